This design comes from an exercise in tuning for small area on the open sky130 flow, not from production work.
Function was checked by simulation only, so behaviour that the tests miss may differ from the original.
The runs stand in the order in which they began. Some may have run side by side, so a run need not build on the results above it, and the first need not be the original design.
Some runs may be left out. An edit can pass the tests and still lose a function that they never use.
The clock port is modelled as an ideal driver; clocking choices that lean on that would not hold on a real chip.

`design/flow/constraint.sdc`:
```
create_clock -name core_clock -period 10.0 [get_ports {clk}]
set_input_delay 2.0000 -clock core_clock [delete_from_list [all_inputs] [get_ports {clk}]]
set_output_delay 2.0000 -clock core_clock [all_outputs]
set_load 0.01 [all_outputs]
```
`design/flow/run.sh`:
```
#!/bin/bash
# synth_recipe.tcl (not shown) runs the flow's synth.tcl, then flattens the netlist and writes it again
# the make line also repeats each setting of config.mk as NAME=value (left out here)
make -C /OpenROAD-flow-scripts/flow DESIGN_CONFIG=/design/flow/config.mk WORK_HOME=/design/flow/orfs CLKGATE_MAP_FILE= SYNTH_SCRIPT=/design/flow/synth_recipe.tcl finish
```
`design/flow/design.v`:
```
module divide(clk,rst,sw,clkout_1khz,tick_1khz,tick_1hz,tick_out);
input clk,rst; 
input [1:0] sw; 
output reg clkout_1khz; 
output tick_1khz; 
output tick_1hz; 
output tick_out; 
reg clkout_half_hz,clkout_1hz,clkout_2hz,clkout_4hz,clkout_d;
reg clkout;
reg [6:0] cnt1;
reg [8:0] cnt;
always @(sw or clkout_half_hz or clkout_1hz or clkout_2hz or clkout_4hz) 
begin
	case(sw)
	 2'b00:clkout = clkout_half_hz;
	 2'b01:clkout = clkout_1hz;
	 2'b10:clkout = clkout_2hz;
	 default:clkout = clkout_4hz;
	endcase
end
assign tick_1khz = (cnt == 500) & ~clkout_1khz;
wire   tick_4hz  = tick_1khz & (cnt1 == 125) & ~clkout_4hz;
wire   tick_2hz  = tick_4hz & ~clkout_2hz;
assign tick_1hz  = tick_2hz & ~clkout_1hz;
assign tick_out  = clkout & ~clkout_d;
always @(posedge clk or posedge rst) 
begin
	if(rst) begin cnt <= 0; clkout_1khz <= 0; end
	else begin
	if(cnt == 500) begin clkout_1khz <= ~clkout_1khz;cnt <= 0;end
	else cnt <= cnt + 1;
	end
end
always @(posedge clk or posedge rst) 
begin
	if(rst) begin cnt1 <= 0; clkout_4hz <= 0; end
	else if (tick_1khz) begin
	if(cnt1 == 125) begin clkout_4hz <= ~clkout_4hz;cnt1 <= 0;end
	else cnt1 <= cnt1 + 1;
	end
end
always @(posedge clk or posedge rst) 
begin
	if(rst) clkout_2hz <= 0;
	else if (tick_4hz) clkout_2hz <= ~clkout_2hz;
end
always @(posedge clk or posedge rst) 
begin
	if(rst) clkout_1hz <= 0;
	else if (tick_2hz) clkout_1hz <= ~clkout_1hz;
end
always @(posedge clk or posedge rst) 
begin
	if(rst) clkout_half_hz <= 0;
	else if (tick_1hz) clkout_half_hz <= ~clkout_half_hz;
end
always @(posedge clk or posedge rst) 
begin
	if(rst) clkout_d <= 0;
	else clkout_d <= clkout;
end
endmodule
module counter (clk,en,cnt,rst,stop);
input clk,en,rst,stop; 
parameter N = 5; 
output reg [N:0] cnt;
always @ (posedge clk or posedge rst)
	if (rst) begin
		cnt <= 0;
	end
	else if (en) begin
	if (stop ==0) begin  
			if (cnt == 60) cnt <= 0;
			else cnt <= cnt + 1;
		end
		else
			cnt <= cnt;
	end
endmodule
module seg_led (num,seg_led,seg_leds,clk,rst);
input [5:0] num; 
input clk,rst;
output reg [8:0] seg_led; 
output reg [1:0] seg_leds; 
function [7:0] seg; 
input [3:0] n;
begin
	case (n)
	4'd0: seg = 8'b11111100;
	4'd1: seg = 8'b01100000;
	4'd2: seg = 8'b11011010;
	4'd3: seg = 8'b11110010;
	4'd4: seg = 8'b01100110;
	4'd5: seg = 8'b10110110;
	4'd6: seg = 8'b10111110;
	4'd7: seg = 8'b11100100;
	4'd8: seg = 8'b11111110;
	4'd9: seg = 8'b11110110;
	default: seg = 8'b00000000;
	endcase
end
endfunction
wire [5:0] tens = num / 10;
wire [5:0] ones = num - 10*(num/10);
always @ (posedge clk or posedge rst) 
begin
if (rst) begin
	seg_leds <= 2'b01;
	seg_led <= 9'b0_1111_1100;
end
else begin
seg_leds <= ~seg_leds;
if (~seg_leds == 2'b10) seg_led <= {1'b0, seg(tens[3:0])};
else if (~seg_leds == 2'b01) seg_led <= {1'b0, seg(ones[3:0])};
end
end
endmodule
module debounce (clk,rst,key,key_pulse);
parameter   N = 1;  
input             clk;
input             rst;
input   [N-1:0]   key;          
output  [N-1:0]   key_pulse;    
reg     [N-1:0]   key_rst_pre;   
reg     [N-1:0]   key_rst;       
wire    [N-1:0]   key_edge;    
always @(posedge clk  or  posedge rst)
begin
  if (rst) begin
	   key_rst <= {N{1'b1}};
	   key_rst_pre <= {N{1'b1}};
  end
  else begin
	   key_rst <= key;
	   key_rst_pre <= key_rst;
  end    
end
assign  key_edge = key_rst_pre & (~key_rst);
reg	[16:0]	  cnt;
always @(posedge clk or posedge rst)
begin
	if(rst)
	 cnt <= 0;
	else if(key_edge)
	 cnt <= 0;
	else
	 cnt <= cnt + 1'h1;
end  
  reg     [N-1:0]   key_sec_pre;
  reg     [N-1:0]   key_sec;                    
always @(posedge clk  or  posedge rst)
begin
	if (rst) 
	  key_sec <= {N{1'b1}};                
	else begin
	if (cnt==16'h4e20)
	  key_sec <= key;
	else if (key_edge)
	  key_sec <= {N{1'b1}};
	end
end
always @(posedge clk  or  posedge rst)
begin
 if (rst)
	  key_sec_pre <= {N{1'b1}};
 else                   
	  key_sec_pre <= key_sec;             
end 
assign  key_pulse = key_sec_pre & (~key_sec);     
endmodule	
module led_matrix (tick,clk,cnt,r_col,g_col,row,rst,sw1,stop);
input clk,tick,rst,sw1,stop;
output reg[7:0]r_col,g_col,row;
input [4:0]cnt;
reg [2:0] row_cnt;
reg [9:0] row_l;
reg [9:0] row_r;
always @(posedge clk or posedge rst)
 if (rst) begin
   row_l <= 10'b11_1111_1111;
	row_r <= 10'b11_1111_1111;
	end
 else if (tick) begin
 if(stop==0)begin   
	 if (!cnt[0]) begin
	  if(sw1==1) row_l <= row_l<<1'b1;   
	  else row_l <= {1'b1,row_l[9:1]};   
	 end
	 else begin
	  if(sw1==1) row_r <= row_r>>1'b1;   
	  else row_r <= {row_r[8:0],1'b1};   
	 end
	end
 end
wire [2:0] rc = row_cnt + 3'd1;
always @(posedge clk or posedge rst)  
begin
 if (rst) begin
  row_cnt <= 3'b000;
  row <= 8'b1111_1111;
  r_col <= 8'b0;
  g_col <= 8'b0;
 end
 else begin
 row_cnt <= rc;
  case(rc)
	3'b000: begin
			row<=8'b1111_1110;
			r_col <= {row_l[3:0],row_r[9:6]};
			g_col <= {~row_l[3:0],~row_r[9:6]};
			  end
	3'b001: begin
			row<=8'b1111_1101;
			r_col <= {1'b0,row_l[6:4],row_r[5:3],1'b0};
			g_col <= {1'b0,~row_l[6:4],~row_r[5:3],1'b0};
			  end
  	3'b010: begin
			row<=8'b1111_1011;
			r_col <= {2'b00,row_l[8:7],row_r[2:1],2'b00};
			g_col <= {2'b00,~row_l[8:7],~row_r[2:1],2'b00};
			  end
	3'b011: begin
			row<=8'b1111_0111;
			r_col <= {3'b000,row_l[9],row_r[0],3'b000};
			g_col <= {3'b000,~row_l[9],~row_r[0],3'b000};
			  end
	3'b100: begin
			row<=8'b1110_1111;
			r_col <= {3'b000,~row_l[9],~row_r[0],3'b000};
			g_col <= {3'b000,row_l[9],row_r[0],3'b000};
			  end
	3'b101: begin
			row<=8'b1101_1111;
			r_col <= {2'b00,~row_l[8:7],~row_r[2:1],2'b00};
			g_col <= {2'b00,row_l[8:7],row_r[2:1],2'b00};
			  end
	3'b110: begin
			row<=8'b1011_1111;
			r_col <= {1'b0,~row_l[6:4],~row_r[5:3],1'b0};
			g_col <= {1'b0,row_l[6:4],row_r[5:3],1'b0};
			  end
	default: begin
			row<=8'b0111_1111;
			r_col <= {~row_l[3:0],~row_r[9:6]};
			g_col <= {row_l[3:0],row_r[9:6]};
			  end
	endcase
 end
end
endmodule
module lcd(clk,tick,clk_LCD,rst,en,RS,RW,data,stop,speed);
input      clk;       
input      tick;      
input      clk_LCD;   
input       rst,stop;
input [1:0] speed;    
output    en,RS,RW;   
output   reg [7:0]  data;
reg               RS,en_sel;
reg     [2:0]   disp_count; 
reg     [2:0]   state; 
parameter   clear_lcd  = 3'b000,  
		  set_disp_mode  = 3'b001,  
	  disp_on           = 3'b010, 
			shift_down    = 3'b011,  
	  write_data_first  = 3'b101, 
				  idle     = 3'b111; 
assign  RW = 1'b0;                     
assign  en = en_sel ? clk_LCD : 1'b0;
reg [7:0]    data_first_line     [13:0];   
reg [1:0] speed_pre,speed_now; 
always @(posedge clk)
begin
	if (tick) begin
	speed_now <= speed;
	speed_pre <= speed_now;
	end
end
wire pulse = (speed_now==speed_pre)? 1'b0:1'b1;
always @(posedge clk)
begin
if (tick) begin
if(stop)begin	  
   data_first_line[0] <= 8'h57;
   data_first_line[1] <= 8'h65;
   data_first_line[2] <= 8'h7c;
   data_first_line[3] <= 8'h63;
   data_first_line[4] <= 8'h6f;
   data_first_line[5] <= 8'h6d;
   data_first_line[6] <= 8'h65;
   end
else begin	 
   data_first_line[0] <= 8'h53;
   data_first_line[1] <= 8'h50;
   data_first_line[2] <= 8'h45;
   data_first_line[3] <= 8'h45;
   data_first_line[4] <= 8'h44;
   data_first_line[5] <= 8'h3a;
	case(speed)				 
	0:data_first_line[6] <= 8'h31;
	1:data_first_line[6] <= 8'h32;
	2:data_first_line[6] <= 8'h33;
	default:data_first_line[6] <= 8'h34;
	endcase
   end
end
end
always @(posedge clk or posedge rst)
begin
   if(rst)
     begin
         state         <= clear_lcd;    
         RS            <= 1'b0;         
         data        <= 8'b0;
         en_sel       <= 1'b1;        
         disp_count <= 3'b0;
     end
   else if (tick)
     case(state)
     clear_lcd:
            begin
               state  <= set_disp_mode;
               data  <= 8'h01;
            end
     set_disp_mode:
            begin
               state  <= disp_on;
               data  <= 8'h38;
            end
     disp_on:
            begin
               state  <= shift_down;
               data  <= 8'h0c;
            end
     shift_down:
           begin
               state  <= write_data_first;
               data  <= 8'h06;
           end
     write_data_first:
           begin
               if(disp_count == 7)
                   begin
                       data    <= 8'hc2;
                       RS     <= 1'b0;
                       disp_count   <= 3'b0;
                       state    <= idle;
                   end
               else
                   begin
                       data    <= data_first_line[disp_count];
                       RS     <= 1'b1;
                       disp_count   <= disp_count + 1'b1;
                       state    <= write_data_first;
                   end
           end
     idle:
           begin
               if(pulse)state <= clear_lcd;  
					else state <= idle;
           end
     default:  state <= clear_lcd;
     endcase
end
endmodule
module music(beep,clk,rst,tick);
input clk,tick,rst;
output reg beep;
reg [10:0]count_end,count;
reg [3:0] seconds;
always @(posedge clk or posedge rst)
if (rst) begin count <= 0;beep <= 0;end
else begin
	if (seconds < 12) begin
		if (count == count_end) begin
		count <= 0;
		beep <= ~beep;
		end
		else count <= count + 1;
	end
	else beep <= 0;
end
always @(posedge clk or posedge rst)
if (rst) begin seconds <= 0; count_end <= 1517; end
else if (tick) begin
	case(seconds)
	0,1:count_end <= 1517;
	2:count_end <= 1275;
	3,4,5:count_end <= 851;
	6,7:count_end <= 956;
	8:count_end <= 1275;
	9,10,11:count_end <= 1432;
	default:;
	endcase
	if (seconds < 12) seconds <= seconds + 1;
	else seconds <= 15;
	end
endmodule
module ehourglass(sw1,btn0,rst,clk,speed,beep,r_col,g_col,row,seg_led,seg_led_d,
				lcd_rs,lcd_rw,lcd_e,d);
input sw1,btn0,rst,clk; 
input [1:0]speed; 
output  lcd_rs,lcd_rw,lcd_e; 
output  [7:0] d;
output beep;
output [7:0]r_col,g_col,row; 
output [8:0]seg_led; 
output [7:0]seg_led_d;
wire [1:0]seg_leds;
assign seg_led_d={6'b111111,seg_leds};
wire clk_1khz; 
wire tick_1khz,tick_1hz,tick_out; 
wire [5:0] cnt_clock;
wire [0:0] cnt_matrix;
wire btn0_pulse;
reg stop;
always @(posedge clk or posedge rst) 
begin
if (rst) stop <= 0;
else if (btn0_pulse) stop <= ~stop;
end
divide  d1(
			.clk(clk),
			.rst(rst),
			.sw(speed),
			.clkout_1khz(clk_1khz),
			.tick_1khz(tick_1khz),
			.tick_1hz(tick_1hz),
			.tick_out(tick_out)
			); 
counter ct(
			.clk(clk),
			.en(tick_1hz),
			.cnt(cnt_clock),
			.rst(rst),
			.stop(stop)
			); 
counter #(.N(0))cm(
			.clk(clk),
			.en(tick_out),
			.cnt(cnt_matrix),
			.rst(rst),
			.stop(stop)
			); 
seg_led s1(
			.num(cnt_clock),
			.seg_led(seg_led),
			.seg_leds(seg_leds),
			.clk(clk),
			.rst(rst)
			); 
debounce de1(
			  .clk(clk),
			  .rst(rst),
			  .key(btn0),
			  .key_pulse(btn0_pulse)
				); 
led_matrix l1(
			  .clk(clk),
			  .cnt({4'b0000,cnt_matrix}),
			  .r_col(r_col),
			  .g_col(g_col),
			  .row(row),
			  .tick(tick_out),
			  .sw1(sw1),
			  .stop(stop),
			  .rst(rst)
			    ); 
lcd 	lcd1(
			  .clk(clk),
			  .tick(tick_1khz),
			  .clk_LCD(clk_1khz),
			  .speed(speed),
			  .rst(rst),
			  .stop(stop),
			  .data(d),
			  .RS(lcd_rs),
			  .RW(lcd_rw),
			  .en(lcd_e)
				);	 
music m1(
			.clk(clk),
			.tick(tick_out),
			.rst(rst),
			.beep(beep)
			); 
endmodule
```
`design/flow/config.mk`:
```
export PLATFORM = sky130hd
export DESIGN_NAME = ehourglass
export DESIGN_NICKNAME = ehourglass
export VERILOG_FILES = /design/flow/design.v
export SDC_FILE = /design/flow/constraint.sdc
export NUM_CORES = 4
export LEC_CHECK = 0
export CAP_MARGIN = 20
export CORE_MARGIN = 2
export CORE_UTILIZATION = 40
export SLEW_MARGIN = 20
```
==> summary.txt, run 1 <==
status finished clean; slew margin rel. 0.377; sequential area share after synthesis 0.478; Hold Path Class reg -> reg; RePlAce Congestion 0.789; CTS sink count 158; Hold Fails Final Rpt 0; Starting Density 0.406; largest net degree at the start of global routing 100; crit path kind reg -> reg; initial drt markers 339; critical path's slowest cell dfrtp_1; Core Area 0.0210 sq mm; die area 0.0225 sq mm; CTS tree yes; vias in the first global route 5,904; crit-path max FO 14; CTS Buffer Depth 2; max frequency 0.207 GHz; Total Nets Final 965; most common cell after layout, fill and taps aside dfrtp_1; clk latency of the worst-skew pair 420 ps; TritonRoute pass-1 iters 6; H-tree levels 4; total track usage 0.156; critical path endpoint category register; Final Slew Violations 0; Wirelength per Cell 14.1 microns; first-pass GRT wire length 28,500 microns; critical-path cell list or2_1 > ha_1 > nor2b_1 > a21oi_1 > a21oi_1 > ha_1 > nand2b_1 > o32ai_1 > a21oi_1 > a21oi_4 > inv_1 > ha_1 > fa_1 > xor2_1 > xor2_2 > or3b_1 > a31oi_1; Seq cells post-synth 158; HPWL after DPL 11,400 microns; Synth warnings 18; skew final 15.0 ps; Die H 150 microns; Least-Margin Pin Slew 926 ps; FFs w/ async S/R, synth 0.930; Yosys top cell area share 0.300; min cycle time layout 4820 ps; RSZ-0062 raised after global routing no; layout cells sized above 1 0.102; Crit path largest cell delay 510 ps; setup TNS 0 ps; post-route ant nets 0; number of distinct library cells after synthesis 76; CP arrival 5170 ps; Final Cycle Share 0.482; commonest cells after routing, fill and taps aside 102 x dfrtp_1, 98 x nor2_1, 66 x nand2_1, 64 x a21oi_1, 62 x o21ai_0; Yosys top cell by area dfrtp_1; Final setup viols 0; buffers added on ports 49; Mapped Cells 884; Ant. Diodes 0; EDFF count, synth 11; ys flop type dfrtp_1; # resized after CTS 0; DRC Markers 0; CP startpoint kind register; largest cells by area after synthesis dfrtp_1 30%, dfstp_2 14%, ha_1 6.8%; clock-pin slew on the worst setup and hold paths 60 ps; Root Buffer clkbuf_16; initial antenna violation count 0; via count 6,281; IO Count 59; Worst Path Required 10,340 ps; Layout area overhead 14.8%; postcts setup bufs 0; Post-CTS Hold Buffers 0; drt total wl 16,900 microns; # rows 53; # Max-Cap Violations 0; Synth Cell Area 0.00851 sq mm; Die X 150 microns; post-synthesis area per instance 9.62 sq um; aggregate global routing overflow 0; Vias/cell 5.23; CTS buffer count 17
-- area by class of cell --
class	count	area [sq um]
repair buffers	53	515
fillers	2025	11200
inverters	46	179
multi-input cells	636	4070
flip-flops and latches	158	4070
clock buffers	20	468
well taps	275	344
clock inverters	12	121
-- per-stage QoR --
step	worst slack, ps	cell area (sq um)	hold slack, ps	instances	util
after global routing	4750	9760	372	1200	0.466
final	5180	9760	368	1200	0.466
after global placement	5220	9170	357	1168	0.438
after detailed placement	5110	9170	360	1168	0.438
after CTS	5200	9760	370	1200	0.466
after floorplan	4120	8530	354	891	-
-- layer usage --
layer / global-route usage / vias to the layer above / share of wire
met5: 0 / - / 0
met4: 0.0439 / 0 / 0.0060
met3: 0.0317 / 8 / 0.027
met2: 0.245 / 94 / 0.47
met1: 0.218 / 3038 / 0.50
li1: - / 3141 / -
-- worst max-delay path, delay by kind of cell (launching register included) --
kind / cells / cell delay (ps)
DFF: 1 / 510
xor gates and xnor gates: 2 / 850
buffers and inverters: 1 / 140
adders and majority gates: 4 / 1060
and+or+nand+nor: 4 / 980
AOI/OAI and AO/OA: 6 / 1220
-- cells in the mapped netlist, types with 4 or more instances --
master	n
dfrtp_1	102
nor2_1	98
nand2_1	66
a21oi_1	64
o21ai_0	62
ha_1	46
dfstp_2	45
inv_1	45
clkbuf_1	37
nand3_1	24
xor2_1	24
mux2i_1	21
nor3_1	20
xnor2_1	17
a31oi_1	14
nor2b_1	13
nand4_1	12
edfxtp_1	11
and3_1	10
nand2b_1	10
o22ai_1	10
buf_4	9
o31ai_1	9
a221oi_1	7
a22oi_1	7
o21ai_1	7
or3_1	7
a21o_1	6
nand3b_1	5
o211ai_1	5
nor4_1	4
nor4b_1	4
o32a_1	4
-- state kept, by name, indices dropped and copies added, names as in the netlist, 9 cells and up --
name	cells
m1.count	11
d1.cnt	9
l1.row_l	10
m1.count_end	9
l1.row_r	10
de1.cnt	17
-- cell families (layout without fill, tap and decap cells) --
group,count (synthesis),after routing,share of synthesized area
other cells,2,9,0.000883
compound gates,220,220,0.159
buf+inv,97,131,0.0481
fa+ha+maj,48,48,0.0712
mux,25,25,0.0300
simple gates,291,291,0.166
xor+xnor,43,43,0.0468
flops,158,158,0.478
-- worst paths after layout --
check                                 startpoint  cells past startpoint  slack, ps                         to
max in group asynchronous                    rst                      3       6680  d1.clkout_2hz$_DFFE_PP0P_
max                        ct.cnt[3]$_DFFE_PP0P_                     17       5180  s1.seg_led[7]$_DFFE_PP1P_
min in group asynchronous                    rst                      2       2150      l1.r_col[3]$_DFF_PP0_
min                        de1.key_rst$_DFF_PP1_                      0        370  de1.key_rst_pre$_DFF_PP1_
max reg2reg                ct.cnt[3]$_DFFE_PP0P_                     17       5180  s1.seg_led[7]$_DFFE_PP1P_
min reg2reg                de1.key_rst$_DFF_PP1_                      0        370  de1.key_rst_pre$_DFF_PP1_
Power of run 1 is not shown: the default activity estimate is doubtful for this run.
==> run 2, diff against run 1 <==
==> design/flow/design.v (replaced) <==
module divide(clk,rst,sw,clkout_1khz,tick_1khz,tick_1hz,tick_out);
input clk,rst; 
input [1:0] sw; 
output reg clkout_1khz; 
output tick_1khz; 
output tick_1hz; 
output tick_out; 
reg clkout_half_hz,clkout_1hz,clkout_2hz,clkout_4hz,clkout_d;
reg clkout;
reg [6:0] cnt1;
reg [8:0] cnt;
always @(sw or clkout_half_hz or clkout_1hz or clkout_2hz or clkout_4hz) 
begin
	case(sw)
	 2'b00:clkout = clkout_half_hz;
	 2'b01:clkout = clkout_1hz;
	 2'b10:clkout = clkout_2hz;
	 default:clkout = clkout_4hz;
	endcase
end
assign tick_1khz = (cnt == 500) & ~clkout_1khz;
wire   tick_4hz  = tick_1khz & (cnt1 == 125) & ~clkout_4hz;
wire   tick_2hz  = tick_4hz & ~clkout_2hz;
assign tick_1hz  = tick_2hz & ~clkout_1hz;
assign tick_out  = clkout & ~clkout_d;
always @(posedge clk or posedge rst) 
begin
	if(rst) begin cnt <= 0; clkout_1khz <= 0; end
	else begin
	if(cnt == 500) begin clkout_1khz <= ~clkout_1khz;cnt <= 0;end
	else cnt <= cnt + 1;
	end
end
always @(posedge clk or posedge rst) 
begin
	if(rst) begin cnt1 <= 0; clkout_4hz <= 0; end
	else if (tick_1khz) begin
	if(cnt1 == 125) begin clkout_4hz <= ~clkout_4hz;cnt1 <= 0;end
	else cnt1 <= cnt1 + 1;
	end
end
always @(posedge clk or posedge rst) 
begin
	if(rst) clkout_2hz <= 0;
	else if (tick_4hz) clkout_2hz <= ~clkout_2hz;
end
always @(posedge clk or posedge rst) 
begin
	if(rst) clkout_1hz <= 0;
	else if (tick_2hz) clkout_1hz <= ~clkout_1hz;
end
always @(posedge clk or posedge rst) 
begin
	if(rst) clkout_half_hz <= 0;
	else if (tick_1hz) clkout_half_hz <= ~clkout_half_hz;
end
always @(posedge clk or posedge rst) 
begin
	if(rst) clkout_d <= 0;
	else clkout_d <= clkout;
end
endmodule
module counter (clk,rst,inc,tens,ones);
input clk,rst,inc;
output reg [2:0] tens;
output reg [3:0] ones;
always @(posedge clk or posedge rst)
	if (rst) begin
		tens <= 0;
		ones <= 0;
	end
	else if (inc) begin
		if (tens == 6) begin tens <= 0; ones <= 0; end
		else if (ones == 9) begin tens <= tens + 1'b1; ones <= 0; end
		else ones <= ones + 1'b1;
	end
endmodule
module seg_led (tens,ones,sel,seg_led);
input [2:0] tens;
input [3:0] ones;
input sel;
output [8:0] seg_led;
function [7:0] seg; 
input [3:0] n;
begin
	case (n)
	4'd0: seg = 8'b11111100;
	4'd1: seg = 8'b01100000;
	4'd2: seg = 8'b11011010;
	4'd3: seg = 8'b11110010;
	4'd4: seg = 8'b01100110;
	4'd5: seg = 8'b10110110;
	4'd6: seg = 8'b10111110;
	4'd7: seg = 8'b11100100;
	4'd8: seg = 8'b11111110;
	4'd9: seg = 8'b11110110;
	default: seg = 8'b00000000;
	endcase
end
endfunction
assign seg_led = {1'b0, seg(sel ? {1'b0,tens} : ones)};
endmodule
module debounce (clk,rst,key,key_pulse);
parameter   N = 1;  
input             clk;
input             rst;
input   [N-1:0]   key;          
output  [N-1:0]   key_pulse;    
reg     [N-1:0]   key_rst_pre;   
reg     [N-1:0]   key_rst;       
wire    [N-1:0]   key_edge;    
always @(posedge clk  or  posedge rst)
begin
  if (rst) begin
	   key_rst <= {N{1'b1}};
	   key_rst_pre <= {N{1'b1}};
  end
  else begin
	   key_rst <= key;
	   key_rst_pre <= key_rst;
  end    
end
assign  key_edge = key_rst_pre & (~key_rst);
reg	[16:0]	  cnt;
always @(posedge clk or posedge rst)
begin
	if(rst)
	 cnt <= 0;
	else if(key_edge)
	 cnt <= 0;
	else
	 cnt <= cnt + 1'h1;
end  
  reg     [N-1:0]   key_sec_pre;
  reg     [N-1:0]   key_sec;                    
always @(posedge clk  or  posedge rst)
begin
	if (rst) 
	  key_sec <= {N{1'b1}};                
	else begin
	if (cnt==16'h4e20)
	  key_sec <= key;
	else if (key_edge)
	  key_sec <= {N{1'b1}};
	end
end
always @(posedge clk  or  posedge rst)
begin
 if (rst)
	  key_sec_pre <= {N{1'b1}};
 else                   
	  key_sec_pre <= key_sec;             
end 
assign  key_pulse = key_sec_pre & (~key_sec);     
endmodule	
module led_matrix (clk,rst,shift,side,sw1,r_col,g_col,row);
input clk,rst;
input shift;    
input side;     
input sw1;
output reg [7:0] r_col,g_col,row;
reg [2:0] row_cnt;
reg valid;
reg pend, dir;
reg [3:0] nl, nr;    
always @(posedge clk or posedge rst)
	if (rst) begin
		row_cnt <= 0;
		valid <= 0;
		pend <= 0;
	end
	else begin
		row_cnt <= row_cnt + 1'b1;
		valid <= 1'b1;
		pend <= shift;
	end
always @(posedge clk)
	dir <= sw1;
always @(posedge clk or posedge rst)
	if (rst) begin
		nl <= 0;
		nr <= 0;
	end
	else if (pend) begin
		if (side) begin
			if (dir) begin if (nl != 10) nl <= nl + 1'b1; end
			else begin if (nl != 0) nl <= nl - 1'b1; end
		end
		else begin
			if (dir) begin if (nr != 10) nr <= nr + 1'b1; end
			else begin if (nr != 0) nr <= nr - 1'b1; end
		end
	end
wire [9:0] row_l, row_r;
genvar i;
generate for (i = 0; i < 10; i = i + 1) begin : th
	assign row_l[i] = (nl <= i);
	assign row_r[i] = (nr <= 9 - i);
end endgenerate
always @(*) begin
	if (!valid) begin
		row = 8'b1111_1111; r_col = 8'b0; g_col = 8'b0;
	end
	else case (row_cnt)
	3'b000: begin
			row=8'b1111_1110;
			r_col = {row_l[3:0],row_r[9:6]};
			g_col = {~row_l[3:0],~row_r[9:6]};
			  end
	3'b001: begin
			row=8'b1111_1101;
			r_col = {1'b0,row_l[6:4],row_r[5:3],1'b0};
			g_col = {1'b0,~row_l[6:4],~row_r[5:3],1'b0};
			  end
	3'b010: begin
			row=8'b1111_1011;
			r_col = {2'b00,row_l[8:7],row_r[2:1],2'b00};
			g_col = {2'b00,~row_l[8:7],~row_r[2:1],2'b00};
			  end
	3'b011: begin
			row=8'b1111_0111;
			r_col = {3'b000,row_l[9],row_r[0],3'b000};
			g_col = {3'b000,~row_l[9],~row_r[0],3'b000};
			  end
	3'b100: begin
			row=8'b1110_1111;
			r_col = {3'b000,~row_l[9],~row_r[0],3'b000};
			g_col = {3'b000,row_l[9],row_r[0],3'b000};
			  end
	3'b101: begin
			row=8'b1101_1111;
			r_col = {2'b00,~row_l[8:7],~row_r[2:1],2'b00};
			g_col = {2'b00,row_l[8:7],row_r[2:1],2'b00};
			  end
	3'b110: begin
			row=8'b1011_1111;
			r_col = {1'b0,~row_l[6:4],~row_r[5:3],1'b0};
			g_col = {1'b0,row_l[6:4],row_r[5:3],1'b0};
			  end
	default: begin
			row=8'b0111_1111;
			r_col = {~row_l[3:0],~row_r[9:6]};
			g_col = {row_l[3:0],row_r[9:6]};
			  end
	endcase
end
endmodule
module lcd(clk,tick,clk_LCD,rst,en,RS,RW,data,stop,speed);
input      clk;       
input      tick;      
input      clk_LCD;   
input       rst,stop;
input [1:0] speed;    
output    en,RS,RW;
output   reg [7:0]  data;
assign  RW = 1'b0;
assign  en = clk_LCD;
reg [1:0] speed_pre,speed_now; 
reg stop_now,stop_pre;
always @(posedge clk)
begin
	if (tick) begin
	speed_now <= speed;
	speed_pre <= speed_now;
	stop_now <= stop;
	stop_pre <= stop_now;
	end
end
wire pulse = (speed_now==speed_pre)? 1'b0:1'b1;
reg [3:0] st;
always @(posedge clk or posedge rst)
	if (rst) st <= 4'd0;
	else if (tick) begin
		if (st == 4'd13) begin if (pulse) st <= 4'd1; end
		else if (st == 4'd0) st <= 4'd2;
		else st <= st + 1'b1;
	end
assign RS = (st >= 4'd6) && (st <= 4'd12);
always @(*)
	case (st)
	4'd0: data = 8'h00;
	4'd2: data = 8'h01;
	4'd3: data = 8'h38;
	4'd4: data = 8'h0c;
	4'd5: data = 8'h06;
	4'd6: data = stop_pre ? 8'h57 : 8'h53;
	4'd7: data = stop_pre ? 8'h65 : 8'h50;
	4'd8: data = stop_pre ? 8'h7c : 8'h45;
	4'd9: data = stop_pre ? 8'h63 : 8'h45;
	4'd10: data = stop_pre ? 8'h6f : 8'h44;
	4'd11: data = stop_pre ? 8'h6d : 8'h3a;
	4'd12: data = stop_pre ? 8'h65 : {6'b001100, speed_pre} + 8'h01;
	default: data = 8'hc2;
	endcase
endmodule
module music(beep,clk,rst,tick);
input clk,tick,rst;
output reg beep;
reg [10:0] count;
reg [3:0] seconds;
reg [10:0] count_end;
always @(*)
	case (seconds)
	4'd0,4'd1,4'd2: count_end = 11'd1517;
	4'd3,4'd9: count_end = 11'd1275;
	4'd4,4'd5,4'd6: count_end = 11'd851;
	4'd7,4'd8: count_end = 11'd956;
	default: count_end = 11'd1432;
	endcase
wire playing = (seconds != 4'd12);
always @(posedge clk or posedge rst)
if (rst) begin count <= 0;beep <= 0;end
else begin
	if (playing) begin
		if (count == count_end) begin
		count <= 0;
		beep <= ~beep;
		end
		else count <= count + 1'b1;
	end
	else beep <= 0;
end
always @(posedge clk or posedge rst)
if (rst) seconds <= 0;
else if (tick && playing) seconds <= seconds + 1'b1;
endmodule
module ehourglass(sw1,btn0,rst,clk,speed,beep,r_col,g_col,row,seg_led,seg_led_d,
				lcd_rs,lcd_rw,lcd_e,d);
input sw1,btn0,rst,clk; 
input [1:0]speed; 
output  lcd_rs,lcd_rw,lcd_e; 
output  [7:0] d;
output beep;
output [7:0]r_col,g_col,row; 
output [8:0]seg_led; 
output [7:0]seg_led_d;
wire clk_1khz; 
wire tick_1khz,tick_1hz,tick_out; 
wire btn0_pulse;
reg stop;
reg cnt_matrix; 
reg sec_inc; 
reg sel; 
wire [2:0] tens;
wire [3:0] ones;
assign seg_led_d={6'b111111,sel,~sel};
always @(posedge clk or posedge rst)
begin
if (rst) begin
	stop <= 0;
	cnt_matrix <= 0;
	sec_inc <= 0;
	sel <= 0;
end
else begin
	if (btn0_pulse) stop <= ~stop;
	if (tick_out & ~stop) cnt_matrix <= ~cnt_matrix;
	sec_inc <= tick_1hz & ~stop;
	sel <= ~sel;
end
end
divide  d1(
			.clk(clk),
			.rst(rst),
			.sw(speed),
			.clkout_1khz(clk_1khz),
			.tick_1khz(tick_1khz),
			.tick_1hz(tick_1hz),
			.tick_out(tick_out)
			);
counter ct(
			.clk(clk),
			.rst(rst),
			.inc(sec_inc),
			.tens(tens),
			.ones(ones)
			);
seg_led s1(
			.tens(tens),
			.ones(ones),
			.sel(sel),
			.seg_led(seg_led)
			);
debounce de1(
			  .clk(clk),
			  .rst(rst),
			  .key(btn0),
			  .key_pulse(btn0_pulse)
				);
led_matrix l1(
			  .clk(clk),
			  .rst(rst),
			  .shift(tick_out & ~stop),
			  .side(cnt_matrix),
			  .sw1(sw1),
			  .r_col(r_col),
			  .g_col(g_col),
			  .row(row)
			    );
lcd 	lcd1(
			  .clk(clk),
			  .tick(tick_1khz),
			  .clk_LCD(clk_1khz),
			  .speed(speed),
			  .rst(rst),
			  .stop(stop),
			  .data(d),
			  .RS(lcd_rs),
			  .RW(lcd_rw),
			  .en(lcd_e)
				);
music m1(
			.clk(clk),
			.tick(tick_out),
			.rst(rst),
			.beep(beep)
			);
endmodule
==> run 2 against run 1 <==
Effect of this change: worst hold slack better by 1.7 ps; maximum frequency is 9.5% lower; via count shrank 18%; global-route usage grew 0.15 points; wire length fell by 25%.
==> summary.txt, run 2 <==
sequential area share after synthesis 0.384 (-0.0937); layout cells sized above 1 0.0471 (-0.0546); Starting Density 0.408 (+0.00196); initial drt markers 347 (+2.4%); largest cells by area after synthesis dfrtp_1 33%, ha_1 7.9%, nor2_1 5.0%; Crit path depth 8 (-9); skew final 7.76 ps (-7.26 ps); most frequent cell after synthesis dfrtp_1; critical-path cell list inv_1 > ha_1 > or3_1 > nor2_1 > nor2_1 > o221ai_1 > and3_1 > clkdlybuf4s50_1; Ant. Diodes 0 (unchanged); Hold Path Class reg -> reg; min cycle time layout 5330 ps (+508 ps); Wirelength per Cell 13.4 microns (-5.0%); Hold Fails Final Rpt 0 (unchanged); # rows 45 (-15%); Final Cycle Share 0.533 (+0.0508); met2 global-route usage 0.260 (+0.0145); Synth warnings 8 (-10); Hold Path Stages 0 (unchanged); Mapped Cells 733 (-17%); fin util 0.465 (-0.00119); Final setup viols 0 (unchanged); Crit path largest cell delay 590 ps (+80 ps); # resized after CTS 0 (unchanged); Final Slew Violations 0 (unchanged); DRC Markers 0 (unchanged); Synth Cell Area 0.00620 sq mm (-27%); CTS Buffer Depth 2 (unchanged); EDFF count, synth 6 (-5); Most Crowded Layer GR met2; # Max-Cap Violations 0 (unchanged); most common library cells after synthesis 83 x dfrtp_1, 82 x nor2_1, 81 x nand2_1; via count 5,164 (-18%); reg2reg path depth 9 (-8); HPWL after DPL 9210 microns (-19%); clock-pin slew on the worst setup and hold paths 70 ps (about the same); Total Nets Final 805 (-17%); Core Area 0.0152 sq mm (-27%); critical path endpoint category output pin; Least-Margin Pin Slew 854 ps (-71.7 ps); CP arrival 3330 ps (-1840 ps); Layout area overhead 13.9%; clk latency of the worst-skew pair 340 ps (-80 ps); status finished clean; TritonRoute pass-1 iters 5 (-1); CTS buffer count 9 (-8); Die X 129 microns (-14%); slew margin rel. 0.431 (+0.0535); drt total wl 12,700 microns (-25%); Vias/cell 5.42 (+3.5%); number of distinct library cells after synthesis 66 (-13%); met1 track demand over resource 0.215 (-0.00390); postcts setup bufs 0 (unchanged); first-pass GRT wire length 21,500 microns (-24%); ys flop type dfrtp_1; most used cell, CP nor2_1; RSZ-0062 raised after global routing no; Root Buffer clkbuf_16; IO Count 59 (unchanged); Post-CTS Hold Buffers 0 (unchanged); most common cell after layout, fill and taps aside dfrtp_1; post-route ant nets 0 (unchanged); Worst Path Required 8000 ps (-2340 ps); Die H 129 microns (-14%); Cells after DPL 937 (-20%); RePlAce Congestion 0.859 (+8.9%); final non-filler cell total 953 (-21%); CP startpoint kind register; die area 0.0165 sq mm (-26%); aggregate global routing overflow 0 (unchanged); H-tree levels 3 (-1); max frequency 0.188 GHz (-9.5%); met3 Track Usage GR 0.0216 (-0.0101); vias in the first global route 4,680 (-21%); post-synthesis area per instance 8.46 sq um (-12%); initial antenna violation count 0 (unchanged); CTS sink count 94 (-41%); WP buf/inv 2 (+1); CTS tree yes; critical path's slowest cell nor2_1; max reg flops 17 (unchanged); Seq cells post-synth 94 (-41%); top cell family by delay on the critical path simple AND/OR/NAND/NOR gates; crit path kind reg -> out; commonest cells after routing, fill and taps aside 83 x dfrtp_1, 82 x nor2_1, 81 x nand2_1, 61 x o21ai_0, 49 x clkdlybuf4s50_1; crit-path max FO 12 (-2); setup TNS 0 ps (unchanged); R2R Setup Slk 7400 ps (+2220 ps); buffers added on ports 49 (unchanged); Largest regs de1.cnt x17, m1.count x11, d1.cnt x9; Yosys top cell area share 0.335 (+0.0349); Yosys top cell by area dfrtp_1; total track usage 0.157 (+0.00148); largest net degree at the start of global routing 68 (-32%); Top reg by flops de1.cnt; FFs w/ async S/R, synth 0.926 (-0.00485)
[run 2: changes by cell type in the layout (fill, tap and decap cells not counted), moves of 9 or more]
| cell | previous run | this run |
|---|---|---|
| nor2_1 | 98 | 82 |
| dfrtp_1 | 102 | 83 |
| inv_1 | 44 | 35 |
| a21oi_1 | 64 | 45 |
| dfstp_2 | 45 | 4 |
| clkbuf_16 | 18 | 9 |
| mux2i_1 | 21 | 11 |
| nand2_1 | 66 | 81 |
[run 2: cells by family after synthesis]
group,count (synthesis),synth area share
other,2,0.00121
adder cells (fa/ha/maj),39,0.0787
AND/OR/NAND/NOR,293,0.233
AO/OA/AOI/OAI,168,0.160
XOR/XNOR,44,0.0621
flip-flops,94,0.384
buffers and inverters,79,0.0555
multiplexers,14,0.0250
[run 2: worst paths after layout]
check | end | start
worst max-delay path | r_col[6] | l1.row_cnt[0]$_DFF_PP0_
worst min-delay path | de1.key_rst_pre$_DFF_PP1_ | de1.key_rst$_DFF_PP1_
worst max register to register | m1.count[7]$_DFFE_PP0N_ | m1.seconds[0]$_DFFE_PP0P_
worst min register to register | de1.key_rst_pre$_DFF_PP1_ | de1.key_rst$_DFF_PP1_
max in group asynchronous | l1.nr[3]$_DFFE_PP0P_ | rst
min in group asynchronous | d1.cnt[3]$_DFF_PP0_ | rst
[run 2: layer usage]
metal / up-vias / wire length (microns)
li1: 2593 / -
met3: 14 / 420
met1: 2448 / 6220
met2: 109 / 5930
met5: - / 0
met4: 0 / 148
[run 2: worst register-to-register path, stage by stage, from the launching register on]
cell and delay, ps:
dfrtp_1 440, ha_1 230, inv_1 70, ha_1 230
nor4bb_1 310, a22oi_1 110, o21ai_0 220, nand3_1 160
nor3_2 560, nor2_1 110
[run 2: through the flow]
stage	hold WS, ps	worst slack [ps]	instance area, sq um
floorplan	354	5760	6230
global placement	356	5180	6760
detailed placement	367	5080	6770
CTS	377	4700	7070
global route	381	4450	7070
finish	369	4670	7070
[run 2: final cells by class]
cell class | count | area (sq um)
well taps | 188 | 235
clock inverters | 4 | 53.8
repair buffers | 50 | 498
flip-flops and latches | 94 | 2380
multi-input cells | 568 | 3510
fillers | 1477 | 8140
inverters | 37 | 141
clock buffers | 12 | 246
Power of run 2 is not shown: the default activity estimate is doubtful for this run.
==> run 3, diff against run 2 <==
--- a/design/flow/design.v
+++ b/design/flow/design.v
@@ -7,8 +7,10 @@
 output tick_out; 
 reg clkout_half_hz,clkout_1hz,clkout_2hz,clkout_4hz,clkout_d;
 reg clkout;
-reg [6:0] cnt1;
 reg [8:0] cnt;
+reg [6:0] cnt1;
+wire cnt_last  = (cnt[7:0] == 8'h21);
+wire cnt1_last = (cnt1[5:0] == 6'h00);
 always @(sw or clkout_half_hz or clkout_1hz or clkout_2hz or clkout_4hz) 
 begin
 	case(sw)
@@ -18,25 +20,25 @@
 	 default:clkout = clkout_4hz;
 	endcase
 end
-assign tick_1khz = (cnt == 500) & ~clkout_1khz;
-wire   tick_4hz  = tick_1khz & (cnt1 == 125) & ~clkout_4hz;
+assign tick_1khz = cnt_last & ~clkout_1khz;
+wire   tick_4hz  = tick_1khz & cnt1_last & ~clkout_4hz;
 wire   tick_2hz  = tick_4hz & ~clkout_2hz;
 assign tick_1hz  = tick_2hz & ~clkout_1hz;
 assign tick_out  = clkout & ~clkout_d;
 always @(posedge clk or posedge rst) 
 begin
-	if(rst) begin cnt <= 0; clkout_1khz <= 0; end
+	if(rst) begin cnt <= 9'h042; clkout_1khz <= 0; end
 	else begin
-	if(cnt == 500) begin clkout_1khz <= ~clkout_1khz;cnt <= 0;end
-	else cnt <= cnt + 1;
+	cnt <= {cnt[7:0], cnt[8] ^ cnt[3] ^ cnt_last};
+	if(cnt_last) clkout_1khz <= ~clkout_1khz;
 	end
 end
 always @(posedge clk or posedge rst) 
 begin
-	if(rst) begin cnt1 <= 0; clkout_4hz <= 0; end
+	if(rst) begin cnt1 <= 7'h01; clkout_4hz <= 0; end
 	else if (tick_1khz) begin
-	if(cnt1 == 125) begin clkout_4hz <= ~clkout_4hz;cnt1 <= 0;end
-	else cnt1 <= cnt1 + 1;
+	cnt1 <= {cnt1[5:0], ~(cnt1[6] ^ cnt1[5]) ^ cnt1_last};
+	if(cnt1_last) clkout_4hz <= ~clkout_4hz;
 	end
 end
 always @(posedge clk or posedge rst) 
@@ -129,7 +131,7 @@
 	else if(key_edge)
 	 cnt <= 0;
 	else
-	 cnt <= cnt + 1'h1;
+	 cnt <= {cnt[15:0], cnt[16] ^ cnt[13] ^ (cnt[15:0] == 16'h0)};
 end  
   reg     [N-1:0]   key_sec_pre;
   reg     [N-1:0]   key_sec;                    
@@ -138,7 +140,7 @@
 	if (rst) 
 	  key_sec <= {N{1'b1}};                
 	else begin
-	if (cnt==16'h4e20)
+	if (cnt==17'h19921)
 	  key_sec <= key;
 	else if (key_edge)
 	  key_sec <= {N{1'b1}};
@@ -176,73 +178,36 @@
 	end
 always @(posedge clk)
 	dir <= sw1;
+wire [3:0] cur = side ? nl : nr;
+wire [3:0] nxt = dir ? ((cur == 4'd10) ? cur : cur + 1'b1) : ((cur == 4'd0) ? cur : cur - 1'b1);
 always @(posedge clk or posedge rst)
 	if (rst) begin
 		nl <= 0;
 		nr <= 0;
 	end
 	else if (pend) begin
-		if (side) begin
-			if (dir) begin if (nl != 10) nl <= nl + 1'b1; end
-			else begin if (nl != 0) nl <= nl - 1'b1; end
-		end
-		else begin
-			if (dir) begin if (nr != 10) nr <= nr + 1'b1; end
-			else begin if (nr != 0) nr <= nr - 1'b1; end
-		end
+		if (side) nl <= nxt;
+		else nr <= nxt;
 	end
-wire [9:0] row_l, row_r;
+wire [9:0] L, R;
 genvar i;
 generate for (i = 0; i < 10; i = i + 1) begin : th
-	assign row_l[i] = (nl <= i);
-	assign row_r[i] = (nr <= 9 - i);
+	assign L[i] = (nl <= i);
+	assign R[i] = (nr <= 9 - i);
 end endgenerate
+wire p = row_cnt[2];
+wire [1:0] j = row_cnt[1:0] ^ {2{p}};
+reg [7:0] raw, mask;
+always @(*) case (j)
+  2'd0: begin raw = {L[3:0],R[9:6]}; mask = 8'b11111111; end
+  2'd1: begin raw = {1'b0,L[6:4],R[5:3],1'b0}; mask = 8'b01111110; end
+  2'd2: begin raw = {2'b0,L[8:7],R[2:1],2'b0}; mask = 8'b00111100; end
+  default: begin raw = {3'b0,L[9],R[0],3'b0}; mask = 8'b00011000; end
+endcase
 always @(*) begin
-	if (!valid) begin
-		row = 8'b1111_1111; r_col = 8'b0; g_col = 8'b0;
-	end
-	else case (row_cnt)
-	3'b000: begin
-			row=8'b1111_1110;
-			r_col = {row_l[3:0],row_r[9:6]};
-			g_col = {~row_l[3:0],~row_r[9:6]};
-			  end
-	3'b001: begin
-			row=8'b1111_1101;
-			r_col = {1'b0,row_l[6:4],row_r[5:3],1'b0};
-			g_col = {1'b0,~row_l[6:4],~row_r[5:3],1'b0};
-			  end
-	3'b010: begin
-			row=8'b1111_1011;
-			r_col = {2'b00,row_l[8:7],row_r[2:1],2'b00};
-			g_col = {2'b00,~row_l[8:7],~row_r[2:1],2'b00};
-			  end
-	3'b011: begin
-			row=8'b1111_0111;
-			r_col = {3'b000,row_l[9],row_r[0],3'b000};
-			g_col = {3'b000,~row_l[9],~row_r[0],3'b000};
-			  end
-	3'b100: begin
-			row=8'b1110_1111;
-			r_col = {3'b000,~row_l[9],~row_r[0],3'b000};
-			g_col = {3'b000,row_l[9],row_r[0],3'b000};
-			  end
-	3'b101: begin
-			row=8'b1101_1111;
-			r_col = {2'b00,~row_l[8:7],~row_r[2:1],2'b00};
-			g_col = {2'b00,row_l[8:7],row_r[2:1],2'b00};
-			  end
-	3'b110: begin
-			row=8'b1011_1111;
-			r_col = {1'b0,~row_l[6:4],~row_r[5:3],1'b0};
-			g_col = {1'b0,row_l[6:4],row_r[5:3],1'b0};
-			  end
-	default: begin
-			row=8'b0111_1111;
-			r_col = {~row_l[3:0],~row_r[9:6]};
-			g_col = {row_l[3:0],row_r[9:6]};
-			  end
-	endcase
+  r_col = {8{valid}} & mask & (raw ^ {8{p}});
+  g_col = {8{valid}} & mask & ~(raw ^ {8{p}});
+  row = valid ? ~(8'd1 << row_cnt) : 8'hff;
 end
 endmodule
 module lcd(clk,tick,clk_LCD,rst,en,RS,RW,data,stop,speed);
@@ -301,11 +266,11 @@
 reg [10:0] count_end;
 always @(*)
 	case (seconds)
-	4'd0,4'd1,4'd2: count_end = 11'd1517;
-	4'd3,4'd9: count_end = 11'd1275;
-	4'd4,4'd5,4'd6: count_end = 11'd851;
-	4'd7,4'd8: count_end = 11'd956;
-	default: count_end = 11'd1432;
+	4'd0,4'd1,4'd2: count_end = 11'd1565;  
+	4'd3,4'd9: count_end = 11'd212;  
+	4'd4,4'd5,4'd6: count_end = 11'd1276;  
+	4'd7,4'd8: count_end = 11'd1056;  
+	default: count_end = 11'd1353;  
 	endcase
 wire playing = (seconds != 4'd12);
 always @(posedge clk or posedge rst)
@@ -316,7 +281,7 @@
 		count <= 0;
 		beep <= ~beep;
 		end
-		else count <= count + 1'b1;
+		else count <= {count[9:0], count[10] ^ count[8] ^ (count[9:0] == 10'h0)};
 	end
 	else beep <= 0;
 end
==> run 3 against run 2 <==
Effect of this change: global-route usage is 0.58 points lower; synthesized cell count fell by 20%; maximum frequency increased by 5.8%; largest cell class unchanged; utilization rose by 1.4 points; clock skew decreased by 1.2 ps; highest routed layer unchanged; register-to-register slack improved by 30 ps; area after synthesis decreased by 12%; die area fell by 11%; design area is 9.9% lower; wire length is 16% lower; first-iteration DRC count fell by 14%.
==> summary.txt, run 3 <==
Top reg by flops de1.cnt; commonest cells after routing, fill and taps aside 80 x dfrtp_1, 72 x nand2_1, 49 x clkdlybuf4s50_1, 39 x nor2_1, 38 x o21ai_0; TritonRoute pass-1 iters 5 (unchanged); layout cells sized above 1 0.0939 (+0.0469); Hold Fails Final Rpt 0 (unchanged); Final setup viols 0 (unchanged); CP startpoint kind register; max frequency 0.198 GHz (+5.8%); FFs w/ async S/R, synth 0.926 (unchanged); Vias/cell 5.29 (-2.3%); CTS sink count 94 (unchanged); Largest regs de1.cnt x17, m1.count x11, d1.cnt x9; Seq cells post-synth 94 (unchanged); post-synthesis area per instance 9.30 sq um (+9.9%); critical-path cell list nand3_1 > a211o_1 > or2_0 > a21oi_2 > xnor2_1 > and2_1 > clkdlybuf4s50_1; Core Area 0.0133 sq mm (-13%); Post-CTS Hold Buffers 0 (unchanged); Wirelength per Cell 13.3 microns (-0.72%); HPWL after DPL 7490 microns (-19%); IO Count 59 (unchanged); Die H 121 microns (-5.8%); Post-DP Area 0.00606 sq mm (-10%); ys flop type dfrtp_1; skew final 6.59 ps (-1.17 ps); status finished clean; most common cell after layout, fill and taps aside dfrtp_1; Crit path largest cell delay 800 ps (+210 ps); number of distinct library cells after synthesis 70 (+6.1%); Mapped Cells 589 (-20%); via count 4,255 (-18%); Worst Path Required 8000 ps (about the same); Die X 121 microns (-5.8%); sequential area share after synthesis 0.435 (+0.0514); Yosys top cell area share 0.365 (+0.0305); Yosys top cell by area dfrtp_1; initial drt markers 297 (-14%); slew margin rel. 0.483 (+0.0527); Ant. Diodes 0 (unchanged); Synth Cell Area 0.00548 sq mm (-12%); max reg flops 17 (unchanged); fill count 1,200 (-19%); largest net degree at the start of global routing 88 (+29%); total track usage 0.151 (-0.00579); H-tree levels 3 (unchanged); reg2reg path depth 6 (-3); Least-Margin Pin Slew 775 ps (-79.0 ps); setup TNS 0 ps (unchanged); RePlAce Congestion 0.847 (-1.5%); Total Nets Final 655 (-19%); initial antenna violation count 0 (unchanged); Hold Path Stages 0 (unchanged); most common library cells after synthesis 80 x dfrtp_1, 72 x nand2_1, 39 x nor2_1; vias in the first global route 3,974 (-15%); Layout area overhead 16.2%; Synth warnings 8 (unchanged); critical path's slowest cell dfrtp_1; Hold Path Class reg -> reg; first-pass GRT wire length 18,400 microns (-14%); postcts setup bufs 0 (unchanged); CP arrival 3040 ps (-290 ps); DRC Markers 0 (unchanged); Final Cycle Share 0.504 (-0.0291); EDFF count, synth 6 (unchanged); clk latency of the worst-skew pair 340 ps (about the same); crit path kind reg -> out; RSZ-0062 raised after global routing no; post-route ant nets 0 (unchanged); min cycle time layout 5040 ps (-291 ps); final instance area 0.00636 sq mm (-9.9%); Final Slew Violations 0 (unchanged); most frequent cell after synthesis dfrtp_1; largest cells by area after synthesis dfrtp_1 37%, ha_1 5.9%, nand2_1 4.9%; drt total wl 10,700 microns (-16%); # resized after CTS 0 (unchanged); crit-path max FO 22 (+10); # rows 42 (-6.7%); critical path endpoint category output pin; buffers added on ports 49 (unchanged); # Max-Cap Violations 0 (unchanged); aggregate global routing overflow 0 (unchanged); clock-pin slew on the worst setup and hold paths 70 ps (about the same); CTS Buffer Depth 2 (unchanged); fin util 0.479 (+0.0140); Root Buffer clkbuf_16; CTS tree yes; CTS buffer count 9 (unchanged); Starting Density 0.412 (+0.00412); die area 0.0146 sq mm (-11%)
## run 3: layout make-up
type / instances / area, sq um / area share
clock buffers: 10 / 229 / 0.0360
clock inverters: 6 / 75.1 / 0.0118
inverters: 22 / 83.8 / 0.0132
multi-input cells: 446 / 2870 / 0.451
flip-flops and latches: 94 / 2390 / 0.375
well taps: 176 / 220 / 0.0346
repair buffers: 50 / 502 / 0.0788
## run 3: per-stage QoR
step           cells  hold WS (ps)  setup slack, ps
2_1_floorplan    597           347             5760
3_3_place_gp     788           353             5350
3_5_place_dp     788           355             5330
4_1_cts          804           365             4950
5_1_grt          804           370             4720
6_report         804           363             4960
## run 3: routing by layer
layer	routed length, microns	track usage	vias to the layer above
li1	-	-	2114
met1	5130	0.206	2044
met2	5000	0.245	85
met3	390	0.0263	12
met4	135	0.0509	0
met5	0	0	-
## run 3: cells by family (layout without fill, tap and decap cells)
logic type | after synthesis | in the layout | share of synthesized area
other | 2 | 10 | 0.00137
buffers and inverters | 57 | 88 | 0.0464
DFF | 94 | 94 | 0.435
xor gates and xnor gates | 23 | 23 | 0.0381
adders and majority gates | 26 | 26 | 0.0594
muxes | 23 | 23 | 0.0477
and+or+nand+nor | 229 | 229 | 0.212
AOI/OAI and AO/OA | 135 | 135 | 0.159
## run 3: worst paths after layout
check / to / from / slack (ps)
worst max-delay path: g_col[3] / l1.row_cnt[2]$_DFF_PP0_ / 4960
worst min-delay path: de1.key_rst_pre$_DFF_PP1_ / de1.key_rst$_DFF_PP1_ / 360
worst max register to register: d1.clkout_half_hz$_DFFE_PP0P_ / d1.cnt[3]$_DFF_PP0_ / 7430
worst min register to register: de1.key_rst_pre$_DFF_PP1_ / de1.key_rst$_DFF_PP1_ / 360
max in group asynchronous: m1.count[3]$_DFFE_PP0N_ / rst / 7280
min in group asynchronous: sel$_DFF_PP0_ / rst / 2170
## run 3: critical path: cells and delay by family, from the launching register on
kind	cells	cell delay, ps
xor gates and xnor gates	1	140
and+or+nand+nor	3	670
buffers and inverters	1	530
DFF	1	800
AOI/OAI and AO/OA	2	570
Power of run 3 is not shown: the default activity estimate is doubtful for this run.
==> run 4, diff against run 3 <==
--- a/design/flow/config.mk
+++ b/design/flow/config.mk
@@ -7,5 +7,6 @@
 export LEC_CHECK = 0
 export CAP_MARGIN = 20
 export CORE_MARGIN = 2
-export CORE_UTILIZATION = 40
+export CORE_UTILIZATION = 55
+export CTS_BUF_LIST = sky130_fd_sc_hd__clkbuf_4 sky130_fd_sc_hd__clkbuf_8
 export SLEW_MARGIN = 20
==> run 4 against run 3 <==
Effect of this change: sequential share of layout area increased by 1.1 points; largest cell class unchanged; design area decreased by 2.8%; clock skew decreased by 1.8 ps; non-clock buffer count unchanged; still clean on timing, DRC and antenna; maximum frequency decreased by 0.22%; register-to-register slack improved by 40 ps; critical path type unchanged; via count increased by 1.5%; worst setup slack got worse by 11 ps; critical endpoint unchanged; worst hold slack improved by 2.9 ps; wire length decreased by 1.3%; die area decreased by 26%; cell count decreased by 5.3%.
==> summary.txt, run 4 <==
fill count 850 (-29%); EDFF count, synth 6 (unchanged); Seq cells post-synth 94 (unchanged); most common library cells after synthesis 80 x dfrtp_1, 72 x nand2_1, 39 x nor2_1; Final Slew Violations 0 (unchanged); # resized after CTS 0 (unchanged); die area 0.0108 sq mm (-26%); max reg flops 17 (unchanged); TritonRoute pass-1 iters 4 (-1); crit path kind reg -> out; Final setup viols 0 (unchanged); total track usage 0.202 (+0.0500); ys flop type dfrtp_1; CP startpoint kind register; crit-path max FO 22 (unchanged); post-route ant nets 0 (unchanged); Yosys top cell by area dfrtp_1; via count 4,319 (+1.5%); Post-Place Setup Slack 5340 ps (+14.1 ps); number of distinct library cells after synthesis 70 (unchanged); most common cell after layout, fill and taps aside dfrtp_1; skew final 4.80 ps (-1.79 ps); H-tree levels 3 (unchanged); Cells after DPL 745 (-5.5%); Wirelength per Cell 13.8 microns (+4.3%); Yosys top cell area share 0.365 (unchanged); min cycle time layout 5050 ps (+11.1 ps); status finished clean; Root Buffer clkbuf_8; # Max-Cap Violations 0 (unchanged); RePlAce Congestion 0.834 (-1.5%); setup TNS 0 ps (unchanged); Post-CTS Hold Buffers 0 (unchanged); buffers added on ports 49 (unchanged); HPWL after DPL 7440 microns (-0.67%); Die H 104 microns (-14%); clk latency of the worst-skew pair 360 ps (+20 ps); postcts setup bufs 0 (unchanged); commonest cells after routing, fill and taps aside 80 x dfrtp_1, 72 x nand2_1, 49 x clkdlybuf4s50_1, 39 x nor2_1, 38 x o21ai_0; Hold Path Class reg -> reg; Mapped Cells 589 (unchanged); Least-Margin Pin Slew 751 ps (-24.6 ps); most frequent cell after synthesis dfrtp_1; initial antenna violation count 0 (unchanged); Register Area 0.00239 sq mm (unchanged); IO Count 59 (unchanged); Final WS setup 4950 ps (-11.1 ps); slew margin rel. 0.500 (+0.0164); Worst Path Required 8000 ps (about the same); Starting Density 0.563 (+0.151); largest cells by area after synthesis dfrtp_1 37%, ha_1 5.9%, nand2_1 4.9%; Total Nets Final 655 (unchanged); drt total wl 10,500 microns (-1.3%); CP arrival 3050 ps (about the same); Die X 104 microns (-14%); Layout area overhead 13.0%; RSZ-0062 raised after global routing no; Core Area 0.00973 sq mm (-27%); Ant. Diodes 0 (unchanged); CTS tree yes; max frequency 0.198 GHz (-0.22%); Synth Cell Area 0.00548 sq mm (unchanged); CTS sink count 94 (unchanged); post-synthesis area per instance 9.30 sq um (unchanged); layout cells sized above 1 0.0955 (+0.00159); aggregate global routing overflow 0 (unchanged); Min Hold Slack 365 ps (+2.94 ps); critical path endpoint category output pin; final non-filler cell total 761 (-5.3%); sequential area share after synthesis 0.435 (unchanged); area of the multi-input gates 0.00287 sq mm (unchanged); Synth warnings 8 (unchanged); CTS buffer count 9 (unchanged); Hold Fails Final Rpt 0 (unchanged); initial drt markers 159 (-46%); Top reg by flops de1.cnt; clock-pin slew on the worst setup and hold paths 90 ps (+20 ps); Largest regs de1.cnt x17, m1.count x11, d1.cnt x9; first-pass GRT wire length 18,100 microns (-1.7%); Vias/cell 5.68 (+7.2%); FFs w/ async S/R, synth 0.926 (unchanged); Final Cycle Share 0.505 (+0.00111); largest net degree at the start of global routing 88 (unchanged); # rows 36 (-14%); CTS Buffer Depth 2 (unchanged); vias in the first global route 3,857 (-2.9%); DRC Markers 0 (unchanged)
==> run 4: changes by cell type in the layout (fill, tap and decap cells not counted), sizes merged <==
cell	change
bufinv	-1
clkbuf	+2
clkinv	+1
inv	-2
==> run 4: through the flow <==
stage | cell area (sq um) | util
after global routing | 6190 | 0.636
after CTS | 6190 | 0.636
after floorplan | 5510 | -
after global placement | 6000 | 0.617
final | 6190 | 0.636
after detailed placement | 6000 | 0.617
==> run 4: kinds of logic (layout without fill, tap and decap cells) <==
kind of cell / count (synthesis) / after routing / share of synthesized area
mux: 23 / 23 / 0.0477
other cells: 2 / 10 / 0.00137
xor+xnor: 23 / 23 / 0.0381
flops: 94 / 94 / 0.435
buf+inv: 57 / 88 / 0.0464
fa+ha+maj: 26 / 26 / 0.0594
compound gates: 135 / 135 / 0.159
simple gates: 229 / 229 / 0.212
==> run 4: area by class of cell <==
type | instances | share of cell area
Clock buffer | 12 | 0.0247
Clock inverter | 4 | 0.00485
Inverter | 22 | 0.0135
Multi-Input combinational cell | 446 | 0.464
Sequential cell | 94 | 0.385
Tap cell | 133 | 0.0269
Timing Repair Buffer | 50 | 0.0811
==> run 4: worst max-delay path, cell delays in order (launching register included) <==
cell	delay [ps]
dfrtp_1	640
or3_4	500
a211o_1	340
or2_0	240
a21oi_2	150
xnor2_1	150
and2_1	150
clkdlybuf4s50_1	530
==> run 4: metal layers <==
metal / vias to the layer above / wire [microns] / track usage
met1: 2069 / 4790 / 0.272
met3: 16 / 491 / 0.0334
li1: 2114 / - / -
met5: - / 0 / 0
met2: 120 / 5080 / 0.329
met4: 0 / 161 / 0.0734
==> run 4: path summary, 6_finish.rpt <==
path / start / to / slack, ps / cells after the start
min in group asynchronous: rst / m1.count[10]$_DFFE_PP0N_ / 2170 / 3
worst min-delay path: de1.key_rst$_DFF_PP1_ / de1.key_rst_pre$_DFF_PP1_ / 370 / 0
worst max register to register: d1.cnt[4]$_DFF_PP0_ / d1.clkout_half_hz$_DFFE_PP0P_ / 7470 / 6
worst min register to register: de1.key_rst$_DFF_PP1_ / de1.key_rst_pre$_DFF_PP1_ / 370 / 0
worst max-delay path: l1.row_cnt[2]$_DFF_PP0_ / g_col[3] / 4950 / 7
max in group asynchronous: rst / de1.cnt[15]$_DFF_PP0_ / 7340 / 3
Power of run 4 is not shown: the default activity estimate is doubtful for this run.
==> run 5, diff against run 4 <==
==> design/flow/flow/run.sh (new file) <==
#!/bin/bash
# Own layout flow: the standard flow (standard.sh) with an area-oriented
# ABC script in synthesis, cells sized down after floorplan, small port
# buffers and a clock tree of small buffers without dummy loads.
set -euo pipefail
W=$(pwd)
export AREA_ABC_SCRIPT=$W/flow/area.script
export FLOW_SYNTH_TCL=$W/synth_recipe.tcl
bash standard.sh \
  SYNTH_SCRIPT=$W/flow/synth_area.tcl \
  POST_FLOORPLAN_TCL=$W/flow/post_floorplan.tcl \
  "BUFFER_PORTS_ARGS=-buffer_cell sky130_fd_sc_hd__buf_1" \
  "CTS_ARGS=-sink_clustering_enable -repair_clock_nets -dont_use_dummy_load -buf_list {sky130_fd_sc_hd__clkbuf_4 sky130_fd_sc_hd__clkbuf_8}" \
  finish > $W/flow_make.log 2>&1
==> design/flow/flow/area.script (new file) <==
strash
dc2
balance
rewrite -l
refactor -l
balance
rewrite -l
rewrite -z -l
dch -f
amap
topo
==> design/flow/flow/post_floorplan.tcl (new file) <==
# Timing is far from critical at this clock period: size cells down to
# recover the area that the synthesis's buffering and upsizing spent.
repair_timing -recover_power 100 -setup_margin 0.5
==> design/flow/flow/synth_area.tcl (new file) <==
# The standard synthesis (synth_recipe.tcl), with ABC's mapping script
# replaced by an area-oriented one. Registers are mapped by dfflibmap before
# ABC runs, so they come out the same as in the standard synthesis.
proc abc {args} {
  set i [lsearch -exact $args -script]
  if {$i >= 0} { lset args [expr {$i + 1}] $::env(AREA_ABC_SCRIPT) }
  yosys abc {*}$args
}
source $::env(FLOW_SYNTH_TCL)
==> design/flow/standard.sh (new file) <==
#!/bin/bash
# synth_recipe.tcl (not shown) runs the flow's synth.tcl, then flattens the netlist and writes it again
# the make line also repeats each setting of config.mk as NAME=value (left out here)
make -C /OpenROAD-flow-scripts/flow DESIGN_CONFIG=/design/flow/config.mk WORK_HOME=/design/flow/orfs CLKGATE_MAP_FILE= SYNTH_SCRIPT=/design/flow/synth_recipe.tcl "${@:-finish}"
--- a/design/flow/config.mk
+++ b/design/flow/config.mk
@@ -8,5 +8,4 @@
 export CAP_MARGIN = 20
 export CORE_MARGIN = 2
 export CORE_UTILIZATION = 55
-export CTS_BUF_LIST = sky130_fd_sc_hd__clkbuf_4 sky130_fd_sc_hd__clkbuf_8
 export SLEW_MARGIN = 20
removed: design/flow/run.sh
==> run 5 against run 4 <==
Effect of this change: critical path depth is 4 higher; global-route usage is 0.87 points lower; clock skew is 37 ps higher.
==> summary.txt, run 5 <==
status finished clean; Total Nets Final 672 (+2.6%); Ant. Diodes 0 (unchanged); FFs w/ async S/R, synth 0.926 (unchanged); Final Cycle Share 0.519 (+0.0142); crit-path max FO 16 (-27%); most common library cells after synthesis 123 x nor2_1, 83 x clkinv_1, 80 x dfrtp_1; via count 4,052 (-6.2%); vias in the first global route 3,737 (-3.1%); Die H 99.1 microns (-4.5%); Hold Path Class reg -> reg; clock-pin slew on the worst setup and hold paths 80 ps (about the same); reg2reg path depth 12 (+6); EDFF count, synth 6 (unchanged); Wirelength per Cell 12.3 microns (-11%); buffers added on ports 49 (unchanged); CP arrival 3190 ps (+140 ps); initial drt markers 157 (-1.3%); R2R Setup Slk 6450 ps (-1020 ps); layout cells sized above 1 0.0298 (-0.0658); critical path endpoint category output pin; # resized after CTS 0 (unchanged); fill count 773 (-9.1%); Hold Crit Start de1.key_sec$_DFFE_PP1P_; drt total wl 9170 microns (-13%); critical path's slowest cell dfrtp_1; DRC Markers 0 (unchanged); Crit path largest cell delay 550 ps (-90 ps); most frequent cell after synthesis nor2_1; most common cell after layout, fill and taps aside nor2_1; Post-Place Setup Slack 5180 ps (-158 ps); Starting Density 0.568 (+0.00453); Synth warnings 8 (unchanged); crit path kind reg -> out; Hold Fails Final Rpt 0 (unchanged); max frequency 0.193 GHz (-2.7%); Largest regs de1.cnt x17, m1.count x11, d1.cnt x9; Root Buffer clkbuf_8; Least-Margin Pin Slew 970 ps (+220 ps); Post-DP Area 0.00526 sq mm (-12%); post-synthesis area per instance 8.56 sq um (-8.0%); CTS buffer count 9 (unchanged); Yosys top cell by area dfrtp_1; top cell family by delay on the critical path simple AND/OR/NAND/NOR gates; Vias/cell 5.43 (-4.3%); # Max-Cap Violations 0 (unchanged); Worst Path Required 8000 ps (about the same); sequential area share after synthesis 0.480 (+0.0441); postcts setup bufs 0 (unchanged); aggregate global routing overflow 0 (unchanged); Layout area overhead 8.30%; Top reg by flops de1.cnt; first-pass GRT wire length 15,900 microns (-12%); min cycle time layout 5190 ps (+142 ps); CTS sink count 94 (unchanged); ys flop type dfrtp_1; critical-path cell list clkinv_1 > o22ai_1 > nor2_1 > clkinv_1 > nor3_1 > clkinv_1 > o32ai_1 > nor2_1 > a21oi_1 > nor2b_1 > buf_1; Min-Delay Endpoint de1.key_sec_pre$_DFF_PP1_; Yosys top cell area share 0.402 (+0.0370); most used cell, CP clkinv_1; RePlAce Congestion 0.895 (+7.3%); Final Slew Violations 0 (unchanged); post-route ant nets 0 (unchanged); number of distinct library cells after synthesis 45 (-36%); Core Area 0.00876 sq mm (-9.9%); Synth Cell Area 0.00497 sq mm (-9.2%); CTS Buffer Depth 2 (unchanged); clk latency of the worst-skew pair 350 ps (about the same); worst r2r src d1.cnt[3]$_DFF_PP0_; # rows 34 (-5.6%); H-tree levels 3 (unchanged); Final setup viols 0 (unchanged); largest net degree at the start of global routing 88 (unchanged); CTS tree yes; max reg flops 17 (unchanged); RSZ-0062 raised after global routing no; skew final 41.6 ps (+36.8 ps); final instance area 0.00539 sq mm (-13%); Post-CTS Hold Buffers 0 (unchanged); total track usage 0.193 (-0.00867); IO Count 59 (unchanged); TritonRoute pass-1 iters 4 (unchanged); WP buf/inv 4 (+3); initial antenna violation count 0 (unchanged); die area 0.00982 sq mm (-8.9%); Hold Path Stages 0 (unchanged); largest cells by area after synthesis dfrtp_1 40%, nor2_1 9.3%, ha_1 6.5%; slew margin rel. 0.351 (-0.149); worst reg2reg path endpoint d1.clkout_half_hz$_DFFE_PP0P_; Mapped Cells 581 (-1.4%); setup TNS 0 ps (unchanged); Seq cells post-synth 94 (unchanged); Final WS setup 4810 ps (-142 ps); CP startpoint kind register; Die X 99.1 microns (-4.5%); commonest cells after routing, fill and taps aside 123 x nor2_1, 82 x clkinv_1, 80 x dfrtp_1, 49 x buf_1, 45 x nand2_1; HPWL after DPL 6870 microns (-7.7%)
[run 5: changes by cell type after synthesis, sizes merged, moves of 17 or more]
| cell | previous run | this run |
|---|---|---|
| xnor2 | 18 | 1 |
| inv | 21 | 0 |
| o22ai | 7 | 24 |
| clkbuf | 21 | 0 |
| nand2 | 72 | 45 |
| nor2 | 40 | 123 |
| and2 | 31 | 0 |
| clkinv | 1 | 83 |
| o21ai | 38 | 19 |
[run 5: cells by family after synthesis]
logic type / count (synthesis) / synth area share
compound gates: 127 / 0.163
xor+xnor: 2 / 0.00352
fa+ha+maj: 26 / 0.0654
buf+inv: 93 / 0.0777
flops: 94 / 0.480
other cells: 2 / 0.00151
simple gates: 237 / 0.209
[run 5: final cells by class]
cell class | instances | area [sq um] | share of cell area
multi-input combinational | 402 | 2230 | 0.415
tap | 108 | 135 | 0.0251
clock buffer | 9 | 124 | 0.0230
timing repair buffer | 50 | 195 | 0.0362
sequential | 94 | 2390 | 0.443
inverter | 83 | 313 | 0.0581
[run 5: per-stage QoR]
stage	util	instances	hold slack [ps]
after floorplan	-	589	347
after global placement	0.600	737	357
after detailed placement	0.600	737	352
after CTS	0.614	746	373
after global routing	0.615	746	383
final	0.615	746	376
[run 5: layer usage]
| metal | vias to the layer above | share of wire | track usage |
|---|---|---|---|
| met1 | 1874 | 0.48 | 0.258 |
| met2 | 81 | 0.48 | 0.332 |
| li1 | 2087 | - | - |
| met5 | - | 0 | 0 |
| met3 | 10 | 0.038 | 0.0267 |
| met4 | 0 | 0.0095 | 0.0527 |
[run 5: worst max path at each step]
stage	from	endpoint	slack (ps)	cells after the start
3_3_place_gp	l1.row_cnt[2]$_DFF_PP0_	r_col[4]	5280	11
2_1_floorplan	l1.row_cnt[2]$_DFF_PP0_	r_col[4]	5620	10
4_1_cts	l1.row_cnt[2]$_DFF_PP0_	r_col[4]	4800	11
5_1_grt	l1.row_cnt[2]$_DFF_PP0_	r_col[4]	4460	11
3_5_place_dp	l1.row_cnt[2]$_DFF_PP0_	r_col[4]	5180	11
6_report	l1.row_cnt[2]$_DFF_PP0_	r_col[4]	4810	11
[run 5: worst reg2reg max path: cells and delay by family (launching register included)]
kind | cells | cell delay [ps]
buffers and inverters | 2 | 620
AOI/OAI and AO/OA | 1 | 70
DFF | 1 | 420
and+or+nand+nor | 9 | 2300
Power of run 5 is not shown: the default activity estimate is doubtful for this run.
==> run 6, diff against run 5 <==
--- a/design/flow/design.v
+++ b/design/flow/design.v
@@ -155,13 +155,15 @@
 end 
 assign  key_pulse = key_sec_pre & (~key_sec);     
 endmodule	
-module led_matrix (clk,rst,shift,side,sw1,r_col,g_col,row);
+module led_matrix (clk,rst,shift,side,sw1,r_col,g_col,row,phase);
 input clk,rst;
 input shift;    
 input side;     
 input sw1;
 output reg [7:0] r_col,g_col,row;
+output phase;   
 reg [2:0] row_cnt;
+assign phase = row_cnt[0];
 reg valid;
 reg pend, dir;
 reg [3:0] nl, nr;    
@@ -179,13 +181,14 @@
 always @(posedge clk)
 	dir <= sw1;
 wire [3:0] cur = side ? nl : nr;
-wire [3:0] nxt = dir ? ((cur == 4'd10) ? cur : cur + 1'b1) : ((cur == 4'd0) ? cur : cur - 1'b1);
+wire lim = dir ? (cur == 4'd10) : (cur == 4'd0);
+wire [3:0] nxt = cur + {~dir, ~dir, ~dir, 1'b1};
 always @(posedge clk or posedge rst)
 	if (rst) begin
 		nl <= 0;
 		nr <= 0;
 	end
-	else if (pend) begin
+	else if (pend & ~lim) begin
 		if (side) nl <= nxt;
 		else nr <= nxt;
 	end
@@ -232,29 +235,57 @@
 	end
 end
 wire pulse = (speed_now==speed_pre)? 1'b0:1'b1;
+localparam [3:0] CLR0 = 4'd0;
+localparam [3:0] CLR1 = 4'd1;
+localparam [3:0] SDM = 4'd2;
+localparam [3:0] DON = 4'd3;
+localparam [3:0] SHD = 4'd4;
+localparam [3:0] W0 = 4'd5;
+localparam [3:0] W1 = 4'd6;
+localparam [3:0] W2 = 4'd7;
+localparam [3:0] W3 = 4'd8;
+localparam [3:0] W4 = 4'd9;
+localparam [3:0] W5 = 4'd10;
+localparam [3:0] W6 = 4'd11;
+localparam [3:0] W7 = 4'd12;
+localparam [3:0] IDLE = 4'd13;
 reg [3:0] st;
+reg [3:0] st_next;
+always @(*)
+	case (st)
+	CLR0, CLR1: st_next = SDM;
+	SDM: st_next = DON;
+	DON: st_next = SHD;
+	SHD: st_next = W0;
+	W0: st_next = W1;
+	W1: st_next = W2;
+	W2: st_next = W3;
+	W3: st_next = W4;
+	W4: st_next = W5;
+	W5: st_next = W6;
+	W6: st_next = W7;
+	W7: st_next = IDLE;
+	IDLE: st_next = pulse ? CLR1 : IDLE;
+	default: st_next = CLR0;
+	endcase
 always @(posedge clk or posedge rst)
-	if (rst) st <= 4'd0;
-	else if (tick) begin
-		if (st == 4'd13) begin if (pulse) st <= 4'd1; end
-		else if (st == 4'd0) st <= 4'd2;
-		else st <= st + 1'b1;
-	end
-assign RS = (st >= 4'd6) && (st <= 4'd12);
+	if (rst) st <= CLR0;
+	else if (tick) st <= st_next;
+assign RS = (st == W1) | (st == W2) | (st == W3) | (st == W4) | (st == W5) | (st == W6) | (st == W7);
 always @(*)
 	case (st)
-	4'd0: data = 8'h00;
-	4'd2: data = 8'h01;
-	4'd3: data = 8'h38;
-	4'd4: data = 8'h0c;
-	4'd5: data = 8'h06;
-	4'd6: data = stop_pre ? 8'h57 : 8'h53;
-	4'd7: data = stop_pre ? 8'h65 : 8'h50;
-	4'd8: data = stop_pre ? 8'h7c : 8'h45;
-	4'd9: data = stop_pre ? 8'h63 : 8'h45;
-	4'd10: data = stop_pre ? 8'h6f : 8'h44;
-	4'd11: data = stop_pre ? 8'h6d : 8'h3a;
-	4'd12: data = stop_pre ? 8'h65 : {6'b001100, speed_pre} + 8'h01;
+	CLR0: data = 8'h00;
+	SDM: data = 8'h01;
+	DON: data = 8'h38;
+	SHD: data = 8'h0c;
+	W0: data = 8'h06;
+	W1: data = stop_pre ? 8'h57 : 8'h53;
+	W2: data = stop_pre ? 8'h65 : 8'h50;
+	W3: data = stop_pre ? 8'h7c : 8'h45;
+	W4: data = stop_pre ? 8'h63 : 8'h45;
+	W5: data = stop_pre ? 8'h6f : 8'h44;
+	W6: data = stop_pre ? 8'h6d : 8'h3a;
+	W7: data = stop_pre ? 8'h65 : {6'b001100, speed_pre} + 8'h01;
 	default: data = 8'hc2;
 	endcase
 endmodule
@@ -305,7 +336,7 @@
 reg stop;
 reg cnt_matrix; 
 reg sec_inc; 
-reg sel; 
+wire sel; 
 wire [2:0] tens;
 wire [3:0] ones;
 assign seg_led_d={6'b111111,sel,~sel};
@@ -315,13 +346,11 @@
 	stop <= 0;
 	cnt_matrix <= 0;
 	sec_inc <= 0;
-	sel <= 0;
 end
 else begin
 	if (btn0_pulse) stop <= ~stop;
 	if (tick_out & ~stop) cnt_matrix <= ~cnt_matrix;
 	sec_inc <= tick_1hz & ~stop;
-	sel <= ~sel;
 end
 end
 divide  d1(
@@ -360,7 +389,8 @@
 			  .sw1(sw1),
 			  .r_col(r_col),
 			  .g_col(g_col),
-			  .row(row)
+			  .row(row),
+			  .phase(sel)
 			    );
 lcd 	lcd1(
 			  .clk(clk),
--- a/design/flow/flow/run.sh
+++ b/design/flow/flow/run.sh
@@ -10,5 +10,5 @@
   SYNTH_SCRIPT=$W/flow/synth_area.tcl \
   POST_FLOORPLAN_TCL=$W/flow/post_floorplan.tcl \
   "BUFFER_PORTS_ARGS=-buffer_cell sky130_fd_sc_hd__buf_1" \
-  "CTS_ARGS=-sink_clustering_enable -repair_clock_nets -dont_use_dummy_load -buf_list {sky130_fd_sc_hd__clkbuf_4 sky130_fd_sc_hd__clkbuf_8}" \
+  "CTS_ARGS=-sink_clustering_enable -repair_clock_nets -dont_use_dummy_load -buf_list {sky130_fd_sc_hd__clkbuf_16} -sink_clustering_size 30 -sink_clustering_max_diameter 200" \
   finish > $W/flow_make.log 2>&1
==> design/flow/flow/area.script (replaced) <==
strash
&get -n
&deepsyn -T 30
&put
dch -f
amap
topo
==> run 6 against run 5 <==
Effect of this change: still clean; first-iteration DRC count fell by 15%; synthesized cell count fell by 8.1%; global-route usage rose by 1.3 points; maximum frequency rose by 9.4%; wire length fell by 4.3%; sequential cell count fell by 1; area after synthesis fell by 5.2%; count of clock-buffer cells in the layout did not move; worst setup slack improved by 450 ps; sequential share of layout area rose by 0.82 points; critical path depth fell by 2; critical path type unchanged; highest routed layer unchanged.
==> summary.txt, run 6 <==
status finished clean; Hold Fails Final Rpt 0 (unchanged); Largest regs de1.cnt x17, m1.count x11, d1.cnt x9; DRC Markers 0 (unchanged); Synth warnings 8 (unchanged); Cells after DPL 688 (-6.6%); Synth Cell Area 0.00472 sq mm (-5.2%); HPWL after DPL 6460 microns (-6.0%); initial antenna violation count 0 (unchanged); Final setup viols 0 (unchanged); EDFF count, synth 6 (unchanged); most frequent cell after synthesis nor2_1; setup TNS 0 ps (unchanged); Crit path largest cell delay 510 ps (-40 ps); Mapped Cells 534 (-8.1%); Die X 96.6 microns (-2.5%); vias in the first global route 3,516 (-5.9%); via count 3,821 (-5.7%); largest net degree at the start of global routing 87 (-1.1%); combinational family with the most area after synthesis simple AND/OR/NAND/NOR gates; RSZ-0062 raised after global routing no; Min Hold Slack 360 ps (-16.4 ps); Root Buffer clkbuf_16; commonest cells after routing, fill and taps aside 98 x nor2_1, 81 x clkinv_1, 79 x dfrtp_1, 49 x buf_1, 40 x nand2_1; Worst Path Required 8000 ps (about the same); Core Area 0.00826 sq mm (-5.8%); Hold Path Stages 0 (unchanged); fin util 0.634 (+0.0190); crit-path max FO 9 (-7); mux share of post-synthesis cell area 0 (unchanged); FFs w/ async S/R, synth 0.925 (about the same); max frequency 0.211 GHz (+9.4%); max reg flops 17 (unchanged); Wirelength per Cell 12.6 microns (+2.5%); post-synthesis simple-gate area fraction 0.181 (-0.0283); post-route ant nets 0 (unchanged); CTS buffer count 9 (unchanged); Hold Path Class reg -> reg; clk latency of the worst-skew pair 340 ps (about the same); postcts setup bufs 0 (unchanged); Final Slew Violations 0 (unchanged); most common library cells after synthesis 98 x nor2_1, 82 x clkinv_1, 79 x dfrtp_1; RePlAce Congestion 0.829 (-7.3%); first-pass GRT wire length 15,100 microns (-4.7%); total track usage 0.206 (+0.0128); post-synthesis area per instance 8.83 sq um (+3.1%); Top reg by flops de1.cnt; crit path kind reg -> out; CP startpoint kind register; CTS tree yes; Synth Area in Compound Gates 0.174 (+0.0108); drt total wl 8780 microns (-4.3%); sequential area share after synthesis 0.501 (+0.0210); initial drt markers 134 (-15%); IO Count 59 (unchanged); Die H 96.6 microns (-2.5%); Total Nets Final 622 (-7.4%); final non-filler cell total 697 (-6.6%); CTS sink count 93 (-1.1%); WP buf/inv 3 (-1); H-tree levels 3 (unchanged); area share of fa/ha/maj cells after synthesis 0.0600 (-0.00543); Yosys top cell by area dfrtp_1; Post-CTS Hold Buffers 0 (unchanged); layout cells sized above 1 0.0338 (+0.00400); Starting Density 0.571 (+0.00339); # rows 33 (-2.9%); Least-Margin Pin Slew 766 ps (-204 ps); critical-path cell list clkinv_1 > o22ai_1 > or2_0 > a21oi_1 > a32oi_1 > clkinv_1 > o22ai_1 > nor2_1 > buf_1; # resized after CTS 0 (unchanged); ys flop type dfrtp_1; min cycle time layout 4750 ps (-447 ps); largest cells by area after synthesis dfrtp_1 42%, nor2_1 7.8%, clkinv_1 6.5%; CTS Buffer Depth 2 (unchanged); top cell family by delay on the critical path compound AO/OA/AOI/OAI gates; fill count 702 (-9.2%); Vias/cell 5.48 (+0.93%); most common cell after layout, fill and taps aside nor2_1; number of distinct library cells after synthesis 42 (-6.7%); reg2reg path depth 10 (-2); critical path's slowest cell o22ai_1; slew margin rel. 0.489 (+0.139); Seq cells post-synth 93 (-1.1%); Final Cycle Share 0.475 (-0.0447); aggregate global routing overflow 0 (unchanged); CP arrival 2750 ps (-440 ps); Synth Area in XOR/XNOR 0.00186 (-0.00166); critical path endpoint category output pin; Crit path depth 9 (-2); buffers added on ports 49 (unchanged); Layout area overhead 11.0%; clock-pin slew on the worst setup and hold paths 60 ps (-20 ps); skew final 22.5 ps (-19.1 ps); # Max-Cap Violations 0 (unchanged); TritonRoute pass-1 iters 4 (unchanged); Ant. Diodes 0 (unchanged); Yosys top cell area share 0.419 (+0.0168); die area 0.00933 sq mm (-5.0%)
-- run 6: cell types whose count changed after synthesis, sizes merged, moves of 3 or more --
cell   before  now
a31oi       7    3
and3        6    1
ha         26   21
nand2      45   40
nor2      123   98
nor3       18    8
o21ai      19   27
or2         1    4
-- run 6: cell type report --
cell class                 instances  area [sq um]  area share
timing repair buffer              51           203      0.0387
multi-input combinational        357          2000       0.383
sequential                        93          2360       0.451
clock buffer                       9           225      0.0430
inverter                          82           309      0.0590
tap                              105           131      0.0251
-- run 6: kinds of logic (layout without fill, tap and decap cells) --
| group | after synthesis | in the layout |
|---|---|---|
| AOI/OAI and AO/OA | 130 | 130 |
| xor gates and xnor gates | 1 | 1 |
| adders and majority gates | 22 | 22 |
| DFF | 93 | 93 |
| buffers and inverters | 92 | 142 |
| and+or+nand+nor | 194 | 194 |
| other | 2 | 10 |
-- run 6: worst paths after layout --
path / slack (ps) / from / endpoint
min in group asynchronous: 1820 / rst / m1.beep$_DFFE_PP0P_
worst min-delay path: 360 / de1.key_sec$_DFFE_PP1P_ / de1.key_sec_pre$_DFF_PP1_
max in group asynchronous: 7610 / rst / m1.count[5]$_DFFE_PP0N_
worst max-delay path: 5250 / l1.row_cnt[2]$_DFF_PP0_ / r_col[4]
worst min register to register: 360 / de1.key_sec$_DFFE_PP1P_ / de1.key_sec_pre$_DFF_PP1_
worst max register to register: 7220 / m1.seconds[0]$_DFFE_PP0P_ / m1.count[5]$_DFFE_PP0N_
-- run 6: per-layer routing --
layer	share of wire	wire length, microns	GRT usage	vias up
met1	0.47	4130	0.276	1776
met2	0.47	4100	0.338	101
met3	0.044	390	0.0334	15
met4	0.018	155	0.0775	0
met5	0	0	0	-
li1	-	-	-	1929
-- run 6: per-stage QoR --
| stage | setup WS, ps | cell area (sq um) |
|---|---|---|
| 2_1_floorplan | 5860 | 4750 |
| 3_3_place_gp | 5790 | 5000 |
| 3_5_place_dp | 5660 | 5000 |
| 4_1_cts | 5300 | 5230 |
| 5_1_grt | 5050 | 5230 |
| 6_report | 5250 | 5230 |
Power of run 6 is not shown: the default activity estimate is doubtful for this run.
==> run 7, diff against run 6 <==
--- a/design/flow/flow/run.sh
+++ b/design/flow/flow/run.sh
@@ -10,5 +10,5 @@
   SYNTH_SCRIPT=$W/flow/synth_area.tcl \
   POST_FLOORPLAN_TCL=$W/flow/post_floorplan.tcl \
   "BUFFER_PORTS_ARGS=-buffer_cell sky130_fd_sc_hd__buf_1" \
-  "CTS_ARGS=-sink_clustering_enable -repair_clock_nets -dont_use_dummy_load -buf_list {sky130_fd_sc_hd__clkbuf_16} -sink_clustering_size 30 -sink_clustering_max_diameter 200" \
+  "CTS_ARGS=-sink_clustering_enable -repair_clock_nets -dont_use_dummy_load -buf_list {sky130_fd_sc_hd__clkbuf_4 sky130_fd_sc_hd__clkbuf_8}" \
   finish > $W/flow_make.log 2>&1
==> run 7 against run 6 <==
Effect of this change: cell count stayed put; first-iteration DRC count is 28% higher; count of clock-buffer cells in the layout stayed put; worst hold slack worse by 3.1 ps; utilization is 1.2 points lower; sequential share of layout area is 0.89 points higher; wire length is 0.83% lower; critical path depth stayed put; die area stayed put; via count is 0.26% lower; design area is 1.9% lower.
==> summary.txt, run 7 <==
setup TNS 0 ps (unchanged); Die X 96.6 microns (unchanged); RePlAce Congestion 0.829 (unchanged); HPWL after DPL 6460 microns (unchanged); TritonRoute pass-1 iters 4 (unchanged); # resized after CTS 0 (unchanged); die area 0.00933 sq mm (unchanged); CTS tree yes; Wirelength per Cell 12.5 microns (-0.83%); Synth Cell Area 0.00472 sq mm (unchanged); Seq cells post-synth 93 (unchanged); largest net degree at the start of global routing 87 (unchanged); Yosys top cell area share 0.419 (unchanged); Hold Fails Final Rpt 0 (unchanged); buffers added on ports 49 (unchanged); Top reg by flops de1.cnt; first-pass GRT wire length 15,000 microns (-0.82%); crit path kind reg -> out; Crit path largest cell delay 510 ps (about the same); # rows 33 (unchanged); drt total wl 8700 microns (-0.83%); CTS Buffer Depth 2 (unchanged); RSZ-0062 raised after global routing no; FFs w/ async S/R, synth 0.925 (unchanged); skew final 35.5 ps (+13.0 ps); slew margin rel. 0.489 (about the same); min cycle time layout 4750 ps (+6.86 ps); crit-path max FO 9 (unchanged); Final setup viols 0 (unchanged); initial drt markers 172 (+28%); total track usage 0.205 (-0.000737); DRC Markers 0 (unchanged); layout cells sized above 1 0.0338 (unchanged); clock-pin slew on the worst setup and hold paths 80 ps (+20 ps); vias in the first global route 3,494 (-0.63%); via count 3,811 (-0.26%); post-route ant nets 0 (unchanged); Layout area overhead 8.84%; commonest cells after routing, fill and taps aside 98 x nor2_1, 81 x clkinv_1, 79 x dfrtp_1, 49 x buf_1, 40 x nand2_1; Root Buffer clkbuf_8; ys flop type dfrtp_1; max reg flops 17 (unchanged); Hold Path Class reg -> reg; Total Nets Final 622 (unchanged); critical-path cell list clkinv_1 > o22ai_1 > or2_0 > a21oi_1 > a32oi_1 > clkinv_1 > o22ai_1 > nor2_1 > buf_1; top cell family by delay on the critical path compound AO/OA/AOI/OAI gates; Min Hold Slack 357 ps (-3.14 ps); # Max-Cap Violations 0 (unchanged); post-synthesis area per instance 8.83 sq um (unchanged); Final Slew Violations 0 (unchanged); initial antenna violation count 0 (unchanged); max frequency 0.210 GHz (-0.14%); critical path endpoint category output pin; Yosys top cell by area dfrtp_1; Core Area 0.00826 sq mm (unchanged); Mapped Cells 534 (unchanged); fin util 0.622 (-0.0123); aggregate global routing overflow 0 (unchanged); largest cells by area after synthesis dfrtp_1 42%, nor2_1 7.8%, clkinv_1 6.5%; CP arrival 2750 ps (about the same); number of distinct library cells after synthesis 42 (unchanged); Die H 96.6 microns (unchanged); final instance area 0.00513 sq mm (-1.9%); most common cell after layout, fill and taps aside nor2_1; CTS sink count 93 (unchanged); sequential area share after synthesis 0.501 (unchanged); status finished clean; most common library cells after synthesis 98 x nor2_1, 82 x clkinv_1, 79 x dfrtp_1; EDFF count, synth 6 (unchanged); Largest regs de1.cnt x17, m1.count x11, d1.cnt x9; Worst Path Required 8000 ps (about the same); Synth warnings 8 (unchanged); postcts setup bufs 0 (unchanged); Least-Margin Pin Slew 766 ps (-0.426 ps); Starting Density 0.571 (unchanged); Ant. Diodes 0 (unchanged); WP buf/inv 3 (unchanged); Final Cycle Share 0.475 (+0.000686); CTS buffer count 9 (unchanged); Post-DP Area 0.00500 sq mm (unchanged); Vias/cell 5.47 (-0.26%); most frequent cell after synthesis nor2_1; Post-CTS Hold Buffers 0 (unchanged); H-tree levels 3 (unchanged); IO Count 59 (unchanged); clk latency of the worst-skew pair 370 ps (+30 ps); critical path's slowest cell o22ai_1; CP startpoint kind register
## run 7: layout make-up
class	instances	area, sq um
clock buffer	9	124
timing repair buffer	51	203
tap	105	131
sequential	93	2360
fill	720	3130
inverter	82	309
multi-input combinational	357	2000
## run 7: logic make-up (layout without fill, tap and decap cells)
| logic type | count (synthesis) | after routing | share of synthesized area |
|---|---|---|---|
| adders and majority gates | 22 | 22 | 0.0600 |
| AOI/OAI and AO/OA | 130 | 130 | 0.174 |
| buffers and inverters | 92 | 142 | 0.0812 |
| xor gates and xnor gates | 1 | 1 | 0.00186 |
| other | 2 | 10 | 0.00159 |
| and+or+nand+nor | 194 | 194 | 0.181 |
| DFF | 93 | 93 | 0.501 |
## run 7: worst paths after layout
kind | start | endpoint | slack, ps | depth (start not counted)
max | l1.row_cnt[2]$_DFF_PP0_ | r_col[4] | 5250 | 9
min | de1.key_sec$_DFFE_PP1P_ | de1.key_sec_pre$_DFF_PP1_ | 360 | 0
max reg2reg | m1.seconds[0]$_DFFE_PP0P_ | m1.count[5]$_DFFE_PP0N_ | 7200 | 10
min reg2reg | de1.key_sec$_DFFE_PP1P_ | de1.key_sec_pre$_DFF_PP1_ | 360 | 0
max in group asynchronous | rst | stop$_DFFE_PP0P_ | 7630 | 3
min in group asynchronous | rst | m1.beep$_DFFE_PP0P_ | 1800 | 3
## run 7: worst register-to-register path: stages, from the launching register on
cell and delay [ps]:
dfrtp_1 430, ha_1 230, nor2_1 220, o22ai_1 170
o31ai_1 220, o2111ai_1 140, nor4_1 510, nor2_1 200
clkinv_1 240, nand3_1 160, o22ai_1 180
## run 7: metal layers
| layer | global-route usage | wire (microns) |
|---|---|---|
| met1 | 0.274 | 4120 |
| met2 | 0.334 | 4030 |
| met3 | 0.0411 | 407 |
| met4 | 0.0728 | 142 |
| met5 | 0 | 0 |
## run 7: stage by stage
step / instances / setup slack, ps
floorplan: 542 / 5860
global placement: 688 / 5790
detailed placement: 688 / 5660
CTS: 697 / 5270
global route: 697 / 5020
finish: 697 / 5250
Power of run 7 is not shown: the default activity estimate is doubtful for this run.
==> run 8, diff against run 7 <==
==> design/flow/flow/synth_area.tcl (replaced) <==
# The standard synthesis (synth_recipe.tcl), with ABC's mapping script
# replaced by an area-oriented one. Registers are mapped by dfflibmap before
# ABC runs and the adder step does not touch them, so they come out the same
# as in the standard synthesis.
proc abc {args} {
  set i [lsearch -exact $args -script]
  if {$i >= 0} { lset args [expr {$i + 1}] $::env(AREA_ABC_SCRIPT) }
  yosys abc {*}$args
}
# Leave adders to ABC too instead of mapping them to adder cells first, so
# they are optimised together with the logic around them.
set ::env(ADDER_MAP_FILE) ""
source $::env(FLOW_SYNTH_TCL)
==> run 8 against run 7 <==
Effect of this change: still clean; non-clock buffer count unchanged; worst hold slack improved by 15 ps; die area decreased by 6.0%; cell count decreased by 4.9%; area after synthesis decreased by 6.2%; via count decreased by 3.6%; global-route usage increased by 0.24 points; design area decreased by 5.8%; sequential share of layout area increased by 2.8 points; wire length decreased by 4.3%; maximum frequency decreased by 4.5%; critical endpoint is now r_col[3]; largest cell class unchanged.
==> summary.txt, run 8 <==
Die H 93.7 microns (-3.0%); die area 0.00877 sq mm (-6.0%); Largest regs de1.cnt x17, m1.count x11, d1.cnt x9; clk latency of the worst-skew pair 360 ps (about the same); skew final 30.2 ps (-5.29 ps); number of distinct library cells after synthesis 42 (unchanged); Hold Crit Start de1.key_rst$_DFF_PP1_; first-pass GRT wire length 14,600 microns (-2.9%); Total Nets Final 569 (-8.5%); # resized after CTS 0 (unchanged); drt total wl 8330 microns (-4.3%); initial antenna violation count 0 (unchanged); WP buf/inv 4 (+1); Vias/cell 5.54 (+1.4%); Synth warnings 8 (unchanged); Layout area overhead 9.34%; Post-CTS Hold Buffers 0 (unchanged); top cell family by delay on the critical path compound AO/OA/AOI/OAI gates; worst reg2reg path endpoint d1.clkout_half_hz$_DFFE_PP0P_; critical path's slowest cell dfrtp_1; crit path kind reg -> out; Seq cells post-synth 93 (unchanged); max reg flops 17 (unchanged); Crit path largest cell delay 570 ps (+60 ps); via count 3,675 (-3.6%); slew margin rel. 0.509 (+0.0199); Register Area 0.00236 sq mm (unchanged); most common library cells after synthesis 88 x nor2_1, 79 x dfrtp_1, 72 x clkinv_1; fill count 683 (-5.1%); RSZ-0062 raised after global routing no; Hold Fails Final Rpt 0 (unchanged); CTS sink count 93 (unchanged); FFs w/ async S/R, synth 0.925 (unchanged); EDFF count, synth 6 (unchanged); R2R Setup Slk 7350 ps (+150 ps); max frequency 0.201 GHz (-4.5%); CP arrival 2980 ps (+230 ps); Ant. Diodes 0 (unchanged); Mapped Cells 503 (-5.8%); CTS tree yes; Core Area 0.00777 sq mm (-5.9%); most common cell after layout, fill and taps aside nor2_1; sequential area share after synthesis 0.534 (+0.0333); IO Count 59 (unchanged); worst r2r src d1.cnt[7]$_DFF_PP0_; DRC Markers 0 (unchanged); largest net degree at the start of global routing 87 (unchanged); Yosys top cell area share 0.447 (+0.0279); initial drt markers 251 (+46%); Top reg by flops de1.cnt; most used cell, CP clkinv_1; aggregate global routing overflow 0 (unchanged); status finished clean; # Max-Cap Violations 0 (unchanged); Die X 93.7 microns (-3.0%); buffers added on ports 49 (unchanged); Final setup viols 0 (unchanged); CTS buffer count 9 (unchanged); Least-Margin Pin Slew 736 ps (-29.9 ps); vias in the first global route 3,251 (-7.0%); crit-path max FO 13 (+4); Hold Path Stages 0 (unchanged); postcts setup bufs 0 (unchanged); area of the multi-input gates 0.00175 sq mm (-13%); Final Cycle Share 0.498 (+0.0225); Root Buffer clkbuf_8; most frequent cell after synthesis nor2_1; RePlAce Congestion 0.907 (+9.4%); post-synthesis area per instance 8.79 sq um (-0.46%); total track usage 0.207 (+0.00238); layout cells sized above 1 0.0357 (+0.00187); ys flop type dfrtp_1; Starting Density 0.569 (-0.00180); Worst Path Required 8000 ps (about the same); Min-Delay Endpoint de1.key_rst_pre$_DFF_PP1_; largest cells by area after synthesis dfrtp_1 45%, nor2_1 7.5%, clkinv_1 6.1%; commonest cells after routing, fill and taps aside 88 x nor2_1, 79 x dfrtp_1, 71 x clkinv_1, 49 x buf_1, 36 x o21ai_0; Yosys top cell by area dfrtp_1; Hold Path Class reg -> reg; TritonRoute pass-1 iters 5 (+1); HPWL after DPL 6030 microns (-6.6%); post-route ant nets 0 (unchanged); clock-pin slew on the worst setup and hold paths 60 ps (-20 ps); setup TNS 0 ps (unchanged); CP startpoint kind register; Final Slew Violations 0 (unchanged); CTS Buffer Depth 2 (unchanged); H-tree levels 3 (unchanged); # rows 32 (-3.0%); critical-path cell list clkinv_1 > o22ai_1 > clkinv_1 > o21ai_0 > clkinv_1 > a31oi_1 > nor2_1 > a211oi_1 > nor2_1 > buf_1; min cycle time layout 4980 ps (+225 ps); Synth Cell Area 0.00442 sq mm (-6.2%); critical path endpoint category output pin; Wirelength per Cell 12.6 microns (+0.60%); reg2reg path depth 11 (+1)
run 8: cell types whose count changed in the layout (fill, tap and decap cells not counted), sizes merged, moves of 7 or more:
cell	before	now
clkinv	82	72
a21oi	34	27
ha	21	0
nor2	98	88
o21ai	27	36
nor3	8	16
run 8: cell type report:
class / instances / area share
inverters: 72 / 0.0562
repair buffers: 51 / 0.0419
well taps: 102 / 0.0264
clock buffers: 9 / 0.0256
flip-flops and latches: 93 / 0.488
multi-input cells: 336 / 0.362
run 8: cells by family after synthesis:
family | synth area share
other | 0.00170
flip-flops | 0.534
AND/OR/NAND/NOR | 0.189
buffers and inverters | 0.0781
AO/OA/AOI/OAI | 0.196
XOR/XNOR | 0.00198
run 8: routing by layer:
| layer | wire length, microns | GRT usage | up-vias |
|---|---|---|---|
| met4 | 136 | 0.0833 | 0 |
| li1 | - | - | 1871 |
| met3 | 392 | 0.0305 | 10 |
| met5 | 0 | 0 | - |
| met2 | 3760 | 0.327 | 102 |
| met1 | 4040 | 0.292 | 1692 |
run 8: through the flow:
stage | util | setup slack [ps] | hold WS (ps) | cell area [sq um] | cells
2_1_floorplan | - | 5630 | 347 | 4450 | 511
6_report | 0.622 | 5020 | 372 | 4830 | 663
3_5_place_dp | 0.606 | 5410 | 360 | 4700 | 654
3_3_place_gp | 0.606 | 5490 | 358 | 4700 | 654
5_1_grt | 0.622 | 4590 | 382 | 4830 | 663
4_1_cts | 0.622 | 5040 | 369 | 4830 | 663
run 8: worst register-to-register path, stage by stage (launching register included):
cell      delay, ps
dfrtp_1         410
nor4b_1         410
nand2_1         150
nor2_1          110
buf_4           220
clkinv_1        320
nor2_1          230
nand2_1         100
or2_0           270
nor2_1          190
nor2_1           60
a21oi_1         100
run 8: worst max path at each step:
stage | start | end | slack (ps) | cells after the start
after global placement | l1.row_cnt[2]$_DFF_PP0_ | r_col[3] | 5490 | 10
after CTS | l1.row_cnt[2]$_DFF_PP0_ | r_col[3] | 5040 | 10
after detailed placement | l1.row_cnt[2]$_DFF_PP0_ | r_col[3] | 5410 | 10
final | l1.row_cnt[2]$_DFF_PP0_ | r_col[3] | 5020 | 10
after floorplan | l1.row_cnt[0]$_DFF_PP0_ | seg_led[6] | 5630 | 10
after global routing | l1.row_cnt[2]$_DFF_PP0_ | r_col[3] | 4590 | 10
Power of run 8 is not shown: the default activity estimate is doubtful for this run.
==> run 9, diff against run 8 <==
--- a/design/flow/design.v
+++ b/design/flow/design.v
@@ -297,22 +297,22 @@
 reg [10:0] count_end;
 always @(*)
 	case (seconds)
-	4'd0,4'd1,4'd2: count_end = 11'd1565;  
-	4'd3,4'd9: count_end = 11'd212;  
-	4'd4,4'd5,4'd6: count_end = 11'd1276;  
-	4'd7,4'd8: count_end = 11'd1056;  
-	default: count_end = 11'd1353;  
+	4'd0,4'd1,4'd2: count_end = 11'd355;  
+	4'd3,4'd9: count_end = 11'd1131;  
+	4'd4,4'd5,4'd6: count_end = 11'd103;  
+	4'd7,4'd8: count_end = 11'd1130;  
+	default: count_end = 11'd483;  
 	endcase
 wire playing = (seconds != 4'd12);
 always @(posedge clk or posedge rst)
-if (rst) begin count <= 0;beep <= 0;end
+if (rst) begin count <= 11'd144;beep <= 0;end
 else begin
 	if (playing) begin
 		if (count == count_end) begin
-		count <= 0;
+		count <= 11'd144;
 		beep <= ~beep;
 		end
-		else count <= {count[9:0], count[10] ^ count[8] ^ (count[9:0] == 10'h0)};
+		else count <= {count[9:0], count[10] ^ count[4] ^ count[5] ^ count[6] ^ (count[9:0] == 10'h0)};
 	end
 	else beep <= 0;
 end
==> run 9 against run 8 <==
Effect of this change: still clean; via count fell by 4.2%; sequential cell count unchanged; die area is 1.3% lower; non-clock buffer count is the same; area after synthesis fell by 1.4%; worst hold slack about the same; synthesized cell count decreased by 1.6%; utilization decreased by 0.13 points; sequential share of layout area grew 0.67 points; cell count is 1.2% lower; design area decreased by 1.2%.
==> summary.txt, run 9 <==
status finished clean; Die H 93.1 microns (-0.66%); HPWL after DPL 6070 microns (+0.67%); Root Buffer clkbuf_8; # rows 32 (unchanged); postcts setup bufs 0 (unchanged); WP buf/inv 2 (-2); Final Slew Violations 0 (unchanged); layout cells sized above 1 0.0398 (+0.00413); Final setup viols 0 (unchanged); IO Count 59 (unchanged); drt total wl 8330 microns (about the same); DRC Markers 0 (unchanged); largest cells by area after synthesis dfrtp_1 44%, nor2_1 8.3%, clkinv_1 6.2%; critical path endpoint category output pin; Synth Cell Area 0.00436 sq mm (-1.4%); CTS Buffer Depth 2 (unchanged); RePlAce Congestion 0.851 (-6.2%); aggregate global routing overflow 0 (unchanged); Layout area overhead 9.47%; top cell family by delay on the critical path simple AND/OR/NAND/NOR gates; via count 3,521 (-4.2%); Vias/cell 5.38 (-3.0%); Wirelength per Cell 12.7 microns (+1.3%); post-synthesis area per instance 8.81 sq um (+0.24%); Largest regs de1.cnt x17, m1.count x11, d1.cnt x9; slew margin rel. 0.503 (-0.00655); critical-path cell list clkinv_1 > nor2_1 > nor2_1 > nor2_1 > o32ai_1 > nor2b_1 > o32ai_1 > nor2b_1 > buf_1; CP startpoint kind register; Yosys top cell by area dfrtp_1; Starting Density 0.567 (-0.00188); # Max-Cap Violations 0 (unchanged); Least-Margin Pin Slew 746 ps (+9.82 ps); initial drt markers 186 (-26%); Hold Fails Final Rpt 0 (unchanged); Top reg by flops de1.cnt; Synth warnings 8 (unchanged); FFs w/ async S/R, synth 0.925 (unchanged); vias in the first global route 3,284 (+1.0%); Yosys top cell area share 0.442 (-0.00532); Mapped Cells 495 (-1.6%); Seq cells post-synth 93 (unchanged); # resized after CTS 0 (unchanged); ys flop type dfrtp_1; Post-CTS Hold Buffers 0 (unchanged); RSZ-0062 raised after global routing no; most used cell, CP nor2_1; min cycle time layout 4670 ps (-306 ps); buffers added on ports 49 (unchanged); clock-pin slew on the worst setup and hold paths 60 ps (about the same); Ant. Diodes 0 (unchanged); number of distinct library cells after synthesis 41 (-2.4%); setup TNS 0 ps (unchanged); CTS sink count 93 (unchanged); Total Nets Final 561 (-1.4%); most common cell after layout, fill and taps aside nor2_1; Worst Path Required 8000 ps (about the same); Die X 93.1 microns (-0.66%); crit path kind reg -> out; CP arrival 2670 ps (-310 ps); Crit path largest cell delay 490 ps (-80 ps); die area 0.00866 sq mm (-1.3%); skew final 32.6 ps (+2.37 ps); commonest cells after routing, fill and taps aside 96 x nor2_1, 77 x dfrtp_1, 71 x clkinv_1, 49 x buf_1, 44 x nand2_1; clk latency of the worst-skew pair 350 ps (about the same); TritonRoute pass-1 iters 4 (-1); largest net degree at the start of global routing 87 (unchanged); total track usage 0.205 (-0.00212); H-tree levels 3 (unchanged); Hold Path Class reg -> reg; Final Cycle Share 0.467 (-0.0306); most common library cells after synthesis 96 x nor2_1, 77 x dfrtp_1, 72 x clkinv_1; post-route ant nets 0 (unchanged); max reg flops 17 (unchanged); critical path's slowest cell dfrtp_1; crit-path max FO 10 (-3); CTS buffer count 9 (unchanged); first-pass GRT wire length 14,400 microns (-1.0%); max frequency 0.214 GHz (+6.6%); EDFF count, synth 6 (unchanged); sequential area share after synthesis 0.542 (+0.00793); Core Area 0.00769 sq mm (-1.0%); CTS tree yes; most frequent cell after synthesis nor2_1; initial antenna violation count 0 (unchanged)
run 9: stage by stage:
step	cells	worst slack [ps]	cell area (sq um)	utilization	hold WS, ps
2_1_floorplan	503	6010	4390	-	347
3_3_place_gp	646	5830	4640	0.604	355
3_5_place_dp	646	5680	4640	0.604	360
4_1_cts	655	5310	4770	0.620	369
5_1_grt	655	5010	4770	0.621	380
6_report	655	5330	4770	0.621	372
run 9: cells by family after synthesis:
| group | Yosys count | share of synthesized area |
|---|---|---|
| compound gates | 122 | 0.178 |
| xor+xnor | 1 | 0.00201 |
| buf+inv | 82 | 0.0792 |
| flops | 93 | 0.542 |
| other cells | 2 | 0.00172 |
| simple gates | 195 | 0.197 |
run 9: path summary, 6_finish.rpt:
kind                                          from                   endpoint  slack (ps)  cells past startpoint
max                        l1.row_cnt[0]$_DFF_PP0_                   g_col[3]        5330                      9
min                          de1.key_rst$_DFF_PP1_  de1.key_rst_pre$_DFF_PP1_         370                      0
max reg2reg                    d1.cnt[4]$_DFF_PP0_     lcd1.st[2]$_DFFE_PP0N_        7350                     10
min reg2reg                  de1.key_rst$_DFF_PP1_  de1.key_rst_pre$_DFF_PP1_         370                      0
max in group asynchronous                      rst    l1.row_cnt[2]$_DFF_PP0_        7650                      3
min in group asynchronous                      rst       de1.cnt[2]$_DFF_PP0_        1810                      3
run 9: layout make-up:
class / count / area [sq um]
Fill cell: 683 / 2910
Sequential cell: 93 / 2360
Tap cell: 102 / 128
Clock buffer: 9 / 124
Timing Repair Buffer: 51 / 203
Inverter: 72 / 272
Multi-Input combinational cell: 328 / 1690
run 9: per-layer routing:
layer,track usage,part of all wire
met5,0,0
met4,0.0613,0.012
met3,0.0371,0.032
met2,0.329,0.46
met1,0.290,0.50
Power of run 9 is not shown: the default activity estimate is doubtful for this run.
==> run 10, diff against run 9 <==
==> design/flow/flow/run.sh (replaced) <==
#!/bin/bash
# Own layout flow: the standard flow (standard.sh) with an area-oriented
# ABC script in synthesis, cells sized down after floorplan, small port
# buffers and a clock tree of small buffers without dummy loads, its leaf
# buffers sized to their load.
set -euo pipefail
W=$(pwd)
export AREA_ABC_SCRIPT=$W/flow/area.script
export FLOW_SYNTH_TCL=$W/synth_recipe.tcl
bash standard.sh \
  SYNTH_SCRIPT=$W/flow/synth_area.tcl \
  POST_FLOORPLAN_TCL=$W/flow/post_floorplan.tcl \
  POST_CTS_TCL=$W/flow/post_cts.tcl \
  "BUFFER_PORTS_ARGS=-buffer_cell sky130_fd_sc_hd__buf_1" \
  "CTS_ARGS=-sink_clustering_enable -repair_clock_nets -dont_use_dummy_load -buf_list {sky130_fd_sc_hd__clkbuf_4 sky130_fd_sc_hd__clkbuf_8}" \
  finish > $W/flow_make.log 2>&1
==> design/flow/flow/post_cts.tcl (new file) <==
# Leaf clock buffers that drive few flip-flops do not need clkbuf_8: give
# those with at most 11 flip-flop clock pins the smaller clkbuf_4. The root
# buffer (which drives buffers, not flip-flops) keeps its size.
set block [ord::get_db_block]
set downsized 0
foreach inst [$block getInsts] {
  if {[[$inst getMaster] getName] ne "sky130_fd_sc_hd__clkbuf_8"} { continue }
  set net [[$inst findITerm X] getNet]
  if {$net eq "NULL"} { continue }
  set sinks 0
  set all_flops 1
  foreach it [$net getITerms] {
    if {[$it isOutputSignal]} { continue }
    incr sinks
    if {[[$it getMTerm] getName] ne "CLK"} { set all_flops 0 }
  }
  if {$all_flops && $sinks > 0 && $sinks <= 11} {
    replace_cell [$inst getName] sky130_fd_sc_hd__clkbuf_4
    incr downsized
  }
}
puts "post_cts: $downsized leaf clock buffers resized to clkbuf_4"
detailed_placement
check_placement -verbose
==> run 10 against run 9 <==
Effect of this change: count of clock-buffer cells in the layout is the same; global-route usage stayed put; maximum frequency down 0.72%; first-iteration DRC count fell by 5.4%; design area shrank 0.52%; register-to-register slack about the same; clock skew shrank 5.6 ps; critical path depth is the same; worst hold slack improved by 6.3 ps; via count barely moved; synthesized cell count stayed put; wire length about the same; critical endpoint unchanged; largest cell class unchanged; highest routed layer unchanged.
==> summary.txt, run 10 <==
Register Area 0.00236 sq mm (unchanged); Yosys top cell by area dfrtp_1; RePlAce Congestion 0.851 (unchanged); via count 3,518 (-0.085%); commonest cells after routing, fill and taps aside 96 x nor2_1, 77 x dfrtp_1, 71 x clkinv_1, 49 x buf_1, 44 x nand2_1; RSZ-0062 raised after global routing no; DRC Markers 0 (unchanged); aggregate global routing overflow 0 (unchanged); met2 global-route usage 0.331 (+0.00242); met1 track demand over resource 0.288 (-0.00220); largest net degree at the start of global routing 87 (unchanged); CTS sink count 93 (unchanged); Final Slew Violations 0 (unchanged); reg2reg path depth 10 (unchanged); Crit path largest cell delay 500 ps (about the same); min cycle time layout 4710 ps (+34.1 ps); Total Nets Final 561 (unchanged); Synth Cell Area 0.00436 sq mm (unchanged); buffers added on ports 49 (unchanged); first-pass GRT wire length 14,400 microns (about the same); Final Cycle Share 0.471 (+0.00341); Die X 93.1 microns (unchanged); most common library cells after synthesis 96 x nor2_1, 77 x dfrtp_1, 72 x clkinv_1; sequential area share after synthesis 0.542 (unchanged); # Max-Cap Violations 0 (unchanged); clock-pin slew on the worst setup and hold paths 100 ps (+40 ps); CP startpoint kind register; number of distinct library cells after synthesis 41 (unchanged); critical path endpoint category output pin; top cell family by delay on the critical path simple AND/OR/NAND/NOR gates; critical path's slowest cell dfrtp_1; FFs w/ async S/R, synth 0.925 (unchanged); crit path kind reg -> out; drt total wl 8330 microns (about the same); Least-Margin Pin Slew 740 ps (-5.47 ps); Wirelength per Cell 12.7 microns (about the same); Worst Path Required 8000 ps (about the same); Die H 93.1 microns (unchanged); Post-Place Setup Slack 5680 ps (unchanged); post-route ant nets 0 (unchanged); critical-path cell list clkinv_1 > nor2_1 > nor2_1 > nor2_1 > o32ai_1 > nor2b_1 > o32ai_1 > nor2b_1 > buf_1; most common cell after layout, fill and taps aside nor2_1; area of the multi-input gates 0.00169 sq mm (unchanged); Most Crowded Layer GR met2; Core Area 0.00769 sq mm (unchanged); IO Count 59 (unchanged); Layout area overhead 8.89%; total track usage 0.205 (unchanged); largest cells by area after synthesis dfrtp_1 44%, nor2_1 8.3%, clkinv_1 6.2%; max frequency 0.213 GHz (-0.72%); initial drt markers 176 (-5.4%); crit-path max FO 10 (unchanged); Hold Path Class reg -> reg; Ant. Diodes 0 (unchanged); slew margin rel. 0.506 (+0.00365); TritonRoute pass-1 iters 4 (unchanged); initial antenna violation count 0 (unchanged); layout cells sized above 1 0.0398 (unchanged); vias in the first global route 3,292 (+0.24%); Mapped Cells 495 (unchanged); Final setup viols 0 (unchanged); skew final 27.0 ps (-5.58 ps); Synth warnings 8 (unchanged); Vias/cell 5.37 (about the same); Top reg by flops de1.cnt; met3 Track Usage GR 0.0371 (unchanged); Starting Density 0.567 (unchanged); Yosys top cell area share 0.442 (unchanged); WP buf/inv 2 (unchanged); most frequent cell after synthesis nor2_1; most used cell, CP nor2_1; Final WS setup 5290 ps (-34.1 ps); status finished clean; clk latency of the worst-skew pair 350 ps (about the same); die area 0.00866 sq mm (unchanged); CP arrival 2710 ps (+40 ps); Hold Path Stages 0 (unchanged); Largest regs de1.cnt x17, m1.count x11, d1.cnt x9; EDFF count, synth 6 (unchanged); ys flop type dfrtp_1; # rows 32 (unchanged); HPWL after DPL 6070 microns (unchanged); Crit path depth 9 (unchanged); max reg flops 17 (unchanged); post-synthesis area per instance 8.81 sq um (unchanged); Hold Fails Final Rpt 0 (unchanged); setup TNS 0 ps (unchanged); CTS tree yes; fill count 688 (+0.73%); Seq cells post-synth 93 (unchanged)
-- run 10: cell counts after synthesis --
No cell type changed its count.
-- run 10: layout make-up --
type / instances / area share
timing repair buffer: 51 / 0.0427
inverter: 72 / 0.0572
sequential: 93 / 0.498
multi-input combinational: 328 / 0.355
tap: 102 / 0.0269
clock buffer: 9 / 0.0208
-- run 10: logic make-up (layout without fill, tap and decap cells) --
kind of cell	count (synthesis)	count (layout)	synth area share
other cells	2	10	0.00172
flops	93	93	0.542
simple gates	195	195	0.197
xor+xnor	1	1	0.00201
compound gates	122	122	0.178
buf+inv	82	132	0.0792
-- run 10: routing by layer --
metal	share of wire	up-vias
met4	0.012	0
met5	0	-
met3	0.033	10
li1	-	1815
met1	0.49	1621
met2	0.46	72
-- run 10: path summary, 6_finish.rpt --
path                                              to  slack (ps)               startpoint
max in group asynchronous       de1.cnt[5]$_DFF_PP0_        7660                      rst
hold reg to reg            de1.key_rst_pre$_DFF_PP1_         380    de1.key_rst$_DFF_PP1_
hold / removal             de1.key_rst_pre$_DFF_PP1_         380    de1.key_rst$_DFF_PP1_
setup reg to reg              lcd1.st[2]$_DFFE_PP0N_        7340      d1.cnt[4]$_DFF_PP0_
setup / recovery                            g_col[3]        5290  l1.row_cnt[0]$_DFF_PP0_
min in group asynchronous  m1.seconds[3]$_DFFE_PP0P_        1820                      rst
-- run 10: through the flow --
step,utilization,instance area [sq um],hold WS (ps),cells
floorplan,-,4390,347,503
global placement,0.604,4640,355,646
detailed placement,0.604,4640,360,646
global route,0.618,4750,386,655
finish,0.618,4750,378,655
Power of run 10 is not shown: the default activity estimate is doubtful for this run.
==> run 11, diff against run 10 <==
--- a/design/flow/config.mk
+++ b/design/flow/config.mk
@@ -7,5 +7,6 @@
 export LEC_CHECK = 0
 export CAP_MARGIN = 20
 export CORE_MARGIN = 2
-export CORE_UTILIZATION = 55
+export CORE_UTILIZATION = 70
+export PLACE_DENSITY = 0.8
 export SLEW_MARGIN = 20
==> run 11 against run 10 <==
Effect of this change: worst setup slack worse by 87 ps; global-route usage is 5.8 points higher; clock skew is 6.2 ps higher; count of clock-buffer cells in the layout stayed put; first-iteration DRC count is 39% higher; largest cell class unchanged.
==> summary.txt, run 11 <==
DRC Markers 0 (unchanged); most frequent cell after synthesis nor2_1; Synth Area in Compound Gates 0.178 (unchanged); min cycle time layout 4790 ps (+86.6 ps); critical path endpoint category output pin; number of distinct library cells after synthesis 41 (unchanged); initial drt markers 245 (+39%); most used cell, CP nor2_1; Wirelength per Cell 13.6 microns (+7.0%); Mapped Cells 495 (unchanged); critical-path cell list clkinv_1 > nor2_1 > nor2_1 > nor2_1 > o32ai_1 > nor2b_1 > o32ai_1 > nor2b_1 > buf_1; crit-path max FO 10 (unchanged); FFs w/ async S/R, synth 0.925 (unchanged); post-synthesis simple-gate area fraction 0.197 (unchanged); Yosys top cell by area dfrtp_1; Yosys top cell area share 0.442 (unchanged); Vias/cell 5.80 (+7.9%); most common library cells after synthesis 96 x nor2_1, 77 x dfrtp_1, 72 x clkinv_1; max reg flops 17 (unchanged); largest cells by area after synthesis dfrtp_1 44%, nor2_1 8.3%, clkinv_1 6.2%; total track usage 0.263 (+0.0576); vias in the first global route 3,461 (+5.1%); # Max-Cap Violations 0 (unchanged); CP arrival 2790 ps (+80 ps); sequential area share after synthesis 0.542 (unchanged); layout cells sized above 1 0.0398 (unchanged); Least-Margin Pin Slew 734 ps (-6.64 ps); Ant. Diodes 0 (unchanged); RSZ-0062 raised after global routing no; Critical Path Source l1.row_cnt[0]$_DFF_PP0_; Synth Cell Area 0.00436 sq mm (unchanged); most common cell after layout, fill and taps aside nor2_1; Synth Area in XOR/XNOR 0.00201 (unchanged); Top reg by flops de1.cnt; HPWL after DPL 6080 microns (about the same); top cell family by delay on the critical path simple AND/OR/NAND/NOR gates; slew margin rel. 0.511 (+0.00442); TritonRoute pass-1 iters 4 (unchanged); reg2reg path depth 10 (unchanged); Final Slew Violations 0 (unchanged); Core Area 0.00596 sq mm (-23%); combinational family with the most area after synthesis simple AND/OR/NAND/NOR gates; first-pass GRT wire length 15,000 microns (+3.8%); commonest cells after routing, fill and taps aside 96 x nor2_1, 77 x dfrtp_1, 71 x clkinv_1, 49 x buf_1, 44 x nand2_1; Largest regs de1.cnt x17, m1.count x11, d1.cnt x9; Post-Place Setup Slack 5660 ps (-14.8 ps); Crit path largest cell delay 510 ps (about the same); RePlAce Congestion 0.943 (+11%); R2R Setup Slk 7390 ps (+50 ps); Starting Density 0.732 (+0.165); Min-Delay Endpoint de1.key_rst_pre$_DFF_PP1_; Hold Fails Final Rpt 0 (unchanged); status finished clean; Die H 82.9 microns (-11%); die area 0.00688 sq mm (-21%); post-route ant nets 0 (unchanged); Post-DP Area 0.00461 sq mm (-0.73%); drt total wl 8550 microns (+2.6%); area share of fa/ha/maj cells after synthesis 0 (unchanged); max frequency 0.209 GHz (-1.8%); clock-pin slew on the worst setup and hold paths 110 ps (about the same); setup TNS 0 ps (unchanged); mux share of post-synthesis cell area 0 (unchanged); Hold Path Class reg -> reg; critical path's slowest cell dfrtp_1; worst r2r src d1.cnt[3]$_DFF_PP0_; Layout area overhead 7.97%; via count 3,641 (+3.5%); aggregate global routing overflow 0 (unchanged); Hold Path Stages 0 (unchanged); Hold Crit Start de1.key_rst$_DFF_PP1_; largest net degree at the start of global routing 87 (unchanged); Seq cells post-synth 93 (unchanged); EDFF count, synth 6 (unchanged); CP startpoint kind register; skew final 33.1 ps (+6.17 ps); crit path kind reg -> out; CTS sink count 93 (unchanged); # rows 28 (-13%); CTS tree yes; buffers added on ports 49 (unchanged); final instance area 0.00471 sq mm (-0.84%); Final WS setup 5210 ps (-86.6 ps); Total Nets Final 561 (unchanged); worst reg2reg path endpoint lcd1.st[2]$_DFFE_PP0N_; initial antenna violation count 0 (unchanged); ys flop type dfrtp_1; IO Count 59 (unchanged); Final setup viols 0 (unchanged); Die X 82.9 microns (-11%); Final Cycle Share 0.479 (+0.00866); Worst Path Required 8000 ps (about the same); Synth warnings 8 (unchanged); WP buf/inv 2 (unchanged); post-synthesis area per instance 8.81 sq um (unchanged); clk latency of the worst-skew pair 360 ps (about the same)
## run 11: cell counts after synthesis
No cell type changed its count.
## run 11: cells by family (layout without fill, tap and decap cells)
logic type	Yosys count	in the layout
XOR/XNOR	1	1
buffers and inverters	82	132
AND/OR/NAND/NOR	195	195
AO/OA/AOI/OAI	122	122
flip-flops	93	93
other	2	10
## run 11: how the worst max path moves through the flow
stage	endpoint	slack, ps	cells after the start
after floorplan	r_col[5]	6010	8
after global placement	g_col[3]	5860	9
after detailed placement	g_col[3]	5660	9
after global routing	r_col[4]	4920	9
final	g_col[3]	5210	9
## run 11: cell type report
class,count,area [sq um]
fill,406,1250
multi-input combinational,328,1690
inverter,72,272
clock buffer,9,92.6
timing repair buffer,51,203
tap,75,93.8
sequential,93,2360
## run 11: metrics by stage
step           hold WS, ps  utilization  std cells
2_1_floorplan          347            -        503
3_3_place_gp           354        0.774        619
3_5_place_dp           360        0.774        619
5_1_grt                383        0.791        628
6_report               377        0.791        628
## run 11: worst register-to-register path, cell delays in order (launching register included)
cell,delay [ps]
dfrtp_1,400
nor4b_1,380
nand2_1,150
nor2_1,110
buf_4,210
clkinv_1,300
a21oi_1,290
o21ai_0,140
nor4_1,300
nor2_1,100
a21o_1,160
## run 11: per-layer routing
layer,GRT usage,routed length [microns],share of wire
met5,0,0,0
met3,0.0437,437,0.051
met4,0.0999,114,0.013
met2,0.430,4070,0.48
met1,0.357,3920,0.46
Power of run 11 is not shown: the default activity estimate is doubtful for this run.

[static timing again, ports no longer ideal]
No port has a modelled driver above. Below, the same layouts with a new extraction and two added sets of constraints.
Step 1 (the two cells are an assumption about what drives the block):
set clk [get_ports {clk}]
set_driving_cell -lib_cell sky130_fd_sc_hd__clkbuf_16 $clk
set_driving_cell -lib_cell sky130_fd_sc_hd__buf_2 [delete_from_list [all_inputs] $clk]
Step 2 adds t to the input delays and takes it off the output delays; t is the mean of the earliest and latest rising clock arrival at the registers after step 1. Input paths then give back, and output paths get back, about the clock's delay inside the block.
a / b / c = ideal ports / drivers / drivers and shift; a / b = the first two.
run	shift t [ns]	setup WS [ns]	hold WS [ns]
run 1	0.465	5.177 / 5.177 / 5.106	0.368 / 0.368 / 0.368
run 2	0.372	4.669 / 4.634 / 5.006	0.369 / 0.369 / 0.369
run 3	0.371	4.960 / 4.923 / 5.294	0.363 / 0.363 / 0.363
run 4	0.388	4.949 / 4.917 / 5.305	0.365 / 0.365 / 0.365
run 5	0.365	4.807 / 4.775 / 5.140	0.376 / 0.376 / 0.376
run 6	0.368	5.254 / 5.215 / 5.584	0.360 / 0.360 / 0.360
run 7	0.385	5.247 / 5.213 / 5.598	0.357 / 0.357 / 0.357
run 8	0.375	5.022 / 4.989 / 5.364	0.372 / 0.372 / 0.372
run 9	0.362	5.328 / 5.301 / 5.663	0.372 / 0.372 / 0.372
run 10	0.359	5.294 / 5.266 / 5.626	0.378 / 0.378 / 0.378
run 11	0.376	5.208 / 5.178 / 5.554	0.377 / 0.377 / 0.377
After both steps every run listed still meets setup and hold. For run 1, which loses most, drivers alone change the setup slack by 0.000 ns; drivers and shift together by -0.071 ns.
